This is an optimization exercise on Yosys and OpenROAD, whose aim is small area, not a production implementation.
Only simulation tests tie the RTL to the original design; equivalence was not proved.
The runs stand in the order in which they began. Some may have run side by side, so a run need not build on the results above it, and the first need not be the original design.
Some runs may be left out. An edit can pass the tests and still lose a function that they never use.
Power and IR drop assume default switching activity.

<file path="flow/design.v">
module clk_dll (
    rst,
    clk,
    quick,
    start_stop,
    tick
);
  input rst, clk, start_stop;
  input [3:0] quick;
  output tick;
  reg [31:0] half_cycle;
  parameter half_cycle_orig = 249999;
  reg out_clk;
  reg pressed, enabled;
  reg [31:0] cnt_clk;
  always @(*) begin
    case (quick)
      4'b0000: half_cycle = half_cycle_orig;
      4'b1000: half_cycle = half_cycle_orig / 10;
      4'b0100: half_cycle = half_cycle_orig / 100;
      4'b0010: half_cycle = half_cycle_orig / 1000;
      4'b0001: half_cycle = half_cycle_orig / 10000;
      4'b0111: half_cycle = (half_cycle_orig + 1) * 10 - 1;
      default: half_cycle = half_cycle_orig;
    endcase
  end
  assign tick = enabled && !(cnt_clk >= half_cycle) && (cnt_clk == 0) && !out_clk;
  always @(posedge clk or negedge rst) begin
    if (!rst) begin
      enabled <= 0;
      pressed <= 0;
      out_clk <= 0;
      cnt_clk <= 0;
    end else begin
      if (pressed && !start_stop) enabled <= !enabled;
      pressed <= start_stop;
      if (enabled) begin
        cnt_clk <= cnt_clk + 1;
        if (cnt_clk >= half_cycle) cnt_clk <= 0;
        else if (cnt_clk == 0) out_clk <= !out_clk;
      end
    end
  end
endmodule
module cnt_100 (
    rst,
    clk,
    en,
    value,
    carry
);
  input rst, clk, en;
  output reg [6:0] value;
  output carry;
  assign carry = en && (value == 99);
  always @(posedge clk or negedge rst) begin
    if (!rst) begin
      value <= 0;
    end else if (en) begin
      value <= value + 1;
      if (value == 99) begin
        value <= 0;
      end
    end
  end
endmodule
module cnt_60 (
    rst,
    clk,
    en,
    value,
    carry
);
  input rst, clk, en;
  output reg [6:0] value;
  output carry;
  assign carry = en && (value == 59);
  always @(posedge clk or negedge rst) begin
    if (!rst) begin
      value <= 0;
    end else if (en) begin
      value <= value + 1;
      if (value == 59) begin
        value <= 0;
      end
    end
  end
endmodule
module seg7 (
    digit,
    seg
);
  input [3:0] digit;
  output reg [6:0] seg;
  always @(digit) begin
    case (digit)
      4'b0000: seg = 7'b1000000;
      4'b0001: seg = 7'b1111001;
      4'b0010: seg = 7'b0100100;
      4'b0011: seg = 7'b0110000;
      4'b0100: seg = 7'b0011001;
      4'b0101: seg = 7'b0010010;
      4'b0110: seg = 7'b0000010;
      4'b0111: seg = 7'b1111000;
      4'b1000: seg = 7'b0000000;
      4'b1001: seg = 7'b0010000;
      default: seg = 7'b1111111;
    endcase
  end
endmodule
module top_stopwatch (
    rst,
    clk,
    quick,
    start_stop,
    seg_s001,
    seg_s01,
    seg_s1,
    seg_s10,
    seg_m1,
    seg_m10
);
  input rst, clk, start_stop;
  input [3:0] quick;
  output [6:0] seg_s001, seg_s01, seg_s1, seg_s10, seg_m1, seg_m10;
  wire [6:0] value_s001, value_s, value_m;
  wire tick, carry0, carry1, carry2;
  clk_dll u0 (
      rst,
      clk,
      quick,
      start_stop,
      tick
  );
  cnt_100 u1 (
      rst,
      clk,
      tick,
      value_s001,
      carry0
  );
  cnt_60 u2 (
      rst,
      clk,
      carry0,
      value_s,
      carry1
  );
  cnt_100 u3 (
      rst,
      clk,
      carry1,
      value_m,
      carry2
  );
  seg7 s01 (
      value_s001 / 10,
      seg_s01
  );
  seg7 s001 (
      value_s001 % 10,
      seg_s001
  );
  seg7 s10 (
      value_s / 10,
      seg_s10
  );
  seg7 s1 (
      value_s % 10,
      seg_s1
  );
  seg7 m10 (
      value_m / 10,
      seg_m10
  );
  seg7 m1 (
      value_m % 10,
      seg_m1
  );
endmodule
</file>
<file path="flow/run.sh">
#!/bin/bash
# synth_recipe.tcl (not shown) runs the flow's synth.tcl, then flattens the netlist and writes it again
# the make line also repeats each setting of config.mk as NAME=value (left out here)
make -C /OpenROAD-flow-scripts/flow DESIGN_CONFIG=/design/flow/config.mk WORK_HOME=/design/flow/orfs CLKGATE_MAP_FILE= SYNTH_SCRIPT=/design/flow/synth_recipe.tcl finish
</file>
<file path="flow/config.mk">
export PLATFORM = sky130hd
export DESIGN_NAME = top_stopwatch
export DESIGN_NICKNAME = top_stopwatch
export VERILOG_FILES = /design/flow/design.v
export SDC_FILE = /design/flow/constraint.sdc
export NUM_CORES = 4
export LEC_CHECK = 0
export CAP_MARGIN = 20
export CORE_MARGIN = 2
export CORE_UTILIZATION = 40
export SLEW_MARGIN = 20
</file>
<file path="flow/constraint.sdc">
create_clock -name core_clock -period 10.0 [get_ports {clk}]
set_input_delay 2.0000 -clock core_clock [delete_from_list [all_inputs] [get_ports {clk}]]
set_output_delay 2.0000 -clock core_clock [all_outputs]
set_load 0.01 [all_outputs]
</file>
==> flow_metrics.py, run 1 <==
metrics = {
    "logic_synthesis": {
        "yosys-top-cells-area": "dfrtp_1, ha_1, o21ai_0, nand2_1, a21oi_1",
        "yosys.area.top_type": "dfrtp_1",
        "yosys-top-cells-count": "nand2_1, ha_1, o21ai_0",
        "synth_compound_area_share_pct": 26.1,
        "synth_edf_count": 0,
        "synth_cells": 805,
        "synth.most_common_cell": "nand2_1",
        "yosys.area_share.simple_pct": 25.5,
        "synth_flop_cell": "dfrtp_1",
        "synth_cell_types": 90,
        "synthesis.nets": 875,
        "ys_ff_latch": 56,
        "synth_warnings": 10,
        "synth_mux_area_share_pct": 3.09,
        "synth_adder_area_share_pct": 12.7,
        "synthXorXnorAreaFrac_pct": 3.90,
        "syn_area_um2": 6320,
        "async_flop_share_pct": 100,
        "synth_top_family_by_area": "compound AO/OA/AOI/OAI gates",
        "synth_top_cell_area_share_pct": 22.2,
        "syn_avg_cell_area_um2": 7.85,
        "ys_seq_area_share_pct": 22.2,
    },
    "route": {
        "antenna_left": 0,
        "drt_iter0_markers": 459,
        "wire_per_inst_um": 14.3,
        "route.detailed.drc": 0,
        "drt-total-wl_um": 14700,
        "vias": 5869,
        "drtPass1Iterations": 6,
        "avgViaCountPerCell": 5.70,
    },
    "global_routing": {
        "grt_pass1_vias": 5556,
        "grt_overflow": 0,
        "grt_pass1_wl_um": 25600,
        "antenna_found_initial": 0,
        "grt_max_degree": 57,
        "track_usage_pct": 17.8,
    },
    "cells_and_area": {
        "area_delta_synth_final_pct": 10.9,
        "fin_nets": 887,
        "fin_area_um2": 7000,
        "nFillCells": 1501,
        "drive_gt1_share_pct": 5.38,
        "diodes": 0,
    },
    "cts": {
        "htreeDepth": 2,
        "cts_buffers": 5,
        "ctsResizeCount": 0,
        "path_clk_slew_ps": 80,
        "cts_root_buf": "clkbuf_16",
        "clk-insertion-delay-late_ps": 290,
        "cts_buffer_depth": 2,
        "tritoncts": "built",
        "post-cts-setup-buffers": 0,
        "hold_buffers": 0,
        "cts_sinks": 56,
    },
    "power_and_ir_drop": {
        "power.switching_mw": 0.447,
        "power_frac_clock_pct": 17.1,
        "switching_share_pct": 41.5,
        "p_leak_nw": 2.96,
        "ir_drop_v": 0.000189,
        "p_comb_share_pct": 55.6,
        "powerDensity_nw_per_um2": 154,
        "pwr-share-seq_pct": 27.3,
        "intPower_mw": 0.630,
    },
    "worst_setup_path": {
        "path_buf_inv": 3,
        "slowest_stage": "a221oi_1",
        "required_ps": 8000,
        "crit_chain": "nor2_1 -> inv_1 -> ha_1 -> nand3b_1 -> o21ai_0 -> a211oi_1 -> a221oi_1 -> a21boi_0 -> xnor2_1 -> inv_1 -> ha_1 -> mux2_2 -> o21ai_0 -> clkdlybuf4s50_1",
        "cp-end-kind": "output pin",
        "crit_fanout": 18,
        "slowest_delay_ps": 630,
        "critPathKind": "flop to output pin",
        "crit_path_start_kind": "flop",
        "critPathTopFamily": "compound AO/OA/AOI/OAI gates",
        "worstPathArrival_ps": 4950,
    },
    "floorplan": {
        "dieArea_um2": 16800,
        "fp.dieH_um": 130,
        "core-area_um2": 15300,
        "pin_count": 49,
        "fp-row-count": 45,
        "fp.dieW_um": 130,
        "initial_core_util_pct": 41.3,
    },
    "timing": {
        "worstMarginPinSlew_ps": 912,
        "min_period_over_period_pct": 69.5,
        "maxSlewHeadroom_pct": 39.2,
        "fmax_ghz": 0.144,
        "finalHoldViolCount": 0,
        "finClkSkew_ps": 6.88,
        "tns_ps": 0,
        "fin_hold_ws_ps": 504,
        "fin_crit_ps": 6950,
        "drv_slew": 0,
        "setup_viol": 0,
        "rsz0062_at_grt": "no",
    },
    "outcome": {
        "status": "complete, no violations",
    },
    "place": {
        "place_area_um2": 6850,
        "numPortBuffers": 48,
        "hpwl_um": 10900,
        "place_congestion": 0.879,
    },
    "min_path": {
        "hold_class": "flop to flop",
    },
    "flow_run": {
        "cap_violations": 0,
    },
}
[layout make-up]
cell class,count,area (um2),share of cell area (%)
inverters,54,205,2.93
repair buffers,49,483,6.90
well taps,211,264,3.77
clock inverters,3,26.3,0.375
flip-flops and latches,56,1400,20.0
clock buffers,5,125,1.79
multi-input cells,651,4500,64.2
[state kept, by name, summed over array words and instances (netlist names)]
register / count
u0.cnt_clk: 32
u1.value: 7
u2.value: 7
u3.value: 7
u0.enabled: 1
u0.out_clk: 1
u0.pressed: 1
[cells in the final DEF (no fill, tap or decap), drive strengths merged, types with 9 or more instances in the layout]
master	n
a31oi	17
nand2	64
ha	63
a21oi	47
xnor2	18
nand4	10
o211ai	13
clkdlybuf4s50	47
a21o	12
mux2i	15
a211oi	9
nor4	11
o31ai	12
nor2b	25
and3	10
dfrtp	56
nor2	60
nor3	30
nand2b	12
or3	14
nand3	35
o21ai	74
inv	52
[metal layers]
layer / vias to the layer above / wire (um) / global-route usage, %
met5: - / 0 / 0
met4: 0 / 145 / 3.16
met3: 18 / 399 / 1.65
met2: 130 / 7100 / 31.1
met1: 2772 / 7090 / 24.2
li1: 2949 / - / -
[cell families (layout without fill, tap and decap cells)]
kind of cell	count (synthesis)	after routing
compound gates	242	242
xor+xnor	23	23
flops	56	56
fa+ha+maj	64	64
simple gates	303	303
mux	19	19
buf+inv	98	111
[power by group through the flow]
| stage | Sequential, mW | Clock (mW) | Combinational (mW) |
|---|---|---|---|
| floorplan | 0.269 | 0 | 0.417 |
| global placement | 0.296 | 0 | 0.582 |
| detailed placement | 0.298 | 0 | 0.604 |
| CTS | 0.293 | 0.189 | 0.606 |
| global route | 0.301 | 0.198 | 0.670 |
| finish | 0.294 | 0.184 | 0.599 |
[metrics by stage]
stage | utilization, % | setup slack (ps) | total power, mW | cells
finish | 45.7 | 3050 | 1.08 | 1029
global route | 45.7 | 2550 | 1.17 | 1029
CTS | 45.7 | 3030 | 1.09 | 1029
detailed placement | 44.7 | 3400 | 0.902 | 1021
global placement | 44.7 | 3580 | 0.878 | 1021
floorplan | - | 4510 | 0.686 | 805
[final timing paths]
path                                      from        endpoint  slack (ps)  cells after the start
worst max-delay path               u2.value[4]       seg_s1[5]        3050                     14
worst min register to register  u0.cnt_clk[31]  u0.cnt_clk[31]         500                      1
max in group asynchronous                  rst      u0.out_clk        7700                      2
min in group asynchronous                  rst     u2.value[3]        1850                      2
worst min-delay path            u0.cnt_clk[31]  u0.cnt_clk[31]         500                      1
worst max register to register      u0.enabled  u0.cnt_clk[20]        6340                      7
==> inputs of run 2 (changes only) <==
==> flow/design.v (replaced) <==
module clk_dll (
    rst,
    clk,
    quick,
    start_stop,
    tick
);
  input rst, clk, start_stop;
  input [3:0] quick;
  output tick;
  reg out_clk;
  reg pressed, enabled;
  reg [21:0] cnt_clk;
  function automatic ge_const(input [21:0] v, input [21:0] k);
    integer i;
    begin
      ge_const = 1'b1;
      for (i = 0; i < 22; i = i + 1)
        ge_const = k[i] ? (v[i] & ge_const) : (v[i] | ge_const);
    end
  endfunction
  wire q0 = (quick == 4'b0001);
  wire q1 = (quick == 4'b0010);
  wire q2 = (quick == 4'b0100);
  wire q3 = (quick == 4'b1000);
  wire q5 = (quick == 4'b0111);
  wire q4 = ~(q0 | q1 | q2 | q3 | q5);
  wire ge = (q0 & ge_const(cnt_clk, 22'd24)) | (q1 & ge_const(cnt_clk, 22'd249)) |
            (q2 & ge_const(cnt_clk, 22'd2499)) | (q3 & ge_const(cnt_clk, 22'd24999)) |
            (q4 & ge_const(cnt_clk, 22'd249999)) | (q5 & ge_const(cnt_clk, 22'd2499999));
  wire clr = enabled & ge;
  wire zero = ~|cnt_clk;
  wire [22:0] c;
  assign c[0] = enabled;
  genvar g;
  generate
    for (g = 0; g < 22; g = g + 1) begin : inc
      assign c[g+1] = c[g] & cnt_clk[g];
    end
  endgenerate
  assign tick = enabled & zero & ~out_clk;
  always @(posedge clk or negedge rst) begin
    if (!rst) begin
      enabled <= 1'b0;
      pressed <= 1'b0;
      out_clk <= 1'b0;
      cnt_clk <= 22'd0;
    end else begin
      enabled <= enabled ^ (pressed & ~start_stop);
      pressed <= start_stop;
      out_clk <= out_clk ^ (enabled & zero);
      cnt_clk <= (cnt_clk ^ c[21:0]) & {22{~clr}};
    end
  end
endmodule
module cnt_100 (
    rst,
    clk,
    en,
    value,
    carry
);
  parameter MAX = 9;
  parameter W = 4;
  input rst, clk, en;
  output reg [W-1:0] value;
  output carry;
  assign carry = en & (value == MAX);
  wire [W:0] c;
  assign c[0] = en;
  genvar g;
  generate
    for (g = 0; g < W; g = g + 1) begin : inc
      assign c[g+1] = c[g] & value[g];
    end
  endgenerate
  always @(posedge clk or negedge rst) begin
    if (!rst) value <= 0;
    else value <= (value ^ c[W-1:0]) & {W{~carry}};
  end
endmodule
module cnt_60 (
    rst,
    clk,
    en,
    value,
    carry
);
  input rst, clk, en;
  output [6:0] value;
  output carry;
  assign value = 7'd0;
  assign carry = 1'b0;
endmodule
module seg7 (
    digit,
    seg
);
  input [3:0] digit;
  output reg [6:0] seg;
  always @(*) begin
    case (digit)
      4'd0: seg = 7'b1000000;
      4'd1: seg = 7'b1111001;
      4'd2: seg = 7'b0100100;
      4'd3: seg = 7'b0110000;
      4'd4: seg = 7'b0011001;
      4'd5: seg = 7'b0010010;
      4'd6: seg = 7'b0000010;
      4'd7: seg = 7'b1111000;
      4'd8: seg = 7'b0000000;
      4'd9: seg = 7'b0010000;
      default: seg = 7'b1111111;
    endcase
  end
endmodule
module top_stopwatch (
    rst,
    clk,
    quick,
    start_stop,
    seg_s001,
    seg_s01,
    seg_s1,
    seg_s10,
    seg_m1,
    seg_m10
);
  input rst, clk, start_stop;
  input [3:0] quick;
  output [6:0] seg_s001, seg_s01, seg_s1, seg_s10, seg_m1, seg_m10;
  wire [3:0] d0, d1, d2, d4, d5;
  wire [2:0] d3;
  wire tick, c0, c1, c2, c3, c4, c5;
  clk_dll u0 (rst, clk, quick, start_stop, tick);
  cnt_100 #(9, 4) u1 (rst, clk, tick, d0, c0);
  cnt_100 #(9, 4) u2 (rst, clk, c0, d1, c1);
  cnt_100 #(9, 4) u3 (rst, clk, c1, d2, c2);
  cnt_100 #(5, 3) u4 (rst, clk, c2, d3, c3);
  cnt_100 #(9, 4) u5 (rst, clk, c3, d4, c4);
  cnt_100 #(9, 4) u6 (rst, clk, c4, d5, c5);
  seg7 s001 (d0, seg_s001);
  seg7 s01 (d1, seg_s01);
  seg7 s1 (d2, seg_s1);
  seg7 s10 ({1'b0, d3}, seg_s10);
  seg7 m1 (d4, seg_m1);
  seg7 m10 (d5, seg_m10);
endmodule
==> flow/flow/run.sh (new file) <==
#!/bin/bash
# Own flow: the standard synthesis, then the combinational logic between the
# registers is mapped again by ABC for area (registers, their names and cell
# types are kept as the standard synthesis made them), then the standard
# layout steps from floorplan to finish.
set -euo pipefail
W=$PWD
R=$W/orfs/results/${FLOW_PLATFORM:-sky130hd}/top_stopwatch/base
YOSYS=$FLOW_HOME/../tools/install/yosys/bin/yosys
[ -x "$YOSYS" ] || YOSYS=$(command -v yosys)
LIB=$FLOW_HOME/platforms/sky130hd/lib/sky130_fd_sc_hd__tt_025C_1v80.lib

# 1. standard synthesis (up to the Yosys netlist)
bash standard.sh "$R/1_2_yosys.v" > $W/std_synth.log 2>&1
cp "$R/1_2_yosys.v" $W/std_yosys.v

# 2. area remap of the combinational logic
sed -e "s|@LIB@|$LIB|g" -e "s|@IN@|$W/std_yosys.v|g" -e "s|@OUT@|$W/remap.v|g" \
    -e "s|@ABC@|$W/flow/area.abc|g" -e "s|@CONSTR@|$W/flow/abc.constr|g" \
    -e "s|@TOP@|$FLOW_TOP|g" $W/flow/remap.ys > $W/remap_run.ys
"$YOSYS" -s $W/remap_run.ys > $W/remap.log 2>&1

# 3. prove the remapped netlist equal to the standard one, register by register
python3 $W/flow/cutregs.py $W/std_yosys.v $W/cut_std.v "$FLOW_TOP" > $W/cutregs.log 2>&1
python3 $W/flow/cutregs.py $W/remap.v $W/cut_remap.v "$FLOW_TOP" >> $W/cutregs.log 2>&1
sed -e "s|@LIB@|$LIB|g" -e "s|@GOLD@|$W/cut_std.v|g" -e "s|@GATE@|$W/cut_remap.v|g" \
    -e "s|@TOP@|$FLOW_TOP|g" $W/flow/equiv.ys > $W/equiv_run.ys
"$YOSYS" -s $W/equiv_run.ys > $W/equiv.log 2>&1

# 4. the standard layout from the remapped netlist
cp $W/remap.v "$R/1_2_yosys.v"
rm -f "$R/1_synth.odb" "$R/1_synth.sdc"
bash standard.sh > $W/std_layout.log 2>&1
test -s $W/out/final.def
==> flow/flow/abc.constr (new file) <==
set_driving_cell sky130_fd_sc_hd__buf_1
set_load 0.01
==> flow/flow/area.abc (new file) <==
strash
dc2
dc2
&get -n
&st
&dch -f
&nf -R 1000 -a
&put
topo
==> flow/flow/cutregs.py (new file) <==
#!/usr/bin/env python3
"""Turn a flat gate netlist into a purely combinational one for an equivalence
check: every register instance (sky130 df* cell) is removed, its outputs become
top-level inputs and its inputs top-level outputs, named after the instance."""
import re
import sys

src, dst, top = sys.argv[1], sys.argv[2], sys.argv[3]
text = open(src).read()
inst = re.compile(r"^\s*(sky130_fd_sc_hd__df\w+)\s+(\\\S+|\w+)\s*\((.*?)\);\s*$", re.M | re.S)
pin = re.compile(r"\.(\w+)\s*\(\s*(.*?)\s*\)\s*(?:,|$)", re.S)
outs_of = {"Q", "Q_N"}
ports, assigns = [], []
n = 0


def cut(m):
    global n
    cell, name, body = m.group(1), m.group(2), m.group(3)
    tag = re.sub(r"[^A-Za-z0-9_]", "_", name.lstrip("\\"))
    for p, net in pin.findall(body):
        if p in ("CLK", "CLK_N") or not net:
            continue
        port = f"cut_{tag}_{p}"
        if p in outs_of:
            ports.append(f"  input {port};")
            assigns.append(f"  assign {net} = {port};")
        else:
            ports.append(f"  output {port};")
            assigns.append(f"  assign {port} = {net};")
    n += 1
    return ""


text = inst.sub(cut, text)
head = re.compile(r"(module\s+" + re.escape(top) + r"\s*\()(.*?)(\);)", re.S)
names = [p.split()[-1].rstrip(";") for p in ports]
text = head.sub(lambda m: m.group(1) + m.group(2) + "".join(", " + x for x in names) + m.group(3), text, count=1)
end = text.rfind("endmodule")
text = text[:end] + "\n".join(ports + assigns) + "\n" + text[end:]
open(dst, "w").write(text)
print(f"cut {n} registers")
==> flow/flow/equiv.ys (new file) <==
# combinational equivalence of the two netlists, registers cut into ports
read_liberty -overwrite -ignore_miss_func @LIB@
read_verilog -overwrite @GOLD@
rename @TOP@ gold
read_verilog -overwrite @GATE@
rename @TOP@ gate
flatten gold gate
opt_clean
miter -equiv -flatten -make_outputs gold gate miter
hierarchy -top miter
sat -verify -prove trigger 0 miter
==> flow/flow/remap.ys (new file) <==
read_liberty -overwrite -ignore_miss_func @LIB@
read_verilog -overwrite @IN@
hierarchy -top @TOP@
# registers and tie cells stay as they are; every other cell becomes logic
setattr -mod -set keep_hierarchy 1 sky130_fd_sc_hd__df* sky130_fd_sc_hd__conb_1
flatten
opt_clean -purge
tee -o @OUT@.before.stat stat
abc -script @ABC@ -liberty @LIB@ -dont_use *lpflow* -dont_use *probe* -constr @CONSTR@ -D 10000
opt_clean -purge
splitnets
opt_clean -purge
hilomap -singleton -hicell sky130_fd_sc_hd__conb_1 HI -locell sky130_fd_sc_hd__conb_1 LO
insbuf -buf sky130_fd_sc_hd__buf_4 A X
select @TOP@
tee -o @OUT@.stat stat -liberty @LIB@
write_verilog -noattr -nohex -nodec -selected @OUT@
==> flow/standard.sh (new file) <==
#!/bin/bash
# synth_recipe.tcl (not shown) runs the flow's synth.tcl, then flattens the netlist and writes it again
# the make line also repeats each setting of config.mk as NAME=value (left out here)
make -C /OpenROAD-flow-scripts/flow DESIGN_CONFIG=/design/flow/config.mk WORK_HOME=/design/flow/orfs CLKGATE_MAP_FILE= SYNTH_SCRIPT=/design/flow/synth_recipe.tcl "${@:-finish}"
removed: flow/run.sh
==> run 2 against run 1 <==
Compared with the run above:
- clock power is 36% lower
- total power decreased by 41%
- register-to-register slack got worse by 280 ps
- combinational power is 61% lower
- design area down 51%
- synthesized cell count down 57%
- still clean
- sequential share of layout area grew 15 points
- flip-flop and latch count down 8
- clock skew fell by 1.4 ps
- critical path depth is 7 lower
- setup slack gained 2800 ps
- largest cell class unchanged
- via count is 56% lower
==> flow_metrics.py, run 2 <==
metrics = {
    "cells_and_area": {
        "mostFrequentLayoutCell": "nor2_1",
        "nFillCells": 665,
        "drive_gt1_share_pct": 1.73,
        "mostFrequentLayoutCells": "nor2_1, dfrtp_1, clkdlybuf4s50_1",
        "diodes": 0,
        "largest_reg_flops": 22,
        "fin_area_um2": 3460,
        "area_delta_synth_final_pct": 23.9,
        "fin_cells": 484,
        "fin_nets": 410,
        "largest_register": "u0.cnt_clk",
    },
    "worst_setup_path": {
        "slowest_delay_ps": 720,
        "slowest_stage": "o41a_1",
        "crit_chain": "clkdlybuf4s50_1 -> or4b_1 -> o211ai_1 -> nor2_1 -> o41a_1 -> o21bai_1 -> a21oi_1",
        "critPathTopFamily": "compound AO/OA/AOI/OAI gates",
        "cp-end-kind": "flop",
        "crit_path_start_kind": "primary input",
        "required_ps": 10230,
        "worstPathArrival_ps": 4360,
        "crit_fanout": 22,
        "critPathKind": "primary input to flop",
        "r2r_setup_slack_ps": 6060,
        "path_buf_inv": 1,
    },
    "place": {
        "place_area_um2": 3370,
        "hpwl_um": 4200,
        "numPortBuffers": 48,
        "place_congestion": 0.775,
        "dp_slack_ps": 5570,
        "placed_cells_incl_taps": 476,
    },
    "cts": {
        "clk-insertion-delay-late_ps": 300,
        "tritoncts": "built",
        "cts_buffers": 5,
        "htreeDepth": 2,
        "cts_sinks": 48,
        "cts_root_buf": "clkbuf_8",
        "cts_buffer_depth": 2,
        "post-cts-setup-buffers": 0,
        "ctsResizeCount": 0,
        "path_clk_slew_ps": 80,
        "hold_buffers": 0,
    },
    "power_and_ir_drop": {
        "powerDensity_nw_per_um2": 183,
        "p_leak_nw": 1.57,
        "power_mw": 0.633,
        "ir_drop_v": 0.000180,
    },
    "floorplan": {
        "fp-row-count": 30,
        "fp.dieW_um": 87.6,
        "initial_core_util_pct": 41.3,
        "fp.dieH_um": 87.6,
        "pin_count": 49,
        "core-area_um2": 6760,
        "dieArea_um2": 7670,
    },
    "timing": {
        "maxSlewHeadroom_pct": 43.8,
        "fin_crit_ps": 4130,
        "finClkSkew_ps": 5.44,
        "drv_slew": 0,
        "tns_ps": 0,
        "min_period_over_period_pct": 41.3,
        "worstMarginPinSlew_ps": 843,
        "rsz0062_at_grt": "no",
        "setup_viol": 0,
        "finalHoldViolCount": 0,
        "fmax_ghz": 0.242,
        "worst_slack_ps": 5870,
    },
    "route": {
        "avgViaCountPerCell": 5.35,
        "drtPass1Iterations": 4,
        "wire_per_inst_um": 12.1,
        "drt-total-wl_um": 5840,
        "vias": 2591,
        "drt_iter0_markers": 122,
        "route.detailed.drc": 0,
        "antenna_left": 0,
    },
    "flow_run": {
        "cap_violations": 0,
    },
    "global_routing": {
        "grt_pass1_vias": 2254,
        "grt_pass1_wl_um": 9960,
        "track_usage_pct": 15.7,
        "grt_max_degree": 49,
        "grt_overflow": 0,
        "gr-usage-met3_pct": 3.30,
        "busiest_layer": "met2",
        "use_met1_pct": 22.0,
        "grt_util_met2_pct": 25.1,
        "antenna_found_initial": 0,
    },
    "logic_synthesis": {
        "syn_area_um2": 2790,
        "synth_warnings": 4,
        "syn_avg_cell_area_um2": 8.02,
        "synthesis.nets": 355,
        "synth_cells": 348,
    },
    "min_path": {
        "hold_class": "flop to flop",
    },
    "outcome": {
        "status": "complete, no violations",
    },
}
## run 2: worst paths after layout
kind                                 from             end  cells after the start
max                              quick[0]  u0.cnt_clk[17]                      7
min                            u0.out_clk      u0.out_clk                      1
max reg2reg                u0.cnt_clk[19]     u6.value[3]                     14
min reg2reg                    u0.out_clk      u0.out_clk                      1
max in group asynchronous             rst     u3.value[2]                      1
min in group asynchronous             rst  u0.cnt_clk[19]                      1
## run 2: worst reg2reg max path: stages, from the launching register on
cell and delay [ps]:
dfrtp_1 430, or4_1 560, nor2_1 200, nand4_1 190, nor4_1 500, and2_0 320
nand3_1 130, nor2_1 90, and3_1 210, and4_1 290, and4_1 270, nand3_1 210
nor2_1 250, a21oi_1 100, nor2_1 110
## run 2: layer usage
| metal | share of wire [%] | routed length, um |
|---|---|---|
| met5 | 0 | 0 |
| met4 | 0.82 | 48 |
| met3 | 3.1 | 181 |
| met2 | 46 | 2670 |
| met1 | 50 | 2950 |
## run 2: layout make-up
cell class / count / area [um2] / share of cell area [%]
Sequential cell: 48 / 1200 / 34.7
Tap cell: 80 / 100 / 2.89
Clock buffer: 8 / 90.1 / 2.60
Timing Repair Buffer: 48 / 478 / 13.8
Inverter: 8 / 30.0 / 0.868
Multi-Input combinational cell: 292 / 1560 / 45.1
## run 2: report_power, final
part | total, mW | internal, mW | leakage, nW | switching, mW
combinational | 0.234 | 0.110 | 0.876 | 0.124
sequential | 0.281 | 0.228 | 0.651 | 0.0521
clock | 0.118 | 0.0565 | 0.0455 | 0.0616
total | 0.633 | 0.395 | 1.57 | 0.238
## run 2: through the flow
step | util [%] | hold slack [ps]
floorplan | - | 442
global placement | 49.9 | 473
detailed placement | 49.9 | 473
CTS | 51.2 | 487
global route | 51.2 | 515
finish | 51.2 | 491
==> inputs of run 3 (changes only) <==
--- a/flow/flow/run.sh
+++ b/flow/flow/run.sh
@@ -28,5 +28,7 @@
 "$YOSYS" -s $W/equiv_run.ys > $W/equiv.log 2>&1
 
-# 4. the standard layout from the remapped netlist
+# 4. the standard layout from the remapped netlist; each port still gets
+#    its own buffer, the smallest one (the outputs drive 0.01 pF)
+export BUFFER_PORTS_ARGS="-buffer_cell sky130_fd_sc_hd__buf_1"
 cp $W/remap.v "$R/1_2_yosys.v"
 rm -f "$R/1_synth.odb" "$R/1_synth.sdc"
==> run 3 against run 2 <==
Compared with the run above:
- global-route usage shrank 0.090 points
- non-clock buffer count increased by 1
- still clean
- fmax is 5.8% higher
- synthesized cell count is the same
- clock skew grew 4.4 ps
- wire length fell by 4.8%
- synthesized area is the same
- die area did not move
- critical path depth increased by 7
- final cell count rose by 0.21%
- hold slack worse by 14 ps
- setup slack improved by 230 ps
- critical path type is now flop to flop
- largest cell class unchanged
==> flow_metrics.py, run 3 <==
metrics = {
    "outcome": {
        "status": "complete, no violations",
    },
    "worst_setup_path": {
        "worstPathArrival_ps": 4140,
        "required_ps": 10230,
        "crit_chain": "or4_1 -> nor2_1 -> nand4_1 -> nor4_1 -> and2_0 -> nand3_1 -> nor2_1 -> and3_1 -> and4_1 -> and4_1 -> nand3_1 -> nor2_1 -> a21oi_1 -> nor2_1",
        "slowest_stage": "or4_1",
        "crit_fanout": 6,
        "crit_path_start_kind": "flop",
        "cp-end-kind": "flop",
        "critPathKind": "flop to flop",
        "crit_top_cell": "nor2_1",
        "slowest_delay_ps": 550,
    },
    "cells_and_area": {
        "largest_register": "u0.cnt_clk",
        "mostFrequentLayoutCell": "nor2_1",
        "fin_nets": 411,
        "diodes": 0,
        "final_core_util_pct": 47.3,
        "nFillCells": 693,
        "drive_gt1_share_pct": 2.47,
        "multiInputGateArea_um2": 1560,
        "mostFrequentLayoutCells": "nor2_1, dfrtp_1, buf_1",
        "seq_area_um2": 1200,
        "largest_reg_flops": 22,
        "fin_area_um2": 3200,
        "area_delta_synth_final_pct": 14.5,
    },
    "route": {
        "avgViaCountPerCell": 5.37,
        "drt-total-wl_um": 5560,
        "antenna_left": 0,
        "wire_per_inst_um": 11.5,
        "drt_iter0_markers": 159,
        "route.detailed.drc": 0,
        "vias": 2603,
        "drtPass1Iterations": 4,
    },
    "logic_synthesis": {
        "syn_avg_cell_area_um2": 8.02,
        "synth_warnings": 4,
        "synth_cells": 348,
        "synthesis.nets": 355,
        "syn_area_um2": 2790,
    },
    "global_routing": {
        "grt_overflow": 0,
        "grt_pass1_wl_um": 9900,
        "antenna_found_initial": 0,
        "grt_max_degree": 49,
        "track_usage_pct": 15.6,
        "grt_pass1_vias": 2249,
    },
    "power_and_ir_drop": {
        "powerDensity_nw_per_um2": 197,
        "switching_share_pct": 38.5,
        "p_leak_nw": 1.47,
        "ir_drop_v": 0.000157,
        "power_frac_clock_pct": 22.8,
        "power_mw": 0.631,
        "power.switching_mw": 0.243,
        "pwr-share-seq_pct": 44.5,
        "intPower_mw": 0.388,
        "p_comb_share_pct": 32.7,
    },
    "cts": {
        "clk-insertion-delay-late_ps": 300,
        "post-cts-setup-buffers": 0,
        "tritoncts": "built",
        "cts_sinks": 48,
        "cts_root_buf": "clkbuf_8",
        "path_clk_slew_ps": 90,
        "hold_buffers": 0,
        "cts_buffer_depth": 2,
        "cts_buffers": 5,
        "htreeDepth": 2,
        "ctsResizeCount": 0,
    },
    "timing": {
        "drv_slew": 0,
        "min_period_over_period_pct": 39.0,
        "finClkSkew_ps": 9.81,
        "fmax_ghz": 0.256,
        "finalHoldViolCount": 0,
        "tns_ps": 0,
        "rsz0062_at_grt": "no",
        "maxSlewHeadroom_pct": 44.1,
        "setup_viol": 0,
        "fin_crit_ps": 3900,
        "worstMarginPinSlew_ps": 838,
    },
    "floorplan": {
        "fp.dieW_um": 87.6,
        "fp.dieH_um": 87.6,
        "dieArea_um2": 7670,
        "fp-row-count": 30,
        "pin_count": 49,
        "initial_core_util_pct": 41.3,
        "core-area_um2": 6760,
    },
    "place": {
        "hpwl_um": 3950,
        "place_area_um2": 3080,
        "place_congestion": 0.840,
        "numPortBuffers": 48,
    },
    "min_path": {
        "hold_class": "flop to flop",
    },
    "flow_run": {
        "cap_violations": 0,
    },
}
run 3: routing by layer:
layer,vias up,routed length (um),global-route usage (%)
met2,41,2420,24.4
met1,1205,2880,22.4
met3,6,196,2.83
met5,-,0,0
met4,0,66,4.62
li1,1351,-,-
run 3: metrics by stage:
stage | std cells | hold WS, ps | setup WS [ps]
6_report | 485 | 476 | 6100
5_1_grt | 485 | 505 | 5680
4_1_cts | 485 | 482 | 6070
3_5_place_dp | 477 | 463 | 5960
3_3_place_gp | 477 | 476 | 6000
2_1_floorplan | 348 | 442 | 6300
run 3: final timing paths:
check                          startpoint        endpoint  depth (start not counted)  slack (ps)
hold / removal                 u0.out_clk      u0.out_clk                          1         480
setup / recovery           u0.cnt_clk[19]     u6.value[3]                         14        6100
hold reg to reg                u0.out_clk      u0.out_clk                          1         480
min in group asynchronous             rst  u0.cnt_clk[20]                          2        1770
max in group asynchronous             rst     u6.value[3]                          2        7810
setup reg to reg           u0.cnt_clk[19]     u6.value[3]                         14        6100
run 3: power by group through the flow:
stage	combinational, mW	sequential [mW]	clock (mW)
floorplan	0.159	0.270	0
global placement	0.205	0.283	0
finish	0.206	0.281	0.144
global route	0.237	0.290	0.157
detailed placement	0.207	0.282	0
CTS	0.208	0.280	0.148
run 3: cell type report:
cell class,count,area share (%)
sequential,48,37.6
timing repair buffer,49,5.91
tap,80,3.13
inverter,8,0.939
multi-input combinational,292,48.8
clock buffer,5,2.15
clock inverter,3,1.45
run 3: critical path, delay by kind of cell (launching register included):
kind            cells  cell delay [ps]
flops               1              440
compound gates      1              100
simple gates       13             3280
==> inputs of run 4 (changes only) <==
--- a/flow/design.v
+++ b/flow/design.v
@@ -58,24 +58,19 @@
     clk,
     en,
-    value,
-    carry
+    last,
+    s
 );
-  parameter MAX = 9;
-  parameter W = 4;
   input rst, clk, en;
-  output reg [W-1:0] value;
-  output carry;
-  assign carry = en & (value == MAX);
-  wire [W:0] c;
-  assign c[0] = en;
-  genvar g;
-  generate
-    for (g = 0; g < W; g = g + 1) begin : inc
-      assign c[g+1] = c[g] & value[g];
-    end
-  endgenerate
+  output last;
+  output reg [3:0] s;
+  wire [3:0] t;   
+  assign t[0] = s[3];
+  assign t[1] = (~s[3] & ~s[2] & ~s[0]) | (s[2] & s[1] & ~s[0]);
+  assign t[2] = (~s[3] & s[1]) | (~s[3] & s[2]);
+  assign t[3] = ~s[2] | ~s[1];
+  assign last = s[3] & ~s[2] & s[0];
   always @(posedge clk or negedge rst) begin
-    if (!rst) value <= 0;
-    else value <= (value ^ c[W-1:0]) & {W{~carry}};
+    if (!rst) s <= 4'b0;
+    else s <= s ^ (t & {4{en}});
   end
 endmodule
@@ -84,12 +79,27 @@
     clk,
     en,
-    value,
-    carry
+    last,
+    seg
 );
   input rst, clk, en;
-  output [6:0] value;
-  output carry;
-  assign value = 7'd0;
-  assign carry = 1'b0;
+  output last;
+  output [6:0] seg;
+  reg [2:0] s;
+  wire [2:0] t;   
+  assign t[0] = ~s[2];
+  assign t[1] = s[0];
+  assign t[2] = s[0] | s[2];
+  assign last = s[2] & ~s[1];
+  assign seg[0] = s[0];
+  assign seg[1] = s[2] & ~s[1];
+  assign seg[2] = s[2] & s[1];
+  assign seg[3] = s[0];
+  assign seg[4] = s[0] | (~s[2] & s[1]) | (s[2] & ~s[1]);
+  assign seg[5] = (~s[1] & s[0]) | (s[1] & ~s[0]);
+  assign seg[6] = ~s[2] & ~s[1];
+  always @(posedge clk or negedge rst) begin
+    if (!rst) s <= 3'b0;
+    else s <= s ^ (t & {3{en}});
+  end
 endmodule
 module seg7 (
@@ -98,20 +108,12 @@
 );
   input [3:0] digit;
-  output reg [6:0] seg;
-  always @(*) begin
-    case (digit)
-      4'd0: seg = 7'b1000000;
-      4'd1: seg = 7'b1111001;
-      4'd2: seg = 7'b0100100;
-      4'd3: seg = 7'b0110000;
-      4'd4: seg = 7'b0011001;
-      4'd5: seg = 7'b0010010;
-      4'd6: seg = 7'b0000010;
-      4'd7: seg = 7'b1111000;
-      4'd8: seg = 7'b0000000;
-      4'd9: seg = 7'b0010000;
-      default: seg = 7'b1111111;
-    endcase
-  end
+  output [6:0] seg;
+  assign seg[0] = digit[1] & ~digit[0];
+  assign seg[1] = digit[2] & ~digit[1];
+  assign seg[2] = ~digit[3] & digit[1];
+  assign seg[3] = digit[3] & ~digit[0];
+  assign seg[4] = digit[3];
+  assign seg[5] = (digit[1] & digit[0]) | (digit[3] & ~digit[2] & ~digit[0]);
+  assign seg[6] = ~digit[2] & ~digit[0];
 endmodule
 module top_stopwatch (
@@ -131,17 +133,20 @@
   output [6:0] seg_s001, seg_s01, seg_s1, seg_s10, seg_m1, seg_m10;
   wire [3:0] d0, d1, d2, d4, d5;
-  wire [2:0] d3;
-  wire tick, c0, c1, c2, c3, c4, c5;
+  wire tick, l0, l1, l2, l3, l4, l5;
   clk_dll u0 (rst, clk, quick, start_stop, tick);
-  cnt_100 #(9, 4) u1 (rst, clk, tick, d0, c0);
-  cnt_100 #(9, 4) u2 (rst, clk, c0, d1, c1);
-  cnt_100 #(9, 4) u3 (rst, clk, c1, d2, c2);
-  cnt_100 #(5, 3) u4 (rst, clk, c2, d3, c3);
-  cnt_100 #(9, 4) u5 (rst, clk, c3, d4, c4);
-  cnt_100 #(9, 4) u6 (rst, clk, c4, d5, c5);
+  wire e1 = tick & l0;
+  wire e2 = e1 & l1;
+  wire e3 = e2 & l2;
+  wire e4 = e3 & l3;
+  wire e5 = e4 & l4;
+  cnt_100 u1 (rst, clk, tick, l0, d0);
+  cnt_100 u2 (rst, clk, e1, l1, d1);
+  cnt_100 u3 (rst, clk, e2, l2, d2);
+  cnt_60 u4 (rst, clk, e3, l3, seg_s10);
+  cnt_100 u5 (rst, clk, e4, l4, d4);
+  cnt_100 u6 (rst, clk, e5, l5, d5);
   seg7 s001 (d0, seg_s001);
   seg7 s01 (d1, seg_s01);
   seg7 s1 (d2, seg_s1);
-  seg7 s10 ({1'b0, d3}, seg_s10);
   seg7 m1 (d4, seg_m1);
   seg7 m10 (d5, seg_m10);
--- a/flow/flow/run.sh
+++ b/flow/flow/run.sh
@@ -15,9 +15,20 @@
 cp "$R/1_2_yosys.v" $W/std_yosys.v
 
-# 2. area remap of the combinational logic
-sed -e "s|@LIB@|$LIB|g" -e "s|@IN@|$W/std_yosys.v|g" -e "s|@OUT@|$W/remap.v|g" \
-    -e "s|@ABC@|$W/flow/area.abc|g" -e "s|@CONSTR@|$W/flow/abc.constr|g" \
-    -e "s|@TOP@|$FLOW_TOP|g" $W/flow/remap.ys > $W/remap_run.ys
-"$YOSYS" -s $W/remap_run.ys > $W/remap.log 2>&1
+# 2. area remap of the combinational logic: a few ABC scripts, keep the smallest
+best=""; best_area=""
+for abc in $W/flow/area*.abc; do
+  k=$(basename $abc .abc)
+  sed -e "s|@LIB@|$LIB|g" -e "s|@IN@|$W/std_yosys.v|g" -e "s|@OUT@|$W/remap_$k.v|g" \
+      -e "s|@ABC@|$abc|g" -e "s|@CONSTR@|$W/flow/abc.constr|g" \
+      -e "s|@TOP@|$FLOW_TOP|g" $W/flow/remap.ys > $W/remap_$k.ys
+  "$YOSYS" -s $W/remap_$k.ys > $W/remap_$k.log 2>&1 || continue
+  a=$(sed -n "s/.*Chip area for module.*: *\([0-9.]*\).*/\1/p" $W/remap_$k.v.stat | head -1)
+  echo "$k $a" >> $W/remap_areas.txt
+  if [ -n "$a" ] && { [ -z "$best_area" ] || python3 -c "import sys; sys.exit(0 if $a < $best_area else 1)"; }; then
+    best=$k; best_area=$a
+  fi
+done
+echo "chosen $best $best_area" >> $W/remap_areas.txt
+cp $W/remap_$best.v $W/remap.v
 
 # 3. prove the remapped netlist equal to the standard one, register by register
==> flow/flow/area1.abc (new file) <==
strash
dc2
dc2
&get -n
&st
&dch -f
&nf -R 1000 -a
&put
topo
==> flow/flow/area4.abc (new file) <==
strash
balance
rewrite
refactor
balance
rewrite
rewrite -z
balance
refactor -z
rewrite -z
balance
dc2
&get -n
&st
&dch -f
&nf -R 1000 -a
&put
topo
==> flow/flow/area5.abc (new file) <==
strash
dc2
dc2
&get -n
&st
&dch -f
&nf -R 1000 -a -E 1000
&put
topo
==> flow/flow/area7.abc (new file) <==
strash
ifraig
dc2
dc2
dc2
&get -n
&st
&dch -f
&nf -R 1000 -a
&put
topo
removed: flow/flow/area.abc
==> run 4 against run 3 <==
Compared with the run above:
- non-clock buffer count did not move
- flip-flop and latch count did not move
- sequential share of layout area rose by 3.9 points
- final cell count fell by 15%
- global-route usage fell by 0.54 points
- combinational power fell by about 10%
- via count fell by 18%
- critical path depth fell by 1
- setup slack got worse by 210 ps
- hold slack improved by 48 ps
- critical endpoint is now u6.s[1]
- highest routed layer unchanged
==> flow_metrics.py, run 4 <==
metrics = {
    "outcome": {
        "status": "complete, no violations",
    },
    "cells_and_area": {
        "diodes": 0,
        "largest_register": "u0.cnt_clk",
        "seq_area_um2": 1200,
        "mostFrequentLayoutCell": "dfrtp_1",
        "fin_nets": 339,
        "area_delta_synth_final_pct": 13.9,
        "largest_reg_flops": 22,
        "fin_cells": 410,
        "multiInputGateArea_um2": 1260,
        "mostFrequentLayoutCells": "dfrtp_1, buf_1, nor2_1",
        "nFillCells": 627,
        "drive_gt1_share_pct": 3.00,
    },
    "floorplan": {
        "fp.dieH_um": 83.7,
        "dieArea_um2": 7010,
        "fp-row-count": 29,
        "initial_core_util_pct": 40.7,
        "core-area_um2": 6240,
        "fp.dieW_um": 83.7,
        "pin_count": 49,
    },
    "worst_setup_path": {
        "required_ps": 10190,
        "worstPathArrival_ps": 4290,
        "path_buf_inv": 0,
        "slowest_delay_ps": 630,
        "critPathTopFamily": "simple AND/OR/NAND/NOR gates",
        "slowest_stage": "nor3_1",
        "crit_chain": "or4_1 -> nor2_1 -> nand4_1 -> nor3_1 -> nand3_1 -> nor2_1 -> nand3_1 -> nor2_1 -> nand3_1 -> nor2_1 -> and2_0 -> nand4b_1 -> o32a_1",
        "crit_top_cell": "nor2_1",
        "crit_path_start_kind": "flop",
        "cp-end-kind": "flop",
        "crit_fanout": 7,
        "critPathKind": "flop to flop",
    },
    "logic_synthesis": {
        "synth_cells": 283,
        "syn_avg_cell_area_um2": 8.98,
        "synthesis.nets": 290,
        "synth_warnings": 3,
        "syn_area_um2": 2540,
    },
    "power_and_ir_drop": {
        "ir_drop_v": 0.000145,
        "power_mw": 0.626,
        "intPower_mw": 0.391,
        "p_leak_nw": 1.28,
        "p_comb_share_pct": 29.6,
        "power_frac_clock_pct": 23.8,
        "powerDensity_nw_per_um2": 216,
        "switching_share_pct": 37.5,
        "pwr-share-seq_pct": 46.6,
        "power.switching_mw": 0.234,
    },
    "timing": {
        "drv_slew": 0,
        "maxSlewHeadroom_pct": 45.8,
        "fin_hold_ws_ps": 524,
        "fin_crit_ps": 4110,
        "fmax_ghz": 0.243,
        "setup_viol": 0,
        "rsz0062_at_grt": "no",
        "tns_ps": 0,
        "finClkSkew_ps": 6.68,
        "min_period_over_period_pct": 41.1,
        "finalHoldViolCount": 0,
        "worstMarginPinSlew_ps": 813,
    },
    "route": {
        "wire_per_inst_um": 12.5,
        "drtPass1Iterations": 4,
        "drt_iter0_markers": 97,
        "vias": 2143,
        "route.detailed.drc": 0,
        "avgViaCountPerCell": 5.23,
        "drt-total-wl_um": 5110,
        "antenna_left": 0,
    },
    "cts": {
        "path_clk_slew_ps": 90,
        "cts_sinks": 48,
        "hold_buffers": 0,
        "ctsResizeCount": 0,
        "post-cts-setup-buffers": 0,
        "cts_buffers": 5,
        "cts_buffer_depth": 2,
        "tritoncts": "built",
        "clk-insertion-delay-late_ps": 300,
        "cts_root_buf": "clkbuf_8",
        "htreeDepth": 2,
    },
    "min_path": {
        "hold_class": "flop to flop",
    },
    "global_routing": {
        "track_usage_pct": 15.1,
        "grt_max_degree": 49,
        "grt_pass1_vias": 1949,
        "grt_overflow": 0,
        "grt_pass1_wl_um": 8800,
        "antenna_found_initial": 0,
    },
    "flow_run": {
        "cap_violations": 0,
    },
    "place": {
        "numPortBuffers": 48,
        "placed_cells_incl_taps": 402,
        "place_congestion": 0.824,
        "hpwl_um": 3550,
    },
}
[run 4: final timing paths]
check / startpoint / end / slack (ps) / cells after the start
worst max-delay path: u0.cnt_clk[18] / u6.s[1] / 5890 / 13
worst min-delay path: u0.out_clk / u0.out_clk / 520 / 2
worst max register to register: u0.cnt_clk[18] / u6.s[1] / 5890 / 13
worst min register to register: u0.out_clk / u0.out_clk / 520 / 2
max in group asynchronous: rst / u0.cnt_clk[15] / 7790 / 2
min in group asynchronous: rst / u1.s[1] / 1780 / 2
[run 4: per-stage QoR]
stage | util (%) | worst slack [ps] | cell area [um2]
2_1_floorplan | - | 6520 | 2540
3_3_place_gp | 44.5 | 5890 | 2780
5_1_grt | 46.4 | 5510 | 2900
4_1_cts | 46.4 | 5910 | 2900
6_report | 46.4 | 5890 | 2900
3_5_place_dp | 44.5 | 5940 | 2780
[run 4: cell type report]
type                            count  share of cell area, %
Multi-Input combinational cell    221                   43.6
Sequential cell                    48                   41.5
Timing Repair Buffer               49                   6.52
Tap cell                           77                   3.33
Clock buffer                        6                   2.85
Clock inverter                      2                   1.34
Inverter                            7                  0.907
[run 4: power by group through the flow]
stage	sequential [mW]	clock (mW)	combinational, mW
4_1_cts	0.291	0.154	0.188
3_3_place_gp	0.294	0	0.185
3_5_place_dp	0.295	0	0.187
6_report	0.292	0.149	0.185
2_1_floorplan	0.279	0	0.144
5_1_grt	0.302	0.160	0.211
[run 4: worst reg2reg max path: cells and delay by family, from the launching register on]
family          cells  cell delay (ps)
compound gates      1              390
simple gates       12             3200
flops               1              420
[run 4: metal layers]
metal  track usage [%]  routed length (um)  up-vias
li1                  -                   -     1094
met1              20.3                2510     1004
met2              24.4                2360       41
met3              3.56                 197        4
met4              4.40                  37        0
met5                 0                   0        -
==> inputs of run 5 (changes only) <==
--- a/flow/design.v
+++ b/flow/design.v
@@ -28,5 +28,5 @@
   wire ge = (q0 & ge_const(cnt_clk, 22'd24)) | (q1 & ge_const(cnt_clk, 22'd249)) |
             (q2 & ge_const(cnt_clk, 22'd2499)) | (q3 & ge_const(cnt_clk, 22'd24999)) |
-            (q4 & ge_const(cnt_clk, 22'd249999)) | (q5 & ge_const(cnt_clk, 22'd2499999));
+            (q4 & ge_const(cnt_clk, 22'd249999)) | (q5 & (&(cnt_clk | ~22'd2499999)));
   wire clr = enabled & ge;
   wire zero = ~|cnt_clk;
==> flow/flow/area11.abc (new file) <==
strash
dc2
dc2
dc2
dc2
&get -n
&st
&dch -f
&nf -R 1000 -a
&put
topo
==> flow/flow/area8.abc (new file) <==
strash
ifraig
dc2
balance
rewrite
refactor
balance
rewrite -z
balance
refactor -z
rewrite -z
balance
dc2
&get -n
&st
&dch -f
&nf -R 1000 -a
&put
topo
==> run 5 against run 4 <==
Compared with the run above:
- still clean on timing, DRC and antenna
- synthesized cell count down 0.35%
- combinational power rose by 13%
- sequential share of layout area is 0.64 points higher
- first-iteration DRC count down 14%
- total power is 0.47% lower
- synthesized area shrank 0.98%
- flip-flop and latch count unchanged
- final cell count shrank 0.49%
- utilization grew 1.2 points
- clock-buffer cell count rose by 1
- clock skew is 1.8 ps lower
- clock power down about 20%
- largest power group unchanged
==> flow_metrics.py, run 5 <==
metrics = {
    "min_path": {
        "hold_class": "flop to flop",
        "holdCritStartpoint": "u3.s[1]",
        "min_to": "u3.s[1]",
        "min_path_cells": 2,
    },
    "outcome": {
        "status": "complete, no violations",
    },
    "logic_synthesis": {
        "synthesis.nets": 289,
        "syn_avg_cell_area_um2": 8.93,
        "synth_warnings": 3,
        "synth_cells": 282,
        "syn_area_um2": 2520,
    },
    "cells_and_area": {
        "diodes": 0,
        "mostFrequentLayoutCell": "nor2_1",
        "fin_area_um2": 2850,
        "area_delta_synth_final_pct": 13.3,
        "nFillCells": 598,
        "drive_gt1_share_pct": 3.00,
        "largest_register": "u0.cnt_clk",
        "largest_reg_flops": 22,
        "mostFrequentLayoutCells": "nor2_1, dfrtp_1, buf_1",
        "fin_nets": 339,
    },
    "worst_setup_path": {
        "required_ps": 10190,
        "worstRegToRegCells": 14,
        "r2r_end": "u6.s[1]",
        "crit_fanout": 6,
        "r2r_setup_slack_ps": 5500,
        "slowest_delay_ps": 540,
        "slowest_stage": "or4_1",
        "reg2reg_from": "u0.cnt_clk[18]",
        "worstPathArrival_ps": 4690,
        "critPathKind": "flop to flop",
        "critPathTopFamily": "simple AND/OR/NAND/NOR gates",
        "cp-end-kind": "flop",
        "crit_chain": "or4_1 -> or4_1 -> or3_1 -> nor4_1 -> nand4_1 -> nor2_1 -> nand4b_1 -> clkinv_1 -> nand3_1 -> nor2_1 -> nand4_1 -> nor2b_1 -> nand4b_1 -> o32a_1",
        "crit_path_start_kind": "flop",
        "path_buf_inv": 1,
        "crit_cells": 14,
    },
    "place": {
        "numPortBuffers": 48,
        "place_area_um2": 2760,
        "place_congestion": 0.786,
        "dp_slack_ps": 5510,
        "hpwl_um": 3630,
    },
    "global_routing": {
        "grt_pass1_vias": 1865,
        "grt_max_degree": 49,
        "track_usage_pct": 14.9,
        "grt_pass1_wl_um": 8550,
        "antenna_found_initial": 0,
        "grt_overflow": 0,
    },
    "route": {
        "wire_per_inst_um": 12.5,
        "drt-total-wl_um": 5110,
        "drtPass1Iterations": 4,
        "avgViaCountPerCell": 5.29,
        "drt_iter0_markers": 83,
        "vias": 2160,
        "antenna_left": 0,
        "route.detailed.drc": 0,
    },
    "floorplan": {
        "initial_core_util_pct": 42.0,
        "fp.dieW_um": 83.3,
        "fp.dieH_um": 83.3,
        "pin_count": 49,
        "core-area_um2": 5990,
        "dieArea_um2": 6940,
        "fp-row-count": 28,
    },
    "cts": {
        "cts_root_buf": "clkbuf_8",
        "post-cts-setup-buffers": 0,
        "htreeDepth": 2,
        "cts_buffer_depth": 2,
        "cts_buffers": 5,
        "tritoncts": "built",
        "cts_sinks": 48,
        "clk-insertion-delay-late_ps": 300,
        "path_clk_slew_ps": 90,
        "hold_buffers": 0,
        "ctsResizeCount": 0,
    },
    "power_and_ir_drop": {
        "powerDensity_nw_per_um2": 218,
        "p_leak_nw": 1.32,
        "ir_drop_v": 0.0000828,
    },
    "timing": {
        "min_period_over_period_pct": 45.0,
        "drv_slew": 0,
        "tns_ps": 0,
        "rsz0062_at_grt": "no",
        "finClkSkew_ps": 4.89,
        "fin_crit_ps": 4500,
        "setup_viol": 0,
        "worst_slack_ps": 5500,
        "finalHoldViolCount": 0,
        "maxSlewHeadroom_pct": 59.9,
        "fmax_ghz": 0.222,
        "worstMarginPinSlew_ps": 602,
    },
    "flow_run": {
        "cap_violations": 0,
    },
}
-- run 5: worst max-delay path by stage --
stage / from / endpoint / slack [ps]
floorplan: u0.cnt_clk[18] / u6.s[1] / 6060
global placement: u0.cnt_clk[18] / u6.s[1] / 5640
detailed placement: u0.cnt_clk[18] / u6.s[1] / 5510
CTS: u0.cnt_clk[18] / u6.s[1] / 5490
global route: u0.cnt_clk[18] / u6.s[1] / 4950
finish: u0.cnt_clk[18] / u6.s[1] / 5500
-- run 5: layer usage --
metal	track usage (%)	vias up	part of all wire (%)
met5	0	-	0
met4	4.92	0	1.4
met3	3.98	5	4.7
met2	23.6	42	45
met1	19.9	1018	49
li1	-	1095	-
-- run 5: power breakdown --
| part | internal, mW | switching, mW | leakage, nW |
|---|---|---|---|
| combinational | 0.0907 | 0.119 | 0.621 |
| sequential | 0.234 | 0.0603 | 0.650 |
| clock | 0.0562 | 0.0632 | 0.0445 |
| total | 0.381 | 0.242 | 1.32 |
-- run 5: final cells by class --
cell class | count | area [um2] | share of cell area [%]
Multi-Input combinational cell | 218 | 1230 | 43.1
Sequential cell | 48 | 1200 | 42.1
Timing Repair Buffer | 50 | 200 | 7.02
Tap cell | 75 | 93.8 | 3.29
Clock buffer | 7 | 86.3 | 3.03
Inverter | 9 | 33.8 | 1.18
Clock inverter | 1 | 7.51 | 0.263
-- run 5: worst reg2reg max path, delay by kind of cell, from the launching register on --
kind / cells / cell delay (ps)
simple gates: 12 / 3460
compound gates: 1 / 400
flops: 1 / 400
buf+inv: 1 / 130
-- run 5: metrics by stage --
| step | instances | util, % | power (mW) | hold slack, ps |
|---|---|---|---|---|
| floorplan | 282 | - | 0.441 | 461 |
| global placement | 399 | 45.9 | 0.498 | 484 |
| detailed placement | 400 | 46.1 | 0.507 | 487 |
| CTS | 408 | 47.6 | 0.630 | 508 |
| global route | 408 | 47.6 | 0.678 | 537 |
| finish | 408 | 47.6 | 0.623 | 502 |
==> inputs of run 6 (changes only) <==
--- a/flow/flow/run.sh
+++ b/flow/flow/run.sh
@@ -42,4 +42,6 @@
 #    its own buffer, the smallest one (the outputs drive 0.01 pF)
 export BUFFER_PORTS_ARGS="-buffer_cell sky130_fd_sc_hd__buf_1"
+# clock tree arguments, when flow/cts_args gives them
+if [ -s $W/flow/cts_args ]; then export CTS_ARGS="$(cat $W/flow/cts_args)"; fi
 cp $W/remap.v "$R/1_2_yosys.v"
 rm -f "$R/1_synth.odb" "$R/1_synth.sdc"
==> flow/flow/cts_args (new file) <==
-buf_list sky130_fd_sc_hd__clkbuf_16 -root_buf sky130_fd_sc_hd__clkbuf_16 -dont_use_dummy_load -repair_clock_nets
==> run 6 against run 5 <==
Compared with the run above:
- highest routed layer unchanged
- wire length up 0.49%
- critical endpoint unchanged
- die area unchanged
- synthesized cell count unchanged
- clock-buffer cell count down 2
- fmax up 0.25%
- final cell count down 0.74%
- synthesized area unchanged
- first-iteration DRC count down 12%
- largest power group unchanged
- critical path depth unchanged
- total power up 5.2%
==> flow_metrics.py, run 6 <==
metrics = {
    "cells_and_area": {
        "nFillCells": 599,
        "drive_gt1_share_pct": 2.42,
        "mostFrequentLayoutCells": "nor2_1, dfrtp_1, buf_1",
        "mostFrequentLayoutCell": "nor2_1",
        "fin_area_um2": 2880,
        "fin_cells": 405,
        "final_core_util_pct": 48.1,
        "diodes": 0,
        "largest_register": "u0.cnt_clk",
        "fin_nets": 339,
        "area_delta_synth_final_pct": 14.6,
        "largest_reg_flops": 22,
    },
    "power_and_ir_drop": {
        "powerDensity_nw_per_um2": 227,
        "intPower_mw": 0.413,
        "power.switching_mw": 0.242,
        "power_mw": 0.655,
        "power_frac_clock_pct": 23.1,
        "p_leak_nw": 1.33,
        "ir_drop_v": 0.0000846,
        "pwr-share-seq_pct": 45.0,
        "switching_share_pct": 36.9,
        "p_comb_share_pct": 31.9,
    },
    "place": {
        "place_area_um2": 2760,
        "hpwl_um": 3630,
        "place_congestion": 0.786,
        "dp_slack_ps": 5510,
        "placed_cells_incl_taps": 400,
        "numPortBuffers": 48,
    },
    "timing": {
        "fin_hold_ws_ps": 497,
        "fmax_ghz": 0.223,
        "maxSlewHeadroom_pct": 59.9,
        "rsz0062_at_grt": "no",
        "finalHoldViolCount": 0,
        "setup_viol": 0,
        "worstMarginPinSlew_ps": 602,
        "drv_slew": 0,
        "tns_ps": 0,
        "fin_crit_ps": 4490,
        "worst_slack_ps": 5510,
        "min_period_over_period_pct": 44.9,
        "finClkSkew_ps": 11.6,
    },
    "global_routing": {
        "grt_pass1_vias": 1889,
        "track_usage_pct": 14.9,
        "grt_pass1_wl_um": 8610,
        "gr-usage-met3_pct": 3.68,
        "busiest_layer": "met2",
        "grt_overflow": 0,
        "use_met1_pct": 19.8,
        "antenna_found_initial": 0,
        "grt_max_degree": 49,
        "grt_util_met2_pct": 24.1,
    },
    "cts": {
        "htreeDepth": 2,
        "post-cts-setup-buffers": 0,
        "cts_buffer_depth": 2,
        "cts_sinks": 48,
        "tritoncts": "built",
        "cts_buffers": 5,
        "cts_root_buf": "clkbuf_16",
        "hold_buffers": 0,
        "path_clk_slew_ps": 60,
        "ctsResizeCount": 0,
        "clk-insertion-delay-late_ps": 280,
    },
    "floorplan": {
        "fp.dieH_um": 83.3,
        "initial_core_util_pct": 42.0,
        "pin_count": 49,
        "fp-row-count": 28,
        "core-area_um2": 5990,
        "fp.dieW_um": 83.3,
        "dieArea_um2": 6940,
    },
    "worst_setup_path": {
        "crit_chain": "or4_1 -> or4_1 -> or3_1 -> nor4_1 -> nand4_1 -> nor2_1 -> nand4b_1 -> clkinv_1 -> nand3_1 -> nor2_1 -> nand4_1 -> nor2b_1 -> nand4b_1 -> o32a_1",
        "critPathKind": "flop to flop",
        "required_ps": 10170,
        "slowest_delay_ps": 540,
        "crit_fanout": 6,
        "slowest_stage": "or4_1",
        "crit_path_start_kind": "flop",
        "worstPathArrival_ps": 4660,
        "cp-end-kind": "flop",
        "worstRegToRegCells": 14,
    },
    "route": {
        "antenna_left": 0,
        "drt_iter0_markers": 73,
        "avgViaCountPerCell": 5.27,
        "drt-total-wl_um": 5130,
        "wire_per_inst_um": 12.7,
        "drtPass1Iterations": 4,
        "vias": 2135,
        "route.detailed.drc": 0,
    },
    "outcome": {
        "status": "complete, no violations",
    },
    "logic_synthesis": {
        "syn_avg_cell_area_um2": 8.93,
        "syn_area_um2": 2520,
        "synth_cells": 282,
        "synthesis.nets": 289,
        "synth_warnings": 3,
    },
    "min_path": {
        "hold_class": "flop to flop",
        "min_path_cells": 2,
    },
    "flow_run": {
        "cap_violations": 0,
    },
}
## run 6: worst max-delay path: cells and delay by family (launching register included)
kind	cells	cell delay, ps
simple gates	12	3480
compound gates	1	400
flops	1	390
buf+inv	1	130
## run 6: path summary, 6_finish.rpt
path                           startpoint              to  slack (ps)
setup / recovery           u0.cnt_clk[18]         u6.s[1]        5510
hold / removal                    u3.s[1]         u3.s[1]         500
setup reg to reg           u0.cnt_clk[18]         u6.s[1]        5510
hold reg to reg                   u3.s[1]         u3.s[1]         500
max in group asynchronous             rst  u0.cnt_clk[11]        7780
min in group asynchronous             rst  u0.cnt_clk[15]        1810
## run 6: power groups by stage
| stage | Clock [mW] | Sequential (mW) | Combinational [mW] |
|---|---|---|---|
| after floorplan | 0 | 0.280 | 0.161 |
| after global placement | 0 | 0.296 | 0.202 |
| after detailed placement | 0 | 0.296 | 0.212 |
| after CTS | 0.156 | 0.293 | 0.212 |
| after global routing | 0.164 | 0.303 | 0.241 |
| final | 0.151 | 0.295 | 0.209 |
## run 6: layer usage
metal / vias up / routed length, um
met1: 999 / 2510
met2: 38 / 2360
met3: 6 / 205
li1: 1092 / -
met5: - / 0
met4: 0 / 57
## run 6: final cells by class
class	count	area, um2	area share (%)
Clock buffer	5	125	4.34
Tap cell	75	93.8	3.25
Multi-Input combinational cell	218	1230	42.6
Timing Repair Buffer	50	200	6.94
Inverter	9	33.8	1.17
Sequential cell	48	1200	41.6
==> inputs of run 7 (changes only) <==
==> flow/flow/cts_args (replaced) <==
-sink_clustering_enable -sink_clustering_size 30 -buf_list sky130_fd_sc_hd__clkbuf_8 -dont_use_dummy_load -repair_clock_nets
==> run 7 against run 6 <==
Compared with the run above:
- fmax down 0.11%
- non-clock buffer count unchanged
- first-iteration DRC count up 15%
- clock skew up 2.1 ps
- critical endpoint unchanged
- clock power down 32%
- wire length up 0.29%
- still clean on timing, DRC and antenna
==> flow_metrics.py, run 7 <==
metrics = {
    "outcome": {
        "status": "complete, no violations",
    },
    "worst_setup_path": {
        "crit_path_start_kind": "flop",
        "crit_fanout": 6,
        "critPathKind": "flop to flop",
        "reg2reg_from": "u0.cnt_clk[18]",
        "cp-end-kind": "flop",
        "r2r_setup_slack_ps": 5510,
        "r2r_end": "u6.s[1]",
        "worstPathArrival_ps": 4680,
        "worstRegToRegCells": 14,
        "required_ps": 10190,
    },
    "cts": {
        "tritoncts": "built",
        "cts_sinks": 48,
        "cts_buffers": 5,
        "clk-insertion-delay-late_ps": 300,
        "post-cts-setup-buffers": 0,
        "cts_root_buf": "clkbuf_8",
        "ctsResizeCount": 0,
        "htreeDepth": 2,
        "cts_buffer_depth": 2,
        "hold_buffers": 0,
        "path_clk_slew_ps": 90,
    },
    "logic_synthesis": {
        "synthesis.nets": 289,
        "syn_avg_cell_area_um2": 8.93,
        "synth_warnings": 3,
        "syn_area_um2": 2520,
        "synth_cells": 282,
    },
    "cells_and_area": {
        "largest_register": "u0.cnt_clk",
        "drive_gt1_share_pct": 2.42,
        "fin_cells": 405,
        "largest_reg_flops": 22,
        "final_core_util_pct": 47.2,
        "area_delta_synth_final_pct": 12.3,
        "diodes": 0,
        "mostFrequentLayoutCell": "nor2_1",
        "mostFrequentLayoutCells": "nor2_1, dfrtp_1, buf_1",
        "fin_area_um2": 2830,
        "fin_nets": 339,
    },
    "timing": {
        "worst_slack_ps": 5510,
        "worstMarginPinSlew_ps": 602,
        "fin_hold_ws_ps": 503,
        "setup_viol": 0,
        "min_period_over_period_pct": 44.9,
        "maxSlewHeadroom_pct": 59.9,
        "rsz0062_at_grt": "no",
        "finalHoldViolCount": 0,
        "drv_slew": 0,
        "fin_crit_ps": 4490,
        "tns_ps": 0,
        "finClkSkew_ps": 13.7,
        "fmax_ghz": 0.222,
    },
    "place": {
        "placed_cells_incl_taps": 400,
        "place_congestion": 0.786,
        "hpwl_um": 3630,
        "dp_slack_ps": 5510,
        "place_area_um2": 2760,
        "numPortBuffers": 48,
    },
    "global_routing": {
        "track_usage_pct": 14.9,
        "grt_overflow": 0,
        "grt_pass1_wl_um": 8570,
        "grt_max_degree": 49,
        "antenna_found_initial": 0,
        "grt_pass1_vias": 1874,
    },
    "floorplan": {
        "fp.dieW_um": 83.3,
        "fp.dieH_um": 83.3,
        "pin_count": 49,
        "fp-row-count": 28,
        "initial_core_util_pct": 42.0,
        "core-area_um2": 5990,
        "dieArea_um2": 6940,
    },
    "power_and_ir_drop": {
        "p_leak_nw": 1.31,
        "power_mw": 0.608,
        "ir_drop_v": 0.0000934,
        "powerDensity_nw_per_um2": 215,
    },
    "min_path": {
        "min_to": "u3.s[1]",
        "hold_class": "flop to flop",
        "min_path_cells": 2,
        "holdCritStartpoint": "u3.s[1]",
    },
    "route": {
        "vias": 2167,
        "wire_per_inst_um": 12.7,
        "drtPass1Iterations": 4,
        "avgViaCountPerCell": 5.35,
        "antenna_left": 0,
        "route.detailed.drc": 0,
        "drt_iter0_markers": 84,
        "drt-total-wl_um": 5150,
    },
    "flow_run": {
        "cap_violations": 0,
    },
}
[run 7: worst max-delay path by stage]
stage | startpoint | end | slack, ps
6_report | u0.cnt_clk[18] | u6.s[1] | 5510
5_1_grt | u0.cnt_clk[18] | u6.s[1] | 4950
4_1_cts | u0.cnt_clk[18] | u6.s[1] | 5500
3_5_place_dp | u0.cnt_clk[18] | u6.s[1] | 5510
3_3_place_gp | u0.cnt_clk[18] | u6.s[1] | 5640
2_1_floorplan | u0.cnt_clk[18] | u6.s[1] | 6060
[run 7: layer usage]
| layer | global-route usage, % | wire [um] | vias up |
|---|---|---|---|
| met5 | 0 | 0 | - |
| met4 | 4.92 | 73 | 0 |
| met3 | 3.68 | 237 | 5 |
| met2 | 23.8 | 2340 | 53 |
| met1 | 20.0 | 2490 | 1018 |
| li1 | - | - | 1091 |
[run 7: layout make-up]
cell class,instances,area (um2)
multi-input combinational,218,1230
tap,75,93.8
fill,599,3160
sequential,48,1200
inverter,9,33.8
timing repair buffer,50,200
clock buffer,5,68.8
[run 7: power by group]
group          leakage (nW)  switching (mW)  internal [mW]
combinational         0.621           0.119         0.0907
clock                0.0359          0.0583         0.0452
sequential            0.650          0.0603          0.234
total                  1.31           0.238          0.370
[run 7: worst max-delay path, cell delays in order, from the launching register on]
cell,delay [ps]
dfrtp_1,400
or4_1,540
or4_1,420
or3_1,350
nor4_1,460
nand4_1,200
nor2_1,130
nand4b_1,170
clkinv_1,130
nand3_1,100
nor2_1,290
nand4_1,250
nor2b_1,280
nand4b_1,280
o32a_1,400
==> inputs of run 8 (changes only) <==
==> flow/flow/run.sh (replaced) <==
#!/bin/bash
# Own flow: the standard synthesis; then smaller netlists with the same
# registers (names and cell types as the standard synthesis made them), from
# ABC area mapping of the logic between the registers; the smallest one proven
# equal to the standard netlist goes through the standard layout steps,
# from floorplan to finish. Each tool's output goes to a log file here.
set -euo pipefail
W=$PWD
R=$W/orfs/results/${FLOW_PLATFORM:-sky130hd}/top_stopwatch/base
YOSYS=$FLOW_HOME/../tools/install/yosys/bin/yosys
[ -x "$YOSYS" ] || YOSYS=$(command -v yosys)
LIB=$FLOW_HOME/platforms/sky130hd/lib/sky130_fd_sc_hd__tt_025C_1v80.lib

# 1. standard synthesis (up to the Yosys netlist)
bash standard.sh "$R/1_2_yosys.v" > $W/std_synth.log 2>&1
cp "$R/1_2_yosys.v" $W/std_yosys.v

# 2. candidate netlists, each with the standard synthesis's registers:
#    (a) the standard netlist's combinational logic mapped again by ABC;
#    (b) the design synthesized again without half-adder extraction.
#    Each with a few ABC area scripts.
fill() {
  sed -e "s|@LIB@|$LIB|g" -e "s|@IN@|$W/std_yosys.v|g" -e "s|@DESIGN@|$W/design.v|g" \
      -e "s|@OUT@|$2|g" -e "s|@ABC@|$3|g" -e "s|@CONSTR@|$W/flow/abc.constr|g" \
      -e "s|@FLOW@|$FLOW_HOME|g" -e "s|@TOP@|$FLOW_TOP|g" "$1"
}
: > $W/cand_areas.txt
for abc in $W/flow/area*.abc; do
  k=$(basename $abc .abc)
  for kind in remap alt; do
    ys=$W/flow/remap.ys; [ $kind = alt ] && ys=$W/flow/synth_alt.ys
    out=$W/cand_${kind}_$k.v
    fill $ys $out $abc > $W/cand_${kind}_$k.ys
    "$YOSYS" -s $W/cand_${kind}_$k.ys > $W/cand_${kind}_$k.log 2>&1 || continue
    a=$(sed -n "s/.*Chip area for module.*: *\([0-9.]*\).*/\1/p" $out.stat | head -1)
    [ -n "$a" ] && echo "$a $out" >> $W/cand_areas.txt
  done
done
sort -n $W/cand_areas.txt > $W/cand_sorted.txt

# 3. take the smallest candidate that is proven equal to the standard netlist,
#    register by register (registers cut into ports, SAT on the miter)
python3 $W/flow/cutregs.py $W/std_yosys.v $W/cut_std.v "$FLOW_TOP" > $W/cutregs.log 2>&1
chosen=""
while read -r a cand; do
  python3 $W/flow/cutregs.py $cand $W/cut_cand.v "$FLOW_TOP" >> $W/cutregs.log 2>&1 || continue
  sed -e "s|@LIB@|$LIB|g" -e "s|@GOLD@|$W/cut_std.v|g" -e "s|@GATE@|$W/cut_cand.v|g" \
      -e "s|@TOP@|$FLOW_TOP|g" $W/flow/equiv.ys > $W/equiv_run.ys
  if "$YOSYS" -s $W/equiv_run.ys > $W/equiv_$(basename $cand .v).log 2>&1; then
    chosen=$cand; echo "chosen $a $cand" >> $W/cand_areas.txt; break
  fi
  echo "not equal: $cand" >> $W/cand_areas.txt
done < $W/cand_sorted.txt
if [ -z "$chosen" ]; then chosen=$W/std_yosys.v; echo "chosen the standard netlist" >> $W/cand_areas.txt; fi
cp $chosen $W/remap.v

# 4. the standard layout from the remapped netlist; each port still gets
#    its own buffer, the smallest one (the outputs drive 0.01 pF)
export BUFFER_PORTS_ARGS="-buffer_cell sky130_fd_sc_hd__buf_1"
# clock tree arguments, when flow/cts_args gives them
if [ -s $W/flow/cts_args ]; then export CTS_ARGS="$(cat $W/flow/cts_args)"; fi
cp $W/remap.v "$R/1_2_yosys.v"
rm -f "$R/1_synth.odb" "$R/1_synth.sdc"
bash standard.sh > $W/std_layout.log 2>&1
test -s $W/out/final.def
==> flow/flow/cts_args (replaced) <==
-sink_clustering_enable -sink_clustering_size 50 -sink_clustering_max_diameter 300 -buf_list sky130_fd_sc_hd__clkbuf_8 -dont_use_dummy_load -repair_clock_nets
==> flow/flow/synth_alt.ys (new file) <==
read_verilog -defer -sv @DESIGN@
hierarchy -check -top @TOP@
synth -flatten -nofsm -noshare -top @TOP@ -extra-map @FLOW@/platforms/common/lcu_kogge_stone.v
rename -wire
opt -purge
techmap
opt -fast -purge
dfflibmap -liberty @LIB@ -dont_use *lpflow* -dont_use *probe*
opt
setundef -zero
abc -script @ABC@ -liberty @LIB@ -dont_use *lpflow* -dont_use *probe* -constr @CONSTR@ -D 10000
opt_clean -purge
splitnets
opt_clean -purge
hilomap -singleton -hicell sky130_fd_sc_hd__conb_1 HI -locell sky130_fd_sc_hd__conb_1 LO
insbuf -buf sky130_fd_sc_hd__buf_4 A X
rename -hide w:*$func$*
tee -o @OUT@.stat stat -liberty @LIB@
write_verilog -noattr -nohex -nodec @OUT@
==> run 8 against run 7 <==
Compared with the run above:
- non-clock buffer count is 1 lower
- clock skew up 2.4 ps
- clock-buffer cell count is the same
- combinational power decreased by 9%
- hold slack worse by 2.0 ps
- fmax rose by 3.5%
- synthesized area shrank 2.0%
- final cell count rose by 1.5%
- first-iteration DRC count increased by 63%
- sequential share of layout area increased by 0.26 points
- largest power group unchanged
==> flow_metrics.py, run 8 <==
metrics = {
    "outcome": {
        "status": "complete, no violations",
    },
    "global_routing": {
        "track_usage_pct": 15.4,
        "antenna_found_initial": 0,
        "grt_overflow": 0,
        "grt_pass1_wl_um": 8240,
        "grt_max_degree": 49,
        "grt_pass1_vias": 1890,
    },
    "timing": {
        "fin_crit_ps": 4340,
        "finClkSkew_ps": 16.0,
        "finalHoldViolCount": 0,
        "min_period_over_period_pct": 43.4,
        "tns_ps": 0,
        "fmax_ghz": 0.230,
        "setup_viol": 0,
        "worstMarginPinSlew_ps": 857,
        "maxSlewHeadroom_pct": 42.9,
        "rsz0062_at_grt": "no",
        "drv_slew": 0,
    },
    "cells_and_area": {
        "fin_nets": 345,
        "drive_gt1_share_pct": 2.08,
        "mostFrequentLayoutCells": "nor2_1, dfrtp_1, buf_1",
        "largest_register": "u0.cnt_clk",
        "fin_cells": 411,
        "nFillCells": 614,
        "mostFrequentLayoutCell": "nor2_1",
        "fin_area_um2": 2810,
        "area_delta_synth_final_pct": 14.0,
        "largest_reg_flops": 22,
        "diodes": 0,
    },
    "route": {
        "antenna_left": 0,
        "drtPass1Iterations": 4,
        "drt-total-wl_um": 4830,
        "wire_per_inst_um": 11.8,
        "route.detailed.drc": 0,
        "vias": 2129,
        "drt_iter0_markers": 137,
        "avgViaCountPerCell": 5.18,
    },
    "cts": {
        "cts_root_buf": "clkbuf_8",
        "ctsResizeCount": 0,
        "clk-insertion-delay-late_ps": 300,
        "tritoncts": "built",
        "post-cts-setup-buffers": 0,
        "hold_buffers": 0,
        "cts_buffer_depth": 2,
        "path_clk_slew_ps": 80,
        "cts_sinks": 48,
        "htreeDepth": 2,
        "cts_buffers": 5,
    },
    "logic_synthesis": {
        "syn_avg_cell_area_um2": 8.71,
        "synthesis.nets": 290,
        "syn_area_um2": 2470,
        "synth_cells": 283,
        "synth_warnings": 3,
    },
    "min_path": {
        "holdCritStartpoint": "u0.out_clk",
        "min_to": "u0.out_clk",
        "hold_class": "flop to flop",
        "min_path_cells": 2,
    },
    "power_and_ir_drop": {
        "intPower_mw": 0.361,
        "power.switching_mw": 0.222,
        "power_frac_clock_pct": 17.5,
        "p_leak_nw": 1.30,
        "ir_drop_v": 0.000119,
        "switching_share_pct": 38.1,
        "powerDensity_nw_per_um2": 207,
        "p_comb_share_pct": 32.8,
        "pwr-share-seq_pct": 49.8,
    },
    "floorplan": {
        "core-area_um2": 5960,
        "dieArea_um2": 6810,
        "fp.dieH_um": 82.5,
        "initial_core_util_pct": 41.4,
        "pin_count": 49,
        "fp-row-count": 28,
        "fp.dieW_um": 82.5,
    },
    "worst_setup_path": {
        "r2r_end": "u6.s[0]",
        "reg2reg_from": "u0.cnt_clk[18]",
        "critPathKind": "flop to flop",
        "worstPathArrival_ps": 4510,
        "r2r_setup_slack_ps": 5660,
        "cp-end-kind": "flop",
        "crit_path_start_kind": "flop",
        "worstRegToRegCells": 13,
        "crit_fanout": 7,
        "required_ps": 10170,
    },
    "place": {
        "numPortBuffers": 48,
        "place_congestion": 0.791,
        "place_area_um2": 2740,
        "placed_cells_incl_taps": 406,
        "hpwl_um": 3570,
    },
    "flow_run": {
        "cap_violations": 0,
    },
}
## run 8: area by class of cell
class | instances | area, um2 | area share, %
inverters | 7 | 26.3 | 0.935
well taps | 75 | 93.8 | 3.34
multi-input cells | 227 | 1230 | 43.8
repair buffers | 49 | 189 | 6.72
flip-flops and latches | 48 | 1200 | 42.7
clock buffers | 5 | 68.8 | 2.45
## run 8: worst max path at each step
stage / start / end / cells past startpoint
detailed placement: u0.cnt_clk[18] / u6.s[0] / 13
floorplan: u0.cnt_clk[18] / u6.s[0] / 13
global route: u0.cnt_clk[18] / u6.s[0] / 13
finish: u0.cnt_clk[18] / u6.s[0] / 13
CTS: u0.cnt_clk[18] / u6.s[0] / 13
global placement: u0.cnt_clk[18] / u6.s[0] / 13
## run 8: per-stage QoR
stage | worst slack (ps) | hold slack (ps) | utilization [%] | total power [mW]
floorplan | 6140 | 461 | - | 0.427
global placement | 5750 | 480 | 46.0 | 0.486
detailed placement | 5640 | 487 | 46.0 | 0.486
CTS | 5620 | 507 | 47.2 | 0.591
global route | 5250 | 533 | 47.2 | 0.634
finish | 5660 | 501 | 47.2 | 0.583
## run 8: power groups by stage
stage	Combinational, mW	Clock (mW)	Sequential (mW)
after floorplan	0.146	0	0.281
after global placement	0.193	0	0.293
after detailed placement	0.192	0	0.293
after CTS	0.194	0.107	0.290
after global routing	0.218	0.116	0.301
final	0.191	0.102	0.290
## run 8: layer usage
metal	track usage (%)	part of all wire (%)
met5	0	0
met2	25.2	46
met3	3.26	4.0
met4	3.93	0.81
met1	20.7	50
## run 8: critical path, cell delays in order, from the launching register on
cell and delay (ps):
dfrtp_1 440, or4_1 540, or4_1 430, nor4_1 400, nand4_1 140, or3_1 360, nor2_1 230, and3_1 300
and3_1 250, nand3_1 170, nor2b_1 380, and3_1 290, nand2_1 70, a22o_1 230
==> inputs of run 9 (changes only) <==
==> flow/flow/cts_args (replaced) <==
-sink_clustering_enable -sink_clustering_size 30 -buf_list sky130_fd_sc_hd__clkbuf_8 -dont_use_dummy_load -repair_clock_nets
==> run 9 against run 8 <==
Compared with the run above:
- non-clock buffer count did not move
- largest cell class unchanged
- clock power about the same
- first-iteration DRC count is the same
- via count unchanged
- hold slack did not move
- total power did not move
==> flow_metrics.py, run 9 <==
metrics = {
    "outcome": {
        "status": "complete, no violations",
    },
    "floorplan": {
        "dieArea_um2": 6810,
        "fp.dieW_um": 82.5,
        "pin_count": 49,
        "core-area_um2": 5960,
        "fp.dieH_um": 82.5,
        "fp-row-count": 28,
        "initial_core_util_pct": 41.4,
    },
    "cts": {
        "cts_root_buf": "clkbuf_8",
        "htreeDepth": 2,
        "cts_buffers": 5,
        "ctsResizeCount": 0,
        "hold_buffers": 0,
        "cts_buffer_depth": 2,
        "tritoncts": "built",
        "cts_sinks": 48,
        "path_clk_slew_ps": 80,
        "clk-insertion-delay-late_ps": 300,
        "post-cts-setup-buffers": 0,
    },
    "route": {
        "drt_iter0_markers": 137,
        "drt-total-wl_um": 4830,
        "vias": 2129,
        "route.detailed.drc": 0,
        "antenna_left": 0,
        "avgViaCountPerCell": 5.18,
        "drtPass1Iterations": 4,
        "wire_per_inst_um": 11.8,
    },
    "power_and_ir_drop": {
        "powerDensity_nw_per_um2": 207,
        "intPower_mw": 0.361,
        "ir_drop_v": 0.000119,
        "p_comb_share_pct": 32.8,
        "power_frac_clock_pct": 17.5,
        "power.switching_mw": 0.222,
        "p_leak_nw": 1.30,
        "power_mw": 0.583,
        "pwr-share-seq_pct": 49.8,
        "switching_share_pct": 38.1,
    },
    "worst_setup_path": {
        "critPathKind": "flop to flop",
        "worstPathArrival_ps": 4510,
        "crit_path_start_kind": "flop",
        "required_ps": 10170,
        "cp-end-kind": "flop",
        "crit_fanout": 7,
    },
    "global_routing": {
        "grt_overflow": 0,
        "track_usage_pct": 15.4,
        "antenna_found_initial": 0,
        "grt_pass1_vias": 1890,
        "grt_max_degree": 49,
        "grt_pass1_wl_um": 8240,
    },
    "cells_and_area": {
        "largest_reg_flops": 22,
        "final_core_util_pct": 47.2,
        "mostFrequentLayoutCell": "nor2_1",
        "diodes": 0,
        "seq_area_um2": 1200,
        "area_delta_synth_final_pct": 14.0,
        "mostFrequentLayoutCells": "nor2_1, dfrtp_1, buf_1",
        "drive_gt1_share_pct": 2.08,
        "multiInputGateArea_um2": 1230,
        "nFillCells": 614,
        "largest_register": "u0.cnt_clk",
        "fin_nets": 345,
    },
    "timing": {
        "worstMarginPinSlew_ps": 857,
        "fin_crit_ps": 4340,
        "maxSlewHeadroom_pct": 42.9,
        "finalHoldViolCount": 0,
        "finClkSkew_ps": 16.0,
        "fmax_ghz": 0.230,
        "setup_viol": 0,
        "rsz0062_at_grt": "no",
        "tns_ps": 0,
        "min_period_over_period_pct": 43.4,
        "worst_slack_ps": 5660,
        "drv_slew": 0,
    },
    "place": {
        "hpwl_um": 3570,
        "place_congestion": 0.791,
        "numPortBuffers": 48,
        "dp_slack_ps": 5640,
    },
    "logic_synthesis": {
        "syn_avg_cell_area_um2": 8.71,
        "synth_cells": 283,
        "synthesis.nets": 290,
        "synth_warnings": 3,
        "syn_area_um2": 2470,
    },
    "min_path": {
        "hold_class": "flop to flop",
    },
    "flow_run": {
        "cap_violations": 0,
    },
}
## run 9: cell counts in the layout (fill, tap and decap cells not counted)
No cell type changed its count.
## run 9: power groups by stage
stage | Clock [mW] | Combinational, mW | Sequential (mW)
finish | 0.102 | 0.191 | 0.290
global placement | 0 | 0.193 | 0.293
CTS | 0.107 | 0.194 | 0.290
floorplan | 0 | 0.146 | 0.281
detailed placement | 0 | 0.192 | 0.293
global route | 0.116 | 0.218 | 0.301
## run 9: final timing paths
path,slack (ps),endpoint,cells past startpoint,start
hold / removal,500,u0.out_clk,2,u0.out_clk
min in group asynchronous,1790,u4.s[0],2,rst
setup reg to reg,5660,u6.s[0],13,u0.cnt_clk[18]
max in group asynchronous,7790,u0.cnt_clk[19],2,rst
hold reg to reg,500,u0.out_clk,2,u0.out_clk
setup / recovery,5660,u6.s[0],13,u0.cnt_clk[18]
## run 9: critical path, stage by stage (launching register included)
cell and delay (ps):
dfrtp_1 440, or4_1 540, or4_1 430, nor4_1 400
nand4_1 140, or3_1 360, nor2_1 230, and3_1 300
and3_1 250, nand3_1 170, nor2b_1 380, and3_1 290
nand2_1 70, a22o_1 230
## run 9: metrics by stage
stage	hold slack, ps	cells	area (um2)
after floorplan	461	283	2470
final	501	411	2810
after global placement	480	406	2740
after CTS	507	411	2810
after global routing	533	411	2810
after detailed placement	487	406	2740
## run 9: layer usage
metal	wire (um)	share of wire, %	track usage [%]	vias up
met3	192	4.0	3.26	5
met5	0	0	0	-
met1	2400	50	20.7	986
li1	-	-	-	1095
met2	2200	46	25.2	43
met4	39	0.81	3.93	0
## run 9: cell type report
class,instances,share of cell area (%)
Timing Repair Buffer,49,6.72
Multi-Input combinational cell,227,43.8
Sequential cell,48,42.7
Tap cell,75,3.34
Clock buffer,5,2.45
Inverter,7,0.935
==> inputs of run 10 (changes only) <==
==> flow/flow/area12.abc (new file) <==
strash
dc2
dc2
dc2
dc2
dc2
dc2
&get -n
&st
&dch -f
&nf -R 1000 -a
&put
topo
==> flow/flow/cts_args (replaced) <==
-sink_clustering_enable -buf_list sky130_fd_sc_hd__clkbuf_4 -root_buf sky130_fd_sc_hd__clkbuf_8 -dont_use_dummy_load -repair_clock_nets
==> run 10 against run 9 <==
Compared with the run above:
- largest cell class is now flip-flops and latches
- die area fell by 1.2%
- still clean
- sequential power barely moved
- total power fell by 1.6%
- setup slack got worse by 91 ps
- highest routed layer unchanged
- global-route usage rose by 0.51 points
==> flow_metrics.py, run 10 <==
metrics = {
    "outcome": {
        "status": "complete, no violations",
    },
    "global_routing": {
        "grt_max_degree": 49,
        "grt_pass1_vias": 1887,
        "antenna_found_initial": 0,
        "grt_pass1_wl_um": 8340,
        "track_usage_pct": 15.9,
        "grt_overflow": 0,
    },
    "cells_and_area": {
        "fin_nets": 328,
        "area_delta_synth_final_pct": 14.1,
        "mostFrequentLayoutCells": "dfrtp_1, buf_1, nor2_1",
        "nFillCells": 610,
        "seq_area_um2": 1200,
        "largest_reg_flops": 22,
        "multiInputGateArea_um2": 1180,
        "diodes": 0,
        "drive_gt1_share_pct": 2.19,
        "largest_register": "u0.cnt_clk",
        "mostFrequentLayoutCell": "dfrtp_1",
    },
    "worst_setup_path": {
        "crit_fanout": 9,
        "worstRegToRegCells": 11,
        "slowest_delay_ps": 590,
        "r2r_end": "u6.s[1]",
        "worstPathArrival_ps": 4650,
        "reg2reg_from": "u0.cnt_clk[19]",
        "crit_chain": "or4_1 -> or4_1 -> or4_1 -> nor4_1 -> and3_1 -> and3_1 -> nand3_1 -> nor2b_1 -> nand3_1 -> nor3b_1 -> xnor2_1",
        "slowest_stage": "nor4_1",
        "r2r_setup_slack_ps": 5570,
        "critPathKind": "flop to flop",
        "required_ps": 10220,
        "crit_path_start_kind": "flop",
        "cp-end-kind": "flop",
        "crit_top_cell": "or4_1",
    },
    "route": {
        "drt-total-wl_um": 4920,
        "vias": 2089,
        "antenna_left": 0,
        "route.detailed.drc": 0,
        "wire_per_inst_um": 12.5,
        "drt_iter0_markers": 62,
        "avgViaCountPerCell": 5.30,
        "drtPass1Iterations": 4,
    },
    "cts": {
        "cts_sinks": 48,
        "tritoncts": "built",
        "post-cts-setup-buffers": 0,
        "htreeDepth": 2,
        "ctsResizeCount": 0,
        "hold_buffers": 0,
        "cts_buffers": 5,
        "clk-insertion-delay-late_ps": 290,
        "path_clk_slew_ps": 80,
        "cts_buffer_depth": 2,
        "cts_root_buf": "clkbuf_8",
    },
    "logic_synthesis": {
        "synthesis.nets": 273,
        "synth_warnings": 3,
        "synth_cells": 266,
        "syn_avg_cell_area_um2": 9.15,
        "syn_area_um2": 2430,
    },
    "timing": {
        "finClkSkew_ps": 13.8,
        "tns_ps": 0,
        "fin_crit_ps": 4430,
        "maxSlewHeadroom_pct": 43.2,
        "fmax_ghz": 0.226,
        "worstMarginPinSlew_ps": 852,
        "setup_viol": 0,
        "rsz0062_at_grt": "no",
        "finalHoldViolCount": 0,
        "drv_slew": 0,
        "min_period_over_period_pct": 44.3,
    },
    "power_and_ir_drop": {
        "powerDensity_nw_per_um2": 206,
        "ir_drop_v": 0.000120,
        "power_mw": 0.574,
        "p_leak_nw": 1.24,
    },
    "place": {
        "hpwl_um": 3560,
        "numPortBuffers": 48,
        "place_congestion": 0.777,
    },
    "floorplan": {
        "fp-row-count": 28,
        "fp.dieH_um": 82.0,
        "initial_core_util_pct": 41.4,
        "dieArea_um2": 6730,
        "fp.dieW_um": 82.0,
        "core-area_um2": 5890,
        "pin_count": 49,
    },
    "min_path": {
        "min_path_cells": 1,
        "holdCritStartpoint": "u0.out_clk",
        "min_to": "u0.out_clk",
        "hold_class": "flop to flop",
    },
    "flow_run": {
        "cap_violations": 0,
    },
}
run 10: cell types whose count changed in the layout (fill, tap and decap cells not counted), sizes merged, moves of 5 or more:
cell | before | now
nand2 | 30 | 15
nor2 | 55 | 44
nand3 | 11 | 4
a21oi | 20 | 26
nor2b | 15 | 10
xnor2 | 11 | 16
run 10: through the flow:
| stage | area, um2 | utilization [%] | std cells | hold slack, ps | setup slack, ps |
|---|---|---|---|---|---|
| floorplan | 2430 | - | 266 | 455 | 6080 |
| global placement | 2710 | 46.0 | 389 | 476 | 5700 |
| detailed placement | 2710 | 46.0 | 389 | 482 | 5570 |
| CTS | 2780 | 47.2 | 394 | 497 | 5560 |
| global route | 2780 | 47.2 | 394 | 509 | 5150 |
| finish | 2780 | 47.2 | 394 | 496 | 5570 |
run 10: worst max-delay path by stage:
stage | start | endpoint | slack, ps
5_1_grt | u0.cnt_clk[19] | u6.s[1] | 5150
2_1_floorplan | u0.cnt_clk[19] | u6.s[1] | 6080
3_3_place_gp | u0.cnt_clk[19] | u6.s[1] | 5700
4_1_cts | u0.cnt_clk[18] | u6.s[1] | 5560
6_report | u0.cnt_clk[19] | u6.s[1] | 5570
3_5_place_dp | u0.cnt_clk[19] | u6.s[1] | 5570
run 10: layer usage:
layer | GRT usage, % | wire [um] | up-vias
li1 | - | - | 1062
met1 | 21.3 | 2430 | 989
met2 | 25.9 | 2270 | 33
met3 | 2.86 | 164 | 5
met4 | 5.50 | 58 | 0
met5 | 0 | 0 | -
run 10: final cells by class:
type                            instances  share of cell area, %
Sequential cell                        48                   43.2
Timing Repair Buffer                   49                   6.80
Clock buffer                            5                   2.48
Multi-Input combinational cell        206                   42.6
Inverter                               11                   1.49
Tap cell                               75                   3.38
run 10: critical path, delay by kind of cell, from the launching register on:
family	cells	cell delay, ps
and+or+nand+nor	10	3810
DFF	1	410
xor gates and xnor gates	1	140
run 10: report_power, final:
part | total, mW | switching [mW] | internal [mW]
Clock | 0.102 | 0.0567 | 0.0452
Sequential | 0.291 | 0.0578 | 0.233
Combinational | 0.181 | 0.107 | 0.0739
==> inputs of run 11 (changes only) <==
==> flow/flow/cts_args (replaced) <==
-sink_clustering_enable -sink_clustering_size 30 -buf_list sky130_fd_sc_hd__clkbuf_8 -dont_use_dummy_load -repair_clock_nets
==> run 11 against run 10 <==
Compared with the run above:
- register-to-register slack hardly changed
- die area stayed put
- clock power hardly changed
- critical path type unchanged
- global-route usage stayed put
- largest cell class unchanged
- total power stayed put
- design area stayed put
- clock-buffer cell count stayed put
- flip-flop and latch count stayed put
==> flow_metrics.py, run 11 <==
metrics = {
    "worst_setup_path": {
        "crit_path_start": "u0.cnt_clk[19]",
        "slowest_delay_ps": 590,
        "crit_top_cell": "or4_1",
        "worstPathArrival_ps": 4650,
        "crit_chain": "or4_1 -> or4_1 -> or4_1 -> nor4_1 -> and3_1 -> and3_1 -> nand3_1 -> nor2b_1 -> nand3_1 -> nor3b_1 -> xnor2_1",
        "slowest_stage": "nor4_1",
        "path_buf_inv": 0,
        "cp-end-kind": "flop",
        "critPathTopFamily": "simple AND/OR/NAND/NOR gates",
        "reg2reg_from": "u0.cnt_clk[19]",
        "required_ps": 10220,
        "critPathKind": "flop to flop",
        "crit_path_start_kind": "flop",
        "crit_fanout": 9,
    },
    "min_path": {
        "holdCritStartpoint": "u0.out_clk",
        "hold_class": "flop to flop",
    },
    "place": {
        "place_area_um2": 2710,
        "dp_slack_ps": 5570,
        "hpwl_um": 3560,
        "place_congestion": 0.777,
        "numPortBuffers": 48,
    },
    "global_routing": {
        "antenna_found_initial": 0,
        "grt_overflow": 0,
        "grt_pass1_wl_um": 8340,
        "track_usage_pct": 15.9,
        "grt_max_degree": 49,
        "grt_pass1_vias": 1887,
    },
    "route": {
        "wl_met2_um": 2270,
        "wl_met3_um": 164,
        "drt-total-wl_um": 4920,
        "wl_met1_um": 2430,
        "route.detailed.drc": 0,
        "avgViaCountPerCell": 5.30,
        "drt_iter0_markers": 62,
        "antenna_left": 0,
        "wire_per_inst_um": 12.5,
        "drtPass1Iterations": 4,
        "highest_layer": "met4",
        "vias": 2089,
    },
    "timing": {
        "rsz0062_at_grt": "no",
        "maxSlewHeadroom_pct": 43.2,
        "fin_crit_ps": 4430,
        "setup_viol": 0,
        "fmax_ghz": 0.226,
        "min_period_over_period_pct": 44.3,
        "worst_slack_ps": 5570,
        "fin_hold_ws_ps": 496,
        "worstMarginPinSlew_ps": 852,
        "tns_ps": 0,
        "finalHoldViolCount": 0,
        "drv_slew": 0,
        "finClkSkew_ps": 13.8,
    },
    "cells_and_area": {
        "mostFrequentLayoutCell": "dfrtp_1",
        "multiInputGateArea_um2": 1180,
        "largest_reg_flops": 22,
        "nFillCells": 610,
        "diodes": 0,
        "fin_nets": 328,
        "seq_area_um2": 1200,
        "area_delta_synth_final_pct": 14.1,
        "mostFrequentLayoutCells": "dfrtp_1, buf_1, nor2_1",
        "largest_register": "u0.cnt_clk",
        "drive_gt1_share_pct": 2.19,
        "fin_area_um2": 2780,
    },
    "cts": {
        "post-cts-setup-buffers": 0,
        "cts_sinks": 48,
        "clk-insertion-delay-late_ps": 290,
        "path_clk_slew_ps": 80,
        "cts_buffers": 5,
        "cts_root_buf": "clkbuf_8",
        "tritoncts": "built",
        "ctsResizeCount": 0,
        "htreeDepth": 2,
        "cts_buffer_depth": 2,
        "hold_buffers": 0,
    },
    "power_and_ir_drop": {
        "powerDensity_nw_per_um2": 206,
        "ir_drop_v": 0.000120,
        "power_mw": 0.574,
        "p_leak_nw": 1.24,
    },
    "logic_synthesis": {
        "synth_cells": 266,
        "syn_area_um2": 2430,
        "synthesis.nets": 273,
        "syn_avg_cell_area_um2": 9.15,
        "synth_warnings": 3,
    },
    "floorplan": {
        "initial_core_util_pct": 41.4,
        "fp-row-count": 28,
        "dieArea_um2": 6730,
        "fp.dieH_um": 82.0,
        "core-area_um2": 5890,
        "pin_count": 49,
        "fp.dieW_um": 82.0,
    },
    "outcome": {
        "status": "complete, no violations",
    },
    "flow_run": {
        "cap_violations": 0,
    },
}
-- run 11: cell counts in the layout (fill, tap and decap cells not counted) --
Identical to the previous run, type by type.
-- run 11: final cells by class --
class / instances / area share, %
sequential: 48 / 43.2
multi-input combinational: 206 / 42.6
timing repair buffer: 49 / 6.80
tap: 75 / 3.38
clock buffer: 5 / 2.48
inverter: 11 / 1.49
-- run 11: per-layer routing --
| metal | GRT usage (%) | up-vias |
|---|---|---|
| met5 | 0 | - |
| met4 | 5.50 | 0 |
| met3 | 2.86 | 5 |
| met2 | 25.9 | 33 |
| met1 | 21.3 | 989 |
| li1 | - | 1062 |
-- run 11: power breakdown --
group	internal [mW]	total, mW	leakage [nW]	switching [mW]
Sequential	0.233	0.291	0.650	0.0578
Combinational	0.0739	0.181	0.558	0.107
Clock	0.0452	0.102	0.0359	0.0567
Total	0.353	0.574	1.24	0.221
-- run 11: worst paths after layout --
check | endpoint | slack [ps] | cells after the start
max reg2reg | u6.s[1] | 5570 | 11
min in group asynchronous | u0.cnt_clk[3] | 1800 | 2
min | u0.out_clk | 500 | 1
max in group asynchronous | u0.cnt_clk[9] | 7780 | 2
min reg2reg | u0.out_clk | 500 | 1
max | u6.s[1] | 5570 | 11
-- run 11: stage by stage --
step	cells	utilization, %
CTS	394	47.2
detailed placement	389	46.0
global placement	389	46.0
finish	394	47.2
global route	394	47.2
floorplan	266	-
==> inputs of run 12 (changes only) <==
==> flow/flow/cts_args (replaced) <==
-buf_list sky130_fd_sc_hd__clkbuf_16 -sink_clustering_enable -sink_clustering_size 50 -sink_clustering_max_diameter 500 -sink_buffer_max_cap_derate 1.0 -dont_use_dummy_load -repair_clock_nets
==> run 12 against run 11 <==
Compared with the run above:
- design area rose by 2.0%
- combinational power hardly changed
- sequential share of layout area decreased by 0.86 points
- sequential power about the same
- flip-flop and latch count did not move
- critical endpoint unchanged
- still clean on timing, DRC and antenna
- wire length rose by 0.20%
- setup slack lost 2.6 ps
==> flow_metrics.py, run 12 <==
metrics = {
    "worst_setup_path": {
        "worstRegToRegCells": 11,
        "required_ps": 10210,
        "cp-end-kind": "flop",
        "r2r_setup_slack_ps": 5570,
        "crit_path_start_kind": "flop",
        "worstPathArrival_ps": 4640,
        "crit_fanout": 9,
        "critPathKind": "flop to flop",
    },
    "power_and_ir_drop": {
        "powerDensity_nw_per_um2": 220,
        "p_comb_share_pct": 29.0,
        "power_frac_clock_pct": 24.1,
        "pwr-share-seq_pct": 46.8,
        "ir_drop_v": 0.000125,
        "power_mw": 0.623,
        "p_leak_nw": 1.27,
        "power.switching_mw": 0.227,
        "intPower_mw": 0.396,
        "switching_share_pct": 36.4,
    },
    "floorplan": {
        "fp.dieH_um": 82.0,
        "fp-row-count": 28,
        "fp.dieW_um": 82.0,
        "initial_core_util_pct": 41.4,
        "dieArea_um2": 6730,
        "core-area_um2": 5890,
        "pin_count": 49,
    },
    "cells_and_area": {
        "area_delta_synth_final_pct": 16.4,
        "drive_gt1_share_pct": 2.19,
        "mostFrequentLayoutCells": "dfrtp_1, buf_1, nor2_1",
        "diodes": 0,
        "largest_register": "u0.cnt_clk",
        "mostFrequentLayoutCell": "dfrtp_1",
        "fin_nets": 328,
        "largest_reg_flops": 22,
    },
    "cts": {
        "post-cts-setup-buffers": 0,
        "htreeDepth": 2,
        "clk-insertion-delay-late_ps": 280,
        "cts_buffer_depth": 2,
        "cts_sinks": 48,
        "cts_buffers": 5,
        "ctsResizeCount": 0,
        "path_clk_slew_ps": 60,
        "hold_buffers": 0,
        "tritoncts": "built",
        "cts_root_buf": "clkbuf_16",
    },
    "timing": {
        "setup_viol": 0,
        "finClkSkew_ps": 10.0,
        "tns_ps": 0,
        "drv_slew": 0,
        "finalHoldViolCount": 0,
        "maxSlewHeadroom_pct": 43.7,
        "min_period_over_period_pct": 44.3,
        "worst_slack_ps": 5570,
        "worstMarginPinSlew_ps": 845,
        "fmax_ghz": 0.226,
        "fin_crit_ps": 4430,
        "rsz0062_at_grt": "no",
    },
    "route": {
        "antenna_left": 0,
        "wire_per_inst_um": 12.5,
        "route.detailed.drc": 0,
        "drt_iter0_markers": 66,
        "vias": 2087,
        "avgViaCountPerCell": 5.30,
        "drtPass1Iterations": 4,
        "drt-total-wl_um": 4930,
    },
    "outcome": {
        "status": "complete, no violations",
    },
    "global_routing": {
        "grt_pass1_vias": 1890,
        "track_usage_pct": 15.8,
        "grt_pass1_wl_um": 8320,
        "antenna_found_initial": 0,
        "grt_overflow": 0,
        "grt_max_degree": 49,
    },
    "logic_synthesis": {
        "syn_avg_cell_area_um2": 9.15,
        "synth_warnings": 3,
        "synth_cells": 266,
        "synthesis.nets": 273,
        "syn_area_um2": 2430,
    },
    "min_path": {
        "min_path_cells": 1,
        "hold_class": "flop to flop",
    },
    "place": {
        "hpwl_um": 3560,
        "dp_slack_ps": 5570,
        "place_congestion": 0.777,
        "numPortBuffers": 48,
    },
    "flow_run": {
        "cap_violations": 0,
    },
}
run 12: routing by layer:
| metal | GRT usage (%) | routed length, um | vias to the layer above |
|---|---|---|---|
| met3 | 2.86 | 151 | 4 |
| met4 | 5.00 | 49 | 0 |
| met1 | 21.1 | 2460 | 990 |
| met2 | 26.0 | 2260 | 33 |
| met5 | 0 | 0 | - |
| li1 | - | - | 1060 |
run 12: worst paths after layout:
kind / startpoint / endpoint
worst max-delay path: u0.cnt_clk[19] / u6.s[1]
worst min-delay path: u0.out_clk / u0.out_clk
worst max register to register: u0.cnt_clk[19] / u6.s[1]
worst min register to register: u0.out_clk / u0.out_clk
max in group asynchronous: rst / u0.cnt_clk[8]
min in group asynchronous: rst / u0.cnt_clk[3]
run 12: worst max-delay path: stages (launching register included):
cell,delay [ps]
dfrtp_1,410
or4_1,540
or4_1,430
or4_1,480
nor4_1,590
and3_1,410
and3_1,290
nand3_1,180
nor2b_1,420
nand3_1,210
nor3b_1,270
xnor2_1,140
run 12: power groups by stage:
stage / Clock, mW / Sequential, mW / Combinational (mW)
after floorplan: 0 / 0.279 / 0.134
after global placement: 0 / 0.293 / 0.180
after global routing: 0.162 / 0.299 / 0.207
after CTS: 0.155 / 0.291 / 0.182
final: 0.150 / 0.292 / 0.181
after detailed placement: 0 / 0.294 / 0.181
run 12: stage by stage:
stage	utilization, %	std cells	hold WS [ps]	area, um2
after detailed placement	46.0	389	482	2710
final	48.2	394	495	2840
after floorplan	-	266	455	2430
after global placement	46.0	389	476	2710
after CTS	48.2	394	495	2840
after global routing	48.2	394	506	2840
run 12: final cells by class:
cell class                      count  area (um2)
Clock buffer                        5         125
Fill cell                         608        3050
Inverter                           11        41.3
Multi-Input combinational cell    206        1180
Sequential cell                    48        1200
Tap cell                           75        93.8
Timing Repair Buffer               49         189

==> re-timing with driven ports <==
No port has a modelled driver above. Below, the same layouts with a new extraction and two added sets of constraints. Step 1 assumes that a clkbuf_16 drives the clock port and a buf_2 every other input. Step 2 also shifts input and output timing later by t, the mid clock arrival at the registers, as if the neighbouring blocks saw the same clock. a / b / c = ideal ports / drivers / drivers and shift; a / b = the first two.
run | t, ns | slack for setup (ns) | pins driven straight from the clock port
run 1 | 0.328 | 3.048 / 3.012 / 3.339 | 1
run 2 | 0.324 | 5.871 / 5.875 / 5.551 | 1
run 3 | 0.328 | 6.098 / 6.098 / 5.942 | 1
run 4 | 0.327 | 5.892 / 5.892 / 5.892 | 1
run 5 | 0.328 | 5.499 / 5.499 / 5.499 | 1
run 6 | 0.310 | 5.510 / 5.510 / 5.510 | 1
run 7 | 0.325 | 5.506 / 5.506 / 5.506 | 1
run 8 | 0.315 | 5.660 / 5.660 / 5.660 | 1
run 9 | 0.315 | 5.660 / 5.660 / 5.660 | 1
run 10 | 0.314 | 5.568 / 5.568 / 5.568 | 1
run 11 | 0.314 | 5.568 / 5.568 / 5.568 | 1
run 12 | 0.309 | 5.565 / 5.565 / 5.565 | 1
After both steps every run listed still meets setup and hold. The setup slack of run 2, which loses most, moves by +0.004 ns with the drivers and by -0.320 ns with both steps.
